From an optimization exercise on the open Yosys and OpenROAD flow, aimed at small area and a short achievable clock period; shortcuts taken in it are not production practice. Where RTL was checked, it was by simulation tests only, not by an equivalence proof against the original. Runs are listed by start time; runs that overlapped did not see each other's results, and the first one shown may already differ from the original design. Some runs may be left out. An edit can pass the tests and still lose a function that they never use. The RTL of runs 3 and 4 was laid out without a check of its function. Power and IR drop assume default switching activity.

[flow/design.v]
module RouteCompute(
    input       [16+128-1:0]  control_in, 
    input       [1:0]    addrx,
    input       [1:0]    addry,
    input       [1:0]    addrx_max,
    input       [1:0]    addry_max,
    output      [4-1:0]  rmatrix);
    wire                valid;
    wire    [1:0]    destx;
    wire    [1:0]    desty;
    assign valid = control_in[11];
    assign destx = control_in[3:2];
    assign desty = control_in[1:0];
    assign rmatrix = 
        valid ? 
        {destx < addrx, destx > addrx, desty > addry, desty < addry} :
        4'b0000;
endmodule
module ejector
(
    input [4-1:0] addr,
    input [(16+128+0)-1:0] c0,
    input [(16+128+0)-1:0] c1,
    input [(16+128+0)-1:0] c2,
    input [(16+128+0)-1:0] c3,
    output [(16+128+0)-1:0] c0_o,
    output [(16+128+0)-1:0] c1_o,
    output [(16+128+0)-1:0] c2_o,
    output [(16+128+0)-1:0] c3_o,
    output [(16+128+0)-1:0] c_out
);
    wire ej_0 = c0[11] && (c0[3:0] == addr);
    wire ej_1 = c1[11] && (c1[3:0] == addr);
    wire ej_2 = c2[11] && (c2[3:0] == addr);
    wire ej_3 = c3[11] && (c3[3:0] == addr);
    wire ej0 = ej_0;
    wire ej1 = ~ej_0 && ej_1;
    wire ej2 = ~ej_0 && ~ej_1 && ej_2;
    wire ej3 = ~ej_0  && ~ej_1 && ~ej_2 && ej_3;
    assign c0_o = ej0 ? 0 : c0;
    assign c1_o = ej1 ? 0 : c1;
    assign c2_o = ej2 ? 0 : c2;
    assign c3_o = ej3 ? 0 : c3;
    assign c_out =
        ej_0 ? c0 :
        (ej_1 ? c1 :
         (ej_2 ? c2 :
          (ej_3 ? c3 : 0)));
endmodule
module injector
(
    input [(16+128+0)-1:0] c0,
    input [(16+128+0)-1:0] c1,
    input [(16+128+0)-1:0] c2,
    input [(16+128+0)-1:0] c3,
    output [(16+128+0)-1:0] c0_o,
    output [(16+128+0)-1:0] c1_o,
    output [(16+128+0)-1:0] c2_o,
    output [(16+128+0)-1:0] c3_o,
    input [(16+128+0)-1:0] c_in,
    output used,
    output ready
);
    wire
        valid0 = c0[11], valid1 = c1[11],
        valid2 = c2[11], valid3 = c3[11],
        valid_inj = c_in[11];
    wire inj_0 = valid_inj && ~valid0;
    wire inj_1 = valid_inj && valid0 && ~valid1;
    wire inj_2 = valid_inj && valid0 && valid1 && ~valid2;
    wire inj_3 = valid_inj && valid0 && valid1 && valid2 && ~valid3;
    assign ready = ~valid0 || ~valid1 || ~valid2 || ~valid3;
    assign used = valid_inj & ready;
    assign c0_o = inj_0 ? c_in : c0;
    assign c1_o = inj_1 ? c_in : c1;
    assign c2_o = inj_2 ? c_in : c2;
    assign c3_o = inj_3 ? c_in : c3;
endmodule
module sortnet
(
    input clk,
    input rst,
    input [4-1:0] rmatrix0,
    input [4-1:0] rmatrix1,
    input [4-1:0] rmatrix2,
    input [4-1:0] rmatrix3,
    input [(16+128+0)-1:0] control0_in,
    input [(16+128+0)-1:0] control1_in,
    input [(16+128+0)-1:0] control2_in,
    input [(16+128+0)-1:0] control3_in,
    output [(16+128+0)-1:0] control0_out,
    output [(16+128+0)-1:0] control1_out,
    output [(16+128+0)-1:0] control2_out,
    output [(16+128+0)-1:0] control3_out
);
    wire [7:0] gold_sel;
    wire [15:0] prand;
    golden_counter gc(.clk(clk), .rst(rst), .gold_sel(gold_sel));
    pseudorandom ps(.clk(clk), .rst(rst), .pseudorand(prand));
    wire [(16+128+0)-1:0] inter0, inter1, inter2, inter3;
    wire [4-1:0] inter0_rm, inter1_rm, inter2_rm, inter3_rm;
    arbiter_block arb0(
            .gold_sel(gold_sel),
            .pseudorand(prand[3]),
            .in0(control0_in),
            .in1(control2_in),
            .rmatrix0(rmatrix0),
            .rmatrix1(rmatrix2),
            .out0(inter0),
            .out1(inter2),
            .rmout0(inter0_rm),
            .rmout1(inter2_rm),
            .route_0(4'b1100),
            .route_1(4'b0011));
    arbiter_block arb1(
            .gold_sel(gold_sel),
            .pseudorand(prand[3]),
            .in0(control1_in),
            .in1(control3_in),
            .rmatrix0(rmatrix1),
            .rmatrix1(rmatrix3),
            .out0(inter1),
            .out1(inter3),
            .rmout0(inter1_rm),
            .rmout1(inter3_rm),
            .route_0(4'b1100),
            .route_1(4'b0011));
    wire [4-1:0] dummy0_rm, dummy1_rm, dummy2_rm, dummy3_rm;
    arbiter_block arb2(
            .gold_sel(gold_sel),
            .pseudorand(prand[3]),
            .in0(inter0),
            .in1(inter1),
            .rmatrix0(inter0_rm),
            .rmatrix1(inter1_rm),
            .out0(control0_out),
            .out1(control1_out),
            .rmout0(dummy0_rm),
            .rmout1(dummy1_rm),
            .route_0(4'b1000),
            .route_1(4'b0100));
    arbiter_block arb3(
            .gold_sel(gold_sel),
            .pseudorand(prand[3]),
            .in0(inter2),
            .in1(inter3),
            .rmatrix0(inter2_rm),
            .rmatrix1(inter3_rm),
            .out0(control2_out),
            .out1(control3_out),
            .rmout0(dummy2_rm),
            .rmout1(dummy3_rm),
            .route_0(4'b0010),
            .route_1(4'b0001));
endmodule
module arbiter_block
(
    input pseudorand,
    input [7:0] gold_sel,
    input [(16+128+0)-1:0] in0,
    input [(16+128+0)-1:0] in1,
    output [(16+128+0)-1:0] out0,
    output [(16+128+0)-1:0] out1,
    input [4-1:0] rmatrix0,
    input [4-1:0] rmatrix1,
    output [4-1:0] rmout0,
    output [4-1:0] rmout1,
    input [4-1:0] route_0,
    input [4-1:0] route_1
);
    wire desired0 = (rmatrix0 & route_1) != 0 ? 1 : 0;
    wire desired1 = (rmatrix1 & route_1) != 0 ? 1 : 0;
    wire valid0 = in0[11], valid1 = in1[11];
    wire [7:0] goldnum0 = { in0[15:12], in0[7:4] }, goldnum1 = { in1[15:12], in1[7:4] };
    wire gold0 = (goldnum0 == gold_sel), gold1 = (goldnum1 == gold_sel);
    wire [3-1:0] seq0 = in0[10:8], seq1 = in1[10:8];
    wire winner = ( 
            (valid0 && valid1) && (gold0 && gold1) && (seq1 > seq0) ||
            (valid0 && valid1) && (~gold0 && gold1) ||
            (valid0 && valid1) && (~gold0 && ~gold1) && pseudorand ||
            (~valid0 && valid1)
            );
    wire swap =
        winner ? ~desired1 : desired0;
    assign rmout0 = swap ? rmatrix1 : rmatrix0;
    assign rmout1 = swap ? rmatrix0 : rmatrix1;
    assign out0 = swap ? in1 : in0;
    assign out1 = swap ? in0 : in1;
endmodule
module golden_counter
(
    input clk,
    input rst,
    output reg [7:0] gold_sel
);
    always @(posedge clk)
        if (rst) gold_sel <= 0;
        else gold_sel <= gold_sel + 1;
endmodule
module pseudorandom
(
    input clk,
    input rst,
    output reg [15:0] pseudorand
);
    always @(posedge clk)
        if (rst) pseudorand <= 16'h0001;
        else pseudorand <= { pseudorand[14:0], pseudorand[7] ^ pseudorand[3] };
endmodule
module brouter
#(parameter     addr = 4'b0101)
(   
    input       [16+128-1:0]  port0_ci,
    input       [16+128-1:0]  port1_ci,
    input       [16+128-1:0]  port2_ci,
    input       [16+128-1:0]  port3_ci,
    input       [16+128-1:0]  port4_ci,
    output                  port4_ack,
    input                   clk,
    input                   rst,
    output      [16+128-1:0]  port0_co,
    output      [16+128-1:0]  port1_co,
    output      [16+128-1:0]  port2_co,
    output      [16+128-1:0]  port3_co,
    output      [16+128-1:0]  port4_co,
    output                  port4_ready);
    wire    [1:0]    addrx, max_addrx;
    wire    [1:0]    addry, max_addry;
    assign addrx = addr[3:2];    
    assign addry = addr[1:0];    
    assign max_addrx = 2'b11;
    assign max_addry = 2'b11;
    wire [16+128-1:0] port0_c_0, port1_c_0, port2_c_0, port3_c_0, port4_c_0;
    assign port0_c_0 = (rst) ? {16+128{1'b0}} : port0_ci;
    assign port1_c_0 = (rst) ? {16+128{1'b0}} : port1_ci;
    assign port2_c_0 = (rst) ? {16+128{1'b0}} : port2_ci;
    assign port3_c_0 = (rst) ? {16+128{1'b0}} : port3_ci;
    assign port4_c_0 = (rst) ? {16+128{1'b0}} : port4_ci;
    reg [16+128-1:0] port0_c_0_r, port1_c_0_r, port2_c_0_r, port3_c_0_r;
    always @(posedge clk) begin
        port0_c_0_r <= port0_c_0;
        port1_c_0_r <= port1_c_0;
        port2_c_0_r <= port2_c_0;
        port3_c_0_r <= port3_c_0;
    end
    wire [(16+128+0)-1:0] port0_c_1, port1_c_1, port2_c_1, port3_c_1;
    wire [(16+128+0)-1:0] port0_c_2, port1_c_2, port2_c_2, port3_c_2;
    wire [(16+128+0)-1:0] port4_c_2;
    ejector ej(
            .addr(addr),
            .c0(port0_c_0_r),
            .c1(port1_c_0_r),
            .c2(port2_c_0_r),
            .c3(port3_c_0_r),
            .c0_o(port0_c_1),
            .c1_o(port1_c_1),
            .c2_o(port2_c_1),
            .c3_o(port3_c_1),
            .c_out(port4_c_2));
    injector ij(
            .c0(port0_c_1),
            .c1(port1_c_1),
            .c2(port2_c_1),
            .c3(port3_c_1),
            .c0_o(port0_c_2),
            .c1_o(port1_c_2),
            .c2_o(port2_c_2),
            .c3_o(port3_c_2),
            .c_in(port4_c_0),
            .used(port4_ack),
            .ready(port4_ready));
    reg [(16+128+0)-1:0] port0_c_2_r, port1_c_2_r, port2_c_2_r, port3_c_2_r;
    always @(posedge clk) begin
        port0_c_2_r <= port0_c_2;
        port1_c_2_r <= port1_c_2;
        port2_c_2_r <= port2_c_2;
        port3_c_2_r <= port3_c_2;
    end
    wire [(16+128+0)-1:0] port0_c_3, port1_c_3, port2_c_3, port3_c_3;
    wire [4-1:0] rmatrix0, rmatrix1, rmatrix2, rmatrix3;
    RouteCompute rc0(.control_in(port0_c_2_r [16+128-1:0] ),
                     .addrx(addrx),
                     .addry(addry),
                     .addrx_max(max_addrx),
                     .addry_max(max_addry),
                     .rmatrix(rmatrix0));
    RouteCompute rc1(.control_in(port1_c_2_r [16+128-1:0] ),
                     .addrx(addrx),
                     .addry(addry),
                     .addrx_max(max_addrx),
                     .addry_max(max_addry),
                     .rmatrix(rmatrix1));
    RouteCompute rc2(.control_in(port2_c_2_r [16+128-1:0] ),
                     .addrx(addrx),
                     .addry(addry),
                     .addrx_max(max_addrx),
                     .addry_max(max_addry),
                     .rmatrix(rmatrix2));
    RouteCompute rc3(.control_in(port3_c_2_r [16+128-1:0] ),
                     .addrx(addrx),
                     .addry(addry),
                     .addrx_max(max_addrx),
                     .addry_max(max_addry),
                     .rmatrix(rmatrix3));
    sortnet sn(
            .clk(clk),
            .rst(rst),
            .rmatrix0(rmatrix0),
            .rmatrix1(rmatrix1),
            .rmatrix2(rmatrix2),
            .rmatrix3(rmatrix3),
            .control0_in(port0_c_2_r),
            .control1_in(port1_c_2_r),
            .control2_in(port2_c_2_r),
            .control3_in(port3_c_2_r),
            .control0_out(port0_c_3),
            .control1_out(port1_c_3),
            .control2_out(port2_c_3),
            .control3_out(port3_c_3));
    reg [(16+128+0)-1:0] port0_c_3_r, port1_c_3_r, port2_c_3_r, port3_c_3_r;
    always @(posedge clk) begin
        port0_c_3_r <= port0_c_3;
        port1_c_3_r <= port1_c_3;
        port2_c_3_r <= port2_c_3;
        port3_c_3_r <= port3_c_3;
    end
    assign port0_co = port0_c_3_r;
    assign port1_co = port1_c_3_r;
    assign port2_co = port2_c_3_r;
    assign port3_co = port3_c_3_r;
    assign port4_co = port4_c_2;
endmodule
[flow/run.sh]
#!/bin/bash
# synth_recipe.tcl (not shown) runs the flow's synth.tcl, then flattens the netlist and writes it again
# the make line also repeats each setting of config.mk as NAME=value (left out here)
make -C /OpenROAD-flow-scripts/flow DESIGN_CONFIG=/design/flow/config.mk WORK_HOME=/design/flow/orfs CLKGATE_MAP_FILE= SYNTH_SCRIPT=/design/flow/synth_recipe.tcl finish
[flow/config.mk]
export PLATFORM = sky130hd
export DESIGN_NAME = brouter
export DESIGN_NICKNAME = brouter
export VERILOG_FILES = /design/flow/design.v
export SDC_FILE = /design/flow/constraint.sdc
export NUM_CORES = 4
export LEC_CHECK = 0
export CAP_MARGIN = 20
export CORE_AREA = 5 5 515 515
export DIE_AREA = 0 0 520 520
export SLEW_MARGIN = 20
[flow/constraint.sdc]
create_clock -name core_clock -period 6.0 [get_ports {clk}]
set_input_delay 1.2000 -clock core_clock [delete_from_list [all_inputs] [get_ports {clk}]]
set_output_delay 1.2000 -clock core_clock [all_outputs]
set_load 0.01 [all_outputs]
==> results of run 1 <==
==> how the worst max path moves through the flow <==
stage,start,cells after the start,end
after detailed placement,sn.gc.gold_sel[5],19,port3_c_3_r[61]
after global placement,sn.gc.gold_sel[5],19,port2_c_3_r[79]
after global routing,sn.gc.gold_sel[3],19,port1_c_3_r[91]
after floorplan,sn.gc.gold_sel[1],22,port1_c_3_r[115]
final,port0_c_0_r[2],6,port4_co[100]
after CTS,port0_c_0_r[3],6,port4_co[100]
==> layer usage <==
layer | track usage [%] | vias up
li1 | - | 24431
met1 | 30.27 | 26626
met2 | 32.85 | 2918
met3 | 6.789 | 629
met4 | 12.08 | 36
met5 | 0 | -
==> flip-flops by register name, summed over array words and instances (netlist names) <==
name              flops
port0_c_0_r         144
port0_c_2_r         144
port0_c_3_r         144
port1_c_0_r         144
port1_c_2_r         144
port1_c_3_r         144
port2_c_0_r         144
port2_c_2_r         144
port2_c_3_r         144
port3_c_0_r         144
port3_c_2_r         144
port3_c_3_r         144
sn.gc.gold_sel        8
sn.ps.pseudorand      8
==> report_power, final <==
| group | total [uW] | internal, uW | switching, uW | leakage [uW] |
|---|---|---|---|---|
| Combinational | 5510 | 2720 | 2780 | 0.0196 |
| Clock | 11700 | 6630 | 5050 | 0.00301 |
| Sequential | 13600 | 12700 | 844 | 0.0145 |
| Total | 30800 | 22100 | 8670 | 0.0372 |
==> cells in the mapped netlist, drive strengths merged, types with 34 or more instances <==
master and instances:
dfxtp 1744, mux2i 1137, o21ai 727, nor2b 602, nand2 465, nand3 444, clkbuf 384, nor2 189
nand2b 158, a221oi 143, buf 111, inv 39, a21oi 34
==> worst min-delay path: stages (launching register included) <==
cell and delay, ns:
dfxtp_1 0.32, nand3_1 0.06, o21ai_0 0.06
==> kinds of logic after synthesis <==
group / Yosys count
AO/OA/AOI/OAI: 956
XOR/XNOR: 35
multiplexers: 1146
buffers and inverters: 535
other: 1
flip-flops: 1744
AND/OR/NAND/NOR: 1901
adder cells (fa/ha/maj): 13
==> through the flow <==
step / cells / utilization, % / cell area [um^2] / worst slack (ns) / hold slack [ns]
after global routing: 11237 / 34.45 / 89310 / 0.3343 / 0.4592
after detailed placement: 10845 / 31.99 / 82940 / 0.7075 / 0.4269
after CTS: 11174 / 34.39 / 89150 / 0.4189 / 0.4142
after floorplan: 6332 / - / 64660 / 1.534 / 0.4138
after global placement: 10845 / 31.99 / 82930 / 0.6113 / 0.4200
final: 11247 / 34.46 / 89340 / 0.3373 / 0.4193
==> area by class of cell <==
cell class | instances | area, um^2
Sequential cell | 1744 | 34910
Multi-Input combinational cell | 4053 | 27390
Inverter | 40 | 150.1
Timing Repair Buffer | 1606 | 16230
Antenna cell | 73 | 182.7
Tap cell | 3402 | 4257
Fill cell | 25960 | 169900
Clock buffer | 264 | 5290
Clock inverter | 65 | 925.9
==> key figures, run 1 <==
Status
  • Status: complete, no violations

Clocking
  • H-Tree Depth: 4
  • Cts hold-fix bufs: 0
  • CTS tree: built
  • Postcts setup bufs: 0
  • CTS resizes: 0
  • Longest Clk Path Bufs: 3
  • Clock sinks: 1744
  • Clock latency on the worst-skew pair: 0.86 ns
  • Num CTS Buffers: 187
  • Clock-pin slew on the worst setup and hold paths: approximately 0.06 ns
  • Clk root buf: clkbuf_16

Yosys
  • Area leader, netlist: dfxtp_1
  • Share of synthesized cell area in full adder, half adder and majority cells: 0.2516%
  • Mux share of post-synthesis cell area: 17.76%
  • Area share of the largest cell type after synthesis: a little over half
  • Compound-Gate Fraction of Synth Area: approximately 8.5%
  • Xor/xnor cell area share of the yosys netlist: less than 1%
  • Top FF cell, synth: dfxtp_1
  • Mapped Area: roughly 65000 um^2
  • Sequential fraction of the synthesis area: 54.00%
  • Synth Area in Simple Gates: around 15%
  • Synth async-reset ratio: 0%
  • Register bit total from synthesis: about 1700
  • Synth Warn #: 3
  • Cells after Synth: between 6000 and 7000
  • Yosys cell types: 66
  • Syn Area/Cell: about 10 um^2
  • Synth top area cells: dfxtp_1 (54%), mux2i_1 (18%), nor2b_1 (5.8%)
  • Largest family of logic cells by synthesized area: multiplexers
  • Post-synth EDFFs: 0

Cells and area
  • Most frequent cells in the layout: dfxtp_1 (1744), clkdlybuf4s50_1 (1440), mux2i_1 (1133), o21ai_0 (727), nor2b_1 (601)
  • Layout cells sized above 1: 6.215%
  • Area Growth Syn to Fin: 38.17%
  • Commonest non-fill, non-tap cell in the layout: dfxtp_1
  • Nets: between 8000 and 9000

Drt
  • Drt drc: 0
  • Vias: approximately 55000
  • Met3 wire length: roughly 30000 um
  • Average vias per placed instance: 4.858
  • Initial DRC count: 5123
  • Avg WL per Cell: ~29 um
  • Antenna Nets Post-Route: 0
  • Routed WL: 322200 um
  • Initial DRT Pass Iterations: 6
  • Top routing layer in use: met5
  • WL met2: roughly 130000 um
  • M1 WL: roughly 140000 um

STA
  • Endpoints failing setup: 0
  • Rel. slew slack: between 20% and 30%
  • Final hold violations: 0
  • Period Utilization, post-route: about 94%
  • Fin. max-slew vios: 0
  • RSZ-0062 raised after global routing: false
  • Fin crit period: 5.663 ns
  • Final setup TNS: 0 ns
  • Final clock skew: 0.09317 ns
  • Peak Freq: 176.6 MHz
  • Slew @ Worst Pin: about 1.2 ns

Power
  • PD cells: about 340 nW/um^2
  • Pwr Total: slightly above 30000 uW
  • Lkg Pwr: ~0.037 uW
  • Worst VDD drop: ~0.00032 V

Critical path
  • Crit Path Class: flop to output pin
  • Critical R2R Capture: port2_c_3_r[58]
  • FF-to-FF path depth: 19
  • Top Family by Delay on Critical Path: compound AO/OA/AOI/OAI gates
  • Reg-to-reg setup timing slack: between 0.5 and 0.6 ns
  • Startpoint types: flop
  • Crit-path slowest cell: o21ai_0
  • CP Max Fanout: between 40 and 50
  • Worst r2r src: sn.gc.gold_sel[5]
  • Critical path's largest stage delay: between 0.9 and 1 ns
  • Buffers & Inverters on Critical Path: 2
  • Worst EP arrival: between 4 and 5 ns
  • Crit path cell chain: nor4bb_1 -> and2_4 -> buf_12 -> a221oi_1 -> o21ai_0 -> clkdlybuf4s50_1
  • Worst Setup End Kind: output pin
  • Worst endpoint required time: 4.80 ns

GRT
  • Vias in the first global route: 54643
  • Total gr overflow: 0
  • Total global-route track usage: between 20% and 30%
  • Antenna violations before repair: between 100 and 150
  • First-pass GRT wire length: roughly 440000 um
  • Largest net degree at the start of global routing: 132

Placed design
  • Gp weighted congestion: 0.9617
  • Post-DP HPWL: between 200000 and 250000 um
  • IO buf count: approximately 1400

Die
  • Initial Util: 24.94%
  • Height of the die: approximately 520 um
  • Die span in x: about 520 um
  • Core ar.: about 260000 um^2
  • Io pins: between 1000 and 1500
  • Die area: 270400 um^2
  • Row count: about 190

Run
  • Max-Cap Viols: 0

Worst hold path
  • Worst min-delay path class: flop to flop
  • Hold EP: port3_c_2_r[108]
  • Worst Hold Path Cells: 2
  • Beginning of the worst hold path: port3_c_0_r[108]
==> inputs of run 2 (changes only) <==
==> flow/design.v (replaced) <==
module brouter
#(parameter     addr = 4'b0101)
(
    input       [143:0]     port0_ci,
    input       [143:0]     port1_ci,
    input       [143:0]     port2_ci,
    input       [143:0]     port3_ci,
    input       [143:0]     port4_ci,
    output                  port4_ack,
    input                   clk,
    input                   rst,
    output      [143:0]     port0_co,
    output      [143:0]     port1_co,
    output      [143:0]     port2_co,
    output      [143:0]     port3_co,
    output      [143:0]     port4_co,
    output                  port4_ready);
    localparam [1:0] ax = addr[3:2];
    localparam [1:0] ay = addr[1:0];
    reg [7:0]  gold_sel;
    reg [15:0] prand;
    always @(posedge clk) begin
        if (rst) gold_sel <= 8'd0;
        else gold_sel <= gold_sel + 8'd1;
        if (rst) prand <= 16'h0001;
        else prand <= {prand[14:0], prand[7] ^ prand[3]};
    end
    wire [7:0] gold_nxt = rst ? 8'd0 : gold_sel + 8'd1;
    wire [143:0] ci [0:3];
    assign ci[0] = port0_ci;
    assign ci[1] = port1_ci;
    assign ci[2] = port2_ci;
    assign ci[3] = port3_ci;
    wire [3:0] vin, ejin;
    genvar k;
    generate for (k = 0; k < 4; k = k + 1) begin : g_in
        assign vin[k] = ci[k][11] & ~rst;
        assign ejin[k] = vin[k] & (ci[k][3:0] == addr);
    end endgenerate
    wire [3:0] eoh = {ejin[3] & ~|ejin[2:0], ejin[2] & ~|ejin[1:0], ejin[1] & ~ejin[0], ejin[0]};
    wire [3:0] pvin = vin & ~eoh;    
    reg [143:0] d1 [0:3];    
    reg [3:0]   e1;          
    reg         ejv1;        
    reg         rdy1;        
    generate for (k = 0; k < 4; k = k + 1) begin : g_r1
        always @(posedge clk)
            d1[k] <= {ci[k][143:12], pvin[k], ci[k][10:0]};
    end endgenerate
    always @(posedge clk) begin
        e1   <= eoh;
        ejv1 <= |ejin;
        rdy1 <= ~&pvin;
    end
    wire [143:0] ej_data = ({144{e1[0]}} & d1[0]) | ({144{e1[1]}} & d1[1]) |
                           ({144{e1[2]}} & d1[2]) | ({144{e1[3]}} & d1[3]);
    assign port4_co = {ej_data[143:12], ejv1, ej_data[10:0]};
    assign port4_ready = rdy1;
    wire vi = port4_ci[11] & ~rst;
    assign port4_ack = vi & rdy1;
    wire [3:0] pv1 = {d1[3][11], d1[2][11], d1[1][11], d1[0][11]};
    wire [3:0] inj = {vi & &pv1[2:0] & ~pv1[3], vi & &pv1[1:0] & ~pv1[2], vi & pv1[0] & ~pv1[1], vi & ~pv1[0]};
    function [7:0] fields(input [143:0] f, input v, input [7:0] gs);
        reg [3:0] rm;
        begin
            rm = v ? {f[3:2] < ax, f[3:2] > ax, f[1:0] > ay, f[1:0] < ay} : 4'b0000;
            fields = {v, {f[15:12], f[7:4]} == gs, f[10:8], rm[1] | rm[0], rm[2], rm[0]};
        end
    endfunction
    wire [7:0] fi = fields(port4_ci, vi, gold_nxt);
    reg [143:0] d2 [0:3];
    reg [143:0] di2;
    reg [3:0]   is2;
    reg [7:0]   c2 [0:3];
    generate for (k = 0; k < 4; k = k + 1) begin : g_r2
        always @(posedge clk) begin
            d2[k] <= d1[k];
            c2[k] <= inj[k] ? fi : fields(d1[k], pv1[k], gold_nxt);
        end
    end endgenerate
    always @(posedge clk) begin
        di2 <= port4_ci;
        is2 <= inj;
    end
    wire pr = prand[3];
    function win1(input [7:0] a, input [7:0] b, input p);
        reg va, vb, ga, gb;
        begin
            va = a[7]; vb = b[7]; ga = a[6]; gb = b[6];
            win1 = (va & vb & ga & gb & (b[5:3] > a[5:3])) |
                   (va & vb & ~ga & gb) |
                   (va & vb & ~ga & ~gb & p) |
                   (~va & vb);
        end
    endfunction
    wire swA = win1(c2[0], c2[2], pr) ? ~c2[2][2] : c2[0][2];
    wire swB = win1(c2[1], c2[3], pr) ? ~c2[3][2] : c2[1][2];
    wire [7:0] i0 = swA ? c2[2] : c2[0];
    wire [7:0] i2 = swA ? c2[0] : c2[2];
    wire [7:0] i1 = swB ? c2[3] : c2[1];
    wire [7:0] i3 = swB ? c2[1] : c2[3];
    wire swC = win1(i0, i1, pr) ? ~i1[1] : i0[1];
    wire swD = win1(i2, i3, pr) ? ~i3[0] : i2[0];
    wire [3:0] s0 = swC ? (swB ? 4'b1000 : 4'b0010) : (swA ? 4'b0100 : 4'b0001);
    wire [3:0] s1 = swC ? (swA ? 4'b0100 : 4'b0001) : (swB ? 4'b1000 : 4'b0010);
    wire [3:0] s2 = swD ? (swB ? 4'b0010 : 4'b1000) : (swA ? 4'b0001 : 4'b0100);
    wire [3:0] s3 = swD ? (swA ? 4'b0001 : 4'b0100) : (swB ? 4'b0010 : 4'b1000);
    wire [3:0] v2 = {c2[3][7], c2[2][7], c2[1][7], c2[0][7]};
    function [143:0] pick(input [3:0] s);
        reg [3:0] sd;
        begin
            sd = s & ~is2;
            pick = ({144{sd[0]}} & d2[0]) | ({144{sd[1]}} & d2[1]) |
                   ({144{sd[2]}} & d2[2]) | ({144{sd[3]}} & d2[3]) |
                   ({144{|(s & is2)}} & di2);
            pick[11] = |(s & v2);
        end
    endfunction
    reg [143:0] d3 [0:3];
    always @(posedge clk) begin
        d3[0] <= pick(s0);
        d3[1] <= pick(s1);
        d3[2] <= pick(s2);
        d3[3] <= pick(s3);
    end
    assign port0_co = d3[0];
    assign port1_co = d3[1];
    assign port2_co = d3[2];
    assign port3_co = d3[3];
endmodule
==> run 2 against run 1 <==
Effect of this change:
- global-route usage grew 3.6 points
- critical path type is now flop to flop
- flip-flop and latch count grew 181
- clock skew grew 0.0065 ns
- still clean on timing, DRC and antenna
- clock power is 15% higher
- combinational power increased by 46%
- non-clock buffer count shrank 11
- critical endpoint is now d3[1][116]
- synthesized cell count increased by 2.3%
- register-to-register slack improved by 0.03 ns
- hold slack worse by 0.10 ns
==> key figures, run 2 <==
Clocking
  • Num CTS Buffers: 204
  • Postcts setup bufs: 0
  • Clk root buf: clkbuf_16
  • Longest Clk Path Bufs: 3
  • Clock-pin slew on the worst setup and hold paths: 0.07 ns
  • CTS tree: built
  • Clock sinks: ~1900
  • Clock latency on the worst-skew pair: slightly below 0.9 ns
  • H-Tree Depth: 4
  • Cts hold-fix bufs: 0
  • CTS resizes: 0

Cells and area
  • Commonest non-fill, non-tap cell in the layout: dfxtp_1
  • Nets: 8374
  • Most frequent cells in the layout: dfxtp_1 (1919), clkdlybuf4s50_1 (1443), o21ai_0 (601), a21oi_1 (587), nor3_1 (577)
  • Fillers: between 20000 and 30000
  • Area Growth Syn to Fin: 39.49%
  • Layout cells sized above 1: 6.888%
  • Final core occ: a little over a third
  • Fin cells: between 10000 and 15000
  • Largest regs: d1: 576 flops, d3: 576 flops, d2: 572 flops

Yosys
  • Most common cell in the netlist: dfxtp_1
  • Sequential fraction of the synthesis area: between 50% and 60%
  • Mux share of post-synthesis cell area: under 10%
  • Share of synthesized cell area in full adder, half adder and majority cells: 0.2485%
  • Area leader, netlist: dfxtp_1
  • Commonest cells post-synth: dfxtp_1 (1925), o21ai_0 (604), a21oi_1 (587)
  • Synth Area in Simple Gates: a little under a tenth
  • Post-synth EDFFs: 0
  • Xor/xnor cell area share of the yosys netlist: less than 1%
  • Synth async-reset ratio: 0%
  • Top FF cell, synth: dfxtp_1
  • Mapped Area: approximately 65000 um^2
  • Register bit total from synthesis: 1925
  • Syn Area/Cell: between 10 and 15 um^2
  • Largest family of logic cells by synthesized area: compound AO/OA/AOI/OAI gates
  • Compound-Gate Fraction of Synth Area: approximately 22%
  • Yosys cell types: 56
  • Synth top area cells: dfxtp_1 (59%), o22ai_1 (5.5%), o21ai_0 (4.6%)
  • Synth Warn #: 5
  • Cells after Synth: roughly 6500
  • Area share of the largest cell type after synthesis: a little under 60%

GRT
  • Largest net degree at the start of global routing: 113
  • Vias in the first global route: between 50000 and 60000
  • Antenna violations before repair: between 100 and 150
  • First-pass GRT wire length: slightly above 500000 um
  • Total gr overflow: 0
  • Total global-route track usage: a little over a quarter

STA
  • Final setup TNS: 0 ns
  • Slew @ Worst Pin: around 1.1 ns
  • Peak Freq: about 180 MHz
  • Endpoints failing setup: 0
  • Final hold violations: 0
  • Final Hold Slack: between 0.3 and 0.4 ns
  • Setup WS post-layout: 0.5748 ns
  • Fin. max-slew vios: 0
  • RSZ-0062 raised after global routing: false
  • Fin crit period: roughly 5.4 ns
  • Final clock skew: 0.09968 ns
  • Period Utilization, post-route: between 90 and 100%
  • Rel. slew slack: 25.52%

Critical path
  • Startpoint types: flop
  • Worst endpoint required time: 6.72 ns
  • Reg-to-reg setup timing slack: about 0.57 ns
  • Worst r2r src: c2[1][5]
  • Crit Path Class: flop to flop
  • CP Max Fanout: between 90 and 100
  • Worst EP arrival: around 6.2 ns
  • FF-to-FF path depth: 18
  • Worst Setup End Kind: flop
  • Critical R2R Capture: d3[1][116]

Drt
  • Drt drc: 0
  • Initial DRT Pass Iterations: 8
  • Average vias per placed instance: about 5.4
  • M1 WL: 130500 um
  • Antenna Nets Post-Route: 0
  • Top routing layer in use: met5
  • Routed WL: 374500 um
  • Initial DRC count: between 8000 and 9000
  • Avg WL per Cell: approximately 33 um
  • Met3 wire length: 34410 um
  • Vias: ~61000
  • WL met2: 173300 um

Placed design
  • Gp weighted congestion: 0.9483
  • IO buf count: approximately 1400
  • Pre-CTS setup slack: about 0.6 ns
  • Placed Instances: ~11000
  • Post-DP HPWL: roughly 270000 um

Worst hold path
  • Hold EP: d2[0][90]
  • Beginning of the worst hold path: d1[0][90]
  • Worst min-delay path class: flop to flop
  • Worst Hold Path Cells: 0

Power
  • Worst VDD drop: 0.0003901 V
  • Lkg Pwr: roughly 0.035 uW
  • PD cells: about 400 nW/um^2

Die
  • Die area: approximately 270000 um^2
  • Core ar.: roughly 260000 um^2
  • Io pins: 1444
  • Row count: between 150 and 200
  • Height of the die: ~520 um
  • Initial Util: 25.25%
  • Die span in x: approximately 520 um

Status
  • Status: complete, no violations

Run
  • Max-Cap Viols: 0
-- run 2: area by class of cell --
class                           count  area, um^2  share of cell area [%]
Sequential cell                  1925       38560                   42.23
Tap cell                         3402        4257                   4.662
Multi-Input combinational cell   3895       24400                   26.72
Timing Repair Buffer             1595       16580                   18.15
Inverter                           18       67.56                 0.07400
Clock inverter                     92        1364                   1.494
Antenna cell                       75       187.7                  0.2056
Clock buffer                      286        5896                   6.457
-- run 2: cell families (layout without fill, tap and decap cells) --
family / after synthesis / after routing
simple gates: 1156 / 1156
other cells: 0 / 75
buf+inv: 656 / 1991
mux: 305 / 305
fa+ha+maj: 13 / 13
compound gates: 2376 / 2376
xor+xnor: 45 / 45
flops: 1925 / 1925
-- run 2: stage by stage --
stage / instance area [um^2] / power, uW
after global routing: 91240 / 38080
after CTS: 91090 / 37100
after global placement: 83800 / 23560
final: 91300 / 36890
after detailed placement: 83830 / 23590
after floorplan: 65460 / 18240
-- run 2: how the worst max path moves through the flow --
stage	start	to	slack [ns]	depth (start not counted)
3_3_place_gp	c2[1][5]	d3[1][8]	0.56	19
4_1_cts	c2[1][5]	d3[1][8]	0.50	19
5_1_grt	c2[1][5]	d3[1][126]	0.08	18
6_report	c2[1][5]	d3[1][116]	0.57	18
2_1_floorplan	c2[0][5]	d3[0][100]	1.59	21
3_5_place_dp	c2[1][5]	d3[1][8]	0.59	19
-- run 2: worst max-delay path: stages (launching register included) --
cell,delay (ns)
dfxtp_1,0.32
inv_1,0.06
ha_1,0.33
a21oi_1,0.14
o21ai_0,0.21
a32oi_1,0.51
nand2_1,0.44
o21ai_0,0.31
ha_1,0.28
nor2b_1,0.13
o21ai_0,0.14
a32oi_1,0.12
and4_1,0.28
nor3_1,0.47
o21a_4,0.28
buf_12,0.28
buf_4,0.43
o21ai_0,0.17
o22ai_1,0.18
-- run 2: per-layer routing --
metal | up-vias | GRT usage (%)
met5 | - | 0
met2 | 4227 | 43.34
met1 | 30028 | 28.62
li1 | 26130 | -
met4 | 56 | 20.79
met3 | 1005 | 6.981
-- run 2: where the power goes --
group | total [uW] | switching [uW] | leakage (uW) | internal, uW
Combinational | 8030 | 4580 | 0.0154 | 3450
Clock | 13500 | 5710 | 0.00349 | 7760
Sequential | 15400 | 1150 | 0.0162 | 14200
Total | 36900 | 11400 | 0.0352 | 25500
==> inputs of run 3 (changes only) <==
--- a/flow/design.v
+++ b/flow/design.v
@@ -53,6 +53,6 @@
         rdy1 <= ~&pvin;
     end
-    wire [143:0] ej_data = ({144{e1[0]}} & d1[0]) | ({144{e1[1]}} & d1[1]) |
-                           ({144{e1[2]}} & d1[2]) | ({144{e1[3]}} & d1[3]);
+    wire [143:0] ej_data;
+    pick5 pe(.s({1'b0, e1}), .a(d1[0]), .b(d1[1]), .c(d1[2]), .d(d1[3]), .e(144'd0), .y(ej_data));
     assign port4_co = {ej_data[143:12], ejv1, ej_data[10:0]};
     assign port4_ready = rdy1;
@@ -107,20 +107,19 @@
     wire [3:0] s3 = swD ? (swA ? 4'b0001 : 4'b0100) : (swB ? 4'b0010 : 4'b1000);
     wire [3:0] v2 = {c2[3][7], c2[2][7], c2[1][7], c2[0][7]};
-    function [143:0] pick(input [3:0] s);
-        reg [3:0] sd;
-        begin
-            sd = s & ~is2;
-            pick = ({144{sd[0]}} & d2[0]) | ({144{sd[1]}} & d2[1]) |
-                   ({144{sd[2]}} & d2[2]) | ({144{sd[3]}} & d2[3]) |
-                   ({144{|(s & is2)}} & di2);
-            pick[11] = |(s & v2);
-        end
-    endfunction
+    wire [4:0] q0 = {|(s0 & is2), s0 & ~is2};
+    wire [4:0] q1 = {|(s1 & is2), s1 & ~is2};
+    wire [4:0] q2 = {|(s2 & is2), s2 & ~is2};
+    wire [4:0] q3 = {|(s3 & is2), s3 & ~is2};
+    wire [143:0] o0, o1, o2, o3;
+    pick5 p0(.s(q0), .a(d2[0]), .b(d2[1]), .c(d2[2]), .d(d2[3]), .e(di2), .y(o0));
+    pick5 p1(.s(q1), .a(d2[0]), .b(d2[1]), .c(d2[2]), .d(d2[3]), .e(di2), .y(o1));
+    pick5 p2(.s(q2), .a(d2[0]), .b(d2[1]), .c(d2[2]), .d(d2[3]), .e(di2), .y(o2));
+    pick5 p3(.s(q3), .a(d2[0]), .b(d2[1]), .c(d2[2]), .d(d2[3]), .e(di2), .y(o3));
     reg [143:0] d3 [0:3];
     always @(posedge clk) begin
-        d3[0] <= pick(s0);
-        d3[1] <= pick(s1);
-        d3[2] <= pick(s2);
-        d3[3] <= pick(s3);
+        d3[0] <= {o0[143:12], |(s0 & v2), o0[10:0]};
+        d3[1] <= {o1[143:12], |(s1 & v2), o1[10:0]};
+        d3[2] <= {o2[143:12], |(s2 & v2), o2[10:0]};
+        d3[3] <= {o3[143:12], |(s3 & v2), o3[10:0]};
     end
     assign port0_co = d3[0];
@@ -129,2 +128,15 @@
     assign port3_co = d3[3];
 endmodule
+module pick5
+(
+    input  [4:0]   s,
+    input  [143:0] a,
+    input  [143:0] b,
+    input  [143:0] c,
+    input  [143:0] d,
+    input  [143:0] e,
+    output [143:0] y
+);
+    assign y = ({144{s[0]}} & a) | ({144{s[1]}} & b) | ({144{s[2]}} & c) |
+               ({144{s[3]}} & d) | ({144{s[4]}} & e);
+endmodule
--- a/flow/config.mk
+++ b/flow/config.mk
@@ -9,3 +9,5 @@
 export CORE_AREA = 5 5 515 515
 export DIE_AREA = 0 0 520 520
+export SETUP_SLACK_MARGIN = 3.0
 export SLEW_MARGIN = 20
+export SYNTH_HIERARCHICAL = 1
==> run 3 against run 2 <==
Effect of this change:
- still clean on timing, DRC and antenna
- routed wire length is 19% higher
- total power rose by 2.7%
- global-route usage rose by 3.7 points
- clock power about the same
- first-iteration DRC count rose by 69%
- clock skew rose by 0.0017 ns
- synthesized cell count down 26%
- count of clock-buffer cells in the layout down 20
- largest power group unchanged
==> key figures, run 3 <==
Cells and area
  • Largest regs: d1: 576 flops, d3: 576 flops, d2: 572 flops
  • Commonest non-fill, non-tap cell in the layout: dfxtp_1
  • Fillers: around 25000
  • Area Growth Syn to Fin: 65.44%
  • Most frequent cells in the layout: dfxtp_1 (1865), clkdlybuf4s50_1 (830), nand2_1 (729), a222oi_1 (715), a22oi_1 (664)
  • Layout cells sized above 1: between 20 and 25%
  • Nets: 7619
  • Fin cells: between 10000 and 15000

Clocking
  • Clk root buf: clkbuf_16
  • Longest Clk Path Bufs: 3
  • Clock-pin slew on the worst setup and hold paths: about 0.060 ns
  • H-Tree Depth: 4
  • Clock sinks: approximately 1900
  • Num CTS Buffers: about 200
  • Clock latency on the worst-skew pair: approximately 0.90 ns
  • CTS tree: built

STA
  • Final clock skew: 0.1014 ns
  • Period Utilization, post-route: approximately 81%
  • RSZ-0062 raised after global routing: true
  • Rel. slew slack: 45.12%
  • Fin. max-slew vios: 0
  • Setup WS post-layout: 1.166 ns
  • Peak Freq: around 210 MHz
  • Endpoints failing setup: 0
  • Final hold violations: 0
  • Final setup TNS: 0 ns
  • Fin crit period: between 4 and 5 ns
  • Final Hold Slack: 0.3056 ns
  • Slew @ Worst Pin: just over 0.8 ns

Die
  • Initial Util: roughly 22%
  • Die span in x: between 500 and 600 um
  • Die area: roughly 270000 um^2
  • Core ar.: between 200000 and 300000 um^2
  • Io pins: around 1400
  • Height of the die: about 520 um
  • Row count: 187

Power
  • Worst VDD drop: ~0.00032 V
  • Clk network pwr share: 36.2%
  • P_sw: between 10000 and 15000 uW
  • P_int: roughly 26000 uW
  • PD cells: 392.5 nW/um^2
  • Gate power share: 23.4%
  • Lkg Pwr: ~0.04 uW
  • Sequential power share: around two fifths
  • Pwr Total: around 38000 uW
  • Switching Share: 31.55%

Placed design
  • Gp weighted congestion: 0.9391
  • IO buf count: between 1000 and 1500
  • Post-DP HPWL: roughly 260000 um
  • Pre-CTS setup slack: ~0.74 ns
  • Placed Instances: between 9000 and 10000

Critical path
  • Worst EP arrival: between 5 and 6 ns
  • Crit Path Class: flop to flop
  • Top Family by Delay on Critical Path: compound AO/OA/AOI/OAI gates
  • Worst Setup End Kind: flop
  • Startpoint types: flop
  • Critical Path Most Common Cell: buf_4
  • Worst endpoint required time: about 6.7 ns
  • Critical path's largest stage delay: around 0.38 ns
  • Crit-path slowest cell: buf_4
  • Crit path cell chain: inv_2 -> ha_4 -> and3_4 -> a211o_1 -> and3_4 -> nor2_4 -> mux2i_1 -> ha_1 -> nor2b_1 -> o21a_1 -> o211a_1 -> a221oi_4 -> buf_4 -> a2111oi_4 -> buf_4 -> nor2_4 -> buf_4 -> nor3_4 -> buf_12 -> buf_4 -> a22oi_1 -> nand2_1
  • Buffers & Inverters on Critical Path: 6
  • CP Max Fanout: 55

GRT
  • Vias in the first global route: 56540
  • Total gr overflow: 0
  • Total global-route track usage: between 20% and 30%
  • Antenna violations before repair: approximately 140
  • Largest net degree at the start of global routing: 144
  • First-pass GRT wire length: 549100 um

Yosys
  • Cells after Synth: just under 5000
  • Mapped Area: 58320 um^2
  • Synth Warn #: 15
  • Syn Area/Cell: ~12 um^2

Drt
  • Drt drc: 0
  • Routed WL: 445400 um
  • Avg WL per Cell: ~42 um
  • Vias: slightly below 60000
  • Average vias per placed instance: between 5 and 6
  • Initial DRT Pass Iterations: 15
  • Antenna Nets Post-Route: 0
  • Initial DRC count: 13618

Worst hold path
  • Worst min-delay path class: flop to flop

Run
  • Max-Cap Viols: 0

Status
  • Status: complete, no violations
run 3: cell count changes in the layout (fill, tap and decap cells not counted), moves of 374 or more:
cell             previous run  this run
clkdlybuf4s50_1          1443       830
dlygate4sd2_1               0       434
o21ai_0                   601        19
a222oi_1                    0       715
a22oi_1                   290       664
a21oi_1                   587         8
nand2_1                   172       729
nor3_1                    577         3
o22ai_1                   573         2
run 3: worst paths after layout:
| check | depth (start not counted) | slack (ns) | to | start |
|---|---|---|---|---|
| setup / recovery | 22 | 1.17 | d3[3][139] | c2[0][5] |
| hold / removal | 0 | 0.31 | d2[3][25] | d1[3][25] |
| setup reg to reg | 22 | 1.17 | d3[3][139] | c2[0][5] |
| hold reg to reg | 0 | 0.31 | d2[3][25] | d1[3][25] |
run 3: final cells by class:
cell class / instances / area (um^2) / area share [%]
clock buffer: 266 / 5749 / 5.959
clock inverter: 112 / 1564 / 1.621
antenna: 84 / 210.2 / 0.2179
sequential: 1925 / 38640 / 40.05
inverter: 21 / 82.58 / 0.08559
timing repair buffer: 2142 / 27250 / 28.25
multi-input combinational: 2591 / 18720 / 19.40
tap: 3402 / 4257 / 4.412
run 3: power groups by stage:
stage / Clock, uW / Sequential (uW) / Combinational [uW]
6_report: 13700 / 15300 / 8850
5_1_grt: 14300 / 15400 / 8950
3_3_place_gp: 0 / 15600 / 6730
2_1_floorplan: 0 / 15400 / 2060
3_5_place_dp: 0 / 15500 / 6760
4_1_cts: 13800 / 15300 / 8130
run 3: metrics by stage:
step	instance area (um^2)	util, %
after floorplan	59230	-
after global placement	77730	29.98
after detailed placement	77740	29.99
after CTS	93490	36.06
after global routing	96400	37.19
final	96480	37.22
run 3: what timing repair did:
action / CTS / global route
pin swaps: 646 / 498
gates resized for setup: 1819 / 248
hold buffers: 0 / 0
setup endpoints to repair: 1183 / 743
cloned: 173 / 43
setup buffers: 230 / 82
run 3: metal layers:
metal / global-route usage (%) / up-vias / part of all wire [%]
met5: 0 / - / 0.042
met4: 21.74 / 30 / 9.3
met3: 10.92 / 1728 / 13
met2: 46.15 / 5990 / 43
met1: 34.15 / 28542 / 34
li1: - / 23087 / -
==> inputs of run 4 (changes only) <==
--- a/flow/config.mk
+++ b/flow/config.mk
@@ -7,6 +7,6 @@
 export LEC_CHECK = 0
 export CAP_MARGIN = 20
-export CORE_AREA = 5 5 515 515
-export DIE_AREA = 0 0 520 520
+export CORE_AREA = 5 5 335 335
+export DIE_AREA = 0 0 340 340
 export SETUP_SLACK_MARGIN = 3.0
 export SLEW_MARGIN = 20
==> run 4 against run 3 <==
Effect of this change:
- the flow now stops in I/O pin placement (3_2_place_iop)
- synthesized area did not move
- synthesized cell count did not move
==> key figures, run 4 <==
Yosys
  • Mapped Area: 58320 um^2
  • Syn Area/Cell: around 12 um^2
  • Cells after Synth: slightly below 5000
  • Synth Warn #: 15

Die
  • Row count: about 120
  • Height of the die: roughly 340 um
  • Die span in x: roughly 340 um
  • Initial Util: between 50% and 60%

Status
  • Error: [ERROR PPL-0024] Number of IO pins (1444) exceeds maximum number of available positions (1228). Increase the die perimeter from 1360.00um to 1963.84um.
  • Status: aborted with a tool error
  • Halt Stage: I/O pin placement (3_2_place_iop)
==> inputs of run 5 (changes only) <==
--- a/flow/design.v
+++ b/flow/design.v
@@ -54,5 +54,5 @@
     end
     wire [143:0] ej_data;
-    pick5 pe(.s({1'b0, e1}), .a(d1[0]), .b(d1[1]), .c(d1[2]), .d(d1[3]), .e(144'd0), .y(ej_data));
+    pick4 pe(.s(e1), .a(d1[0]), .b(d1[1]), .c(d1[2]), .d(d1[3]), .y(ej_data));
     assign port4_co = {ej_data[143:12], ejv1, ej_data[10:0]};
     assign port4_ready = rdy1;
@@ -61,20 +61,40 @@
     wire [3:0] pv1 = {d1[3][11], d1[2][11], d1[1][11], d1[0][11]};
     wire [3:0] inj = {vi & &pv1[2:0] & ~pv1[3], vi & &pv1[1:0] & ~pv1[2], vi & pv1[0] & ~pv1[1], vi & ~pv1[0]};
-    function [7:0] fields(input [143:0] f, input v, input [7:0] gs);
+    function [4:0] dirs(input [143:0] f, input v);
         reg [3:0] rm;
         begin
             rm = v ? {f[3:2] < ax, f[3:2] > ax, f[1:0] > ay, f[1:0] < ay} : 4'b0000;
-            fields = {v, {f[15:12], f[7:4]} == gs, f[10:8], rm[1] | rm[0], rm[2], rm[0]};
+            dirs = {rm[1] | rm[0], rm[2], rm[0]};
         end
     endfunction
-    wire [7:0] fi = fields(port4_ci, vi, gold_nxt);
+    wire pr_nxt = rst ? 1'b0 : prand[2];
+    wire [3:0] sv;               
+    wire [3:0] sg;               
+    wire [2:0] sq [0:3];         
+    wire [2:0] sd [0:3];         
+    wire gi = {port4_ci[15:12], port4_ci[7:4]} == gold_nxt;
+    wire [2:0] di = dirs(port4_ci, vi);
+    generate for (k = 0; k < 4; k = k + 1) begin : g_slot
+        assign sv[k] = pv1[k] | inj[k];
+        assign sg[k] = inj[k] ? gi : ({d1[k][15:12], d1[k][7:4]} == gold_nxt);
+        assign sq[k] = inj[k] ? port4_ci[10:8] : d1[k][10:8];
+        assign sd[k] = inj[k] ? di : dirs(d1[k], pv1[k]);
+    end endgenerate
+    function beats(input integer a, input integer b);
+        beats = (sv[a] & sv[b] & sg[a] & sg[b] & (sq[b] > sq[a])) |
+                (sv[a] & sv[b] & ~sg[a] & sg[b]) |
+                (sv[a] & sv[b] & ~sg[a] & ~sg[b] & pr_nxt) |
+                (~sv[a] & sv[b]);
+    endfunction
     reg [143:0] d2 [0:3];
     reg [143:0] di2;
     reg [3:0]   is2;
-    reg [7:0]   c2 [0:3];
+    reg [3:0]   v2;
+    reg [2:0]   w2 [0:3];        
+    reg         w02, w13, w01, w03, w21, w23;
     generate for (k = 0; k < 4; k = k + 1) begin : g_r2
         always @(posedge clk) begin
             d2[k] <= d1[k];
-            c2[k] <= inj[k] ? fi : fields(d1[k], pv1[k], gold_nxt);
+            w2[k] <= sd[k];
         end
     end endgenerate
@@ -82,29 +102,22 @@
         di2 <= port4_ci;
         is2 <= inj;
+        v2  <= sv;
+        w02 <= beats(0, 2);
+        w13 <= beats(1, 3);
+        w01 <= beats(0, 1);
+        w03 <= beats(0, 3);
+        w21 <= beats(2, 1);
+        w23 <= beats(2, 3);
     end
-    wire pr = prand[3];
-    function win1(input [7:0] a, input [7:0] b, input p);
-        reg va, vb, ga, gb;
-        begin
-            va = a[7]; vb = b[7]; ga = a[6]; gb = b[6];
-            win1 = (va & vb & ga & gb & (b[5:3] > a[5:3])) |
-                   (va & vb & ~ga & gb) |
-                   (va & vb & ~ga & ~gb & p) |
-                   (~va & vb);
-        end
-    endfunction
-    wire swA = win1(c2[0], c2[2], pr) ? ~c2[2][2] : c2[0][2];
-    wire swB = win1(c2[1], c2[3], pr) ? ~c2[3][2] : c2[1][2];
-    wire [7:0] i0 = swA ? c2[2] : c2[0];
-    wire [7:0] i2 = swA ? c2[0] : c2[2];
-    wire [7:0] i1 = swB ? c2[3] : c2[1];
-    wire [7:0] i3 = swB ? c2[1] : c2[3];
-    wire swC = win1(i0, i1, pr) ? ~i1[1] : i0[1];
-    wire swD = win1(i2, i3, pr) ? ~i3[0] : i2[0];
+    wire swA = w02 ? ~w2[2][2] : w2[0][2];
+    wire swB = w13 ? ~w2[3][2] : w2[1][2];
+    wire winC = swA ? (swB ? w23 : w21) : (swB ? w03 : w01);
+    wire swC = winC ? ~(swB ? w2[3][1] : w2[1][1]) : (swA ? w2[2][1] : w2[0][1]);
+    wire winD = swA ? (swB ? w01 : w03) : (swB ? w21 : w23);
+    wire swD = winD ? ~(swB ? w2[1][0] : w2[3][0]) : (swA ? w2[0][0] : w2[2][0]);
     wire [3:0] s0 = swC ? (swB ? 4'b1000 : 4'b0010) : (swA ? 4'b0100 : 4'b0001);
     wire [3:0] s1 = swC ? (swA ? 4'b0100 : 4'b0001) : (swB ? 4'b1000 : 4'b0010);
     wire [3:0] s2 = swD ? (swB ? 4'b0010 : 4'b1000) : (swA ? 4'b0001 : 4'b0100);
     wire [3:0] s3 = swD ? (swA ? 4'b0001 : 4'b0100) : (swB ? 4'b0010 : 4'b1000);
-    wire [3:0] v2 = {c2[3][7], c2[2][7], c2[1][7], c2[0][7]};
     wire [4:0] q0 = {|(s0 & is2), s0 & ~is2};
     wire [4:0] q1 = {|(s1 & is2), s1 & ~is2};
@@ -141,2 +154,14 @@
                ({144{s[3]}} & d) | ({144{s[4]}} & e);
 endmodule
+module pick4
+(
+    input  [3:0]   s,
+    input  [143:0] a,
+    input  [143:0] b,
+    input  [143:0] c,
+    input  [143:0] d,
+    output [143:0] y
+);
+    assign y = ({144{s[0]}} & a) | ({144{s[1]}} & b) | ({144{s[2]}} & c) |
+               ({144{s[3]}} & d);
+endmodule
==> flow/flow/run.sh (new file) <==
#!/bin/bash
set -euo pipefail
export BUFFER_PORTS_ARGS="-buffer_cell sky130_fd_sc_hd__buf_1"
export CTS_ARGS="-sink_clustering_enable -repair_clock_nets -sink_clustering_size 30 -sink_clustering_max_diameter 120 -dont_use_dummy_load"
bash standard.sh finish > standard_flow.log 2>&1
==> flow/standard.sh (new file) <==
#!/bin/bash
# synth_recipe.tcl (not shown) runs the flow's synth.tcl, then flattens the netlist and writes it again
# the make line also repeats each setting of config.mk as NAME=value (left out here)
make -C /OpenROAD-flow-scripts/flow DESIGN_CONFIG=/design/flow/config.mk WORK_HOME=/design/flow/orfs CLKGATE_MAP_FILE= SYNTH_SCRIPT=/design/flow/synth_recipe.tcl "${@:-finish}"
--- a/flow/config.mk
+++ b/flow/config.mk
@@ -7,7 +7,7 @@
 export LEC_CHECK = 0
 export CAP_MARGIN = 20
-export CORE_AREA = 5 5 335 335
-export DIE_AREA = 0 0 340 340
-export SETUP_SLACK_MARGIN = 3.0
+export CORE_AREA = 5 5 515 515
+export DIE_AREA = 0 0 520 520
+export SETUP_SLACK_MARGIN = 3.2
 export SLEW_MARGIN = 20
 export SYNTH_HIERARCHICAL = 1
removed: flow/run.sh
==> run 5 against run 4 <==
Effect of this change:
- the run now finishes clean
- synthesized area about the same
- synthesized cell count barely moved
==> key figures, run 5 <==
Status
  • Status: complete, no violations

Clocking
  • Clk root buf: clkbuf_16
  • Clock sinks: roughly 1900
  • Longest Clk Path Bufs: 3
  • CTS tree: built
  • H-Tree Depth: 3
  • Clock-pin slew on the worst setup and hold paths: 0.11 ns
  • Clock latency on the worst-skew pair: ~0.8 ns
  • Num CTS Buffers: ~80
  • Cts hold-fix bufs: 0

Critical path
  • CP Max Fanout: 8
  • FF-to-FF path depth: 11
  • Crit Path Class: flop to output pin
  • Worst r2r src: w13
  • Reg-to-reg setup timing slack: 2.86 ns
  • Critical R2R Capture: d3[2][97]
  • Worst Setup End Kind: output pin
  • Worst EP arrival: approximately 2.2 ns
  • Worst endpoint required time: between 4 and 5 ns
  • Startpoint types: flop

GRT
  • Largest net degree at the start of global routing: 54
  • First-pass GRT wire length: between 500000 and 600000 um
  • Total gr overflow: 0
  • Vias in the first global route: 53898
  • Antenna violations before repair: 180
  • Total global-route track usage: 29.72%

STA
  • Period Utilization, post-route: between 50% and 60%
  • RSZ-0062 raised after global routing: true
  • Rel. slew slack: a little over two fifths
  • Final clock skew: between 0.08 and 0.09 ns
  • Fin. max-slew vios: 0
  • Slew @ Worst Pin: approximately 0.87 ns
  • Peak Freq: around 300 MHz
  • Endpoints failing setup: 0
  • Fin crit period: 3.387 ns
  • Final hold violations: 0
  • Setup WS post-layout: ~2.6 ns
  • Final setup TNS: 0 ns

Cells and area
  • Seq. cell area: 38370 um^2
  • Layout cells sized above 1: approximately 19%
  • Final instance area: slightly above 80000 um^2
  • Area Growth Syn to Fin: 41.30%
  • Fin cells: roughly 10000
  • Final core occ: 31.80%
  • Fillers: ~26000
  • Multi-input gate area: 19440 um^2
  • Commonest non-fill, non-tap cell in the layout: dfxtp_1
  • Most frequent cells in the layout: dfxtp_1 (1903), buf_1 (1288), nand2_1 (637), a22oi_1 (598), a222oi_1 (572)
  • Nets: just over 7000
  • Largest regs: d1: 576 flops, d3: 576 flops, d2: 572 flops

Die
  • Io pins: between 1000 and 1500
  • Height of the die: around 520 um
  • Die area: 270400 um^2
  • Core ar.: ~260000 um^2
  • Die span in x: 520 um
  • Initial Util: ~23%
  • Row count: between 150 and 200

Placed design
  • Pre-CTS setup slack: approximately 1.8 ns
  • Gp weighted congestion: 0.9451
  • IO buf count: 1443
  • Placed Instances: between 9000 and 10000
  • Post-DP HPWL: 241200 um
  • Post-placement cell area: 66780 um^2

Worst hold path
  • Hold EP: d2[1][108]
  • Worst Hold Path Cells: 0
  • Worst min-delay path class: flop to flop
  • Beginning of the worst hold path: d1[1][108]

Drt
  • Average vias per placed instance: between 5 and 6
  • Avg WL per Cell: about 50 um
  • Initial DRC count: about 13000
  • Antenna Nets Post-Route: 0
  • Vias: about 60000
  • Initial DRT Pass Iterations: 15
  • Routed WL: 492500 um
  • Drt drc: 0

Yosys
  • Mapped Area: slightly below 60000 um^2
  • Cells after Synth: 4804
  • Syn Area/Cell: 12.15 um^2
  • Synth Warn #: 15

Power
  • Worst VDD drop: 0.0002914 V
  • PD cells: roughly 370 nW/um^2
  • Lkg Pwr: about 0.032 uW

Run
  • Max-Cap Viols: 0
## run 5: report_power, final
part | switching [uW] | leakage, uW | internal, uW | total, uW
clock | 4130 | 0.000999 | 2430 | 6560
sequential | 1210 | 0.0161 | 14200 | 15400
combinational | 5480 | 0.0147 | 2900 | 8380
## run 5: layer usage
layer	wire (um)	vias to the layer above	part of all wire, %	GRT usage (%)
li1	-	22075	-	-
met1	170000	28705	35	34.46
met2	214200	6279	43	46.38
met3	57760	1750	12	8.936
met4	49730	66	10	21.99
met5	783	-	0.16	0
## run 5: area by class of cell
cell class | count | share of cell area (%)
diodes | 129 | 0.3915
well taps | 3402 | 5.163
clock buffers | 81 | 2.458
inverters | 30 | 0.1381
flip-flops and latches | 1915 | 46.54
repair buffers | 2007 | 21.73
multi-input cells | 2461 | 23.58
## run 5: what timing repair did
item / 4_1_cts / 5_1_grt
setup buffers: 127 / 100
gates cloned: 118 / 150
setup endpoints to repair: 748 / 723
gates resized for setup: 784 / 433
pin swaps: 211 / 866
## run 5: how the worst max path moves through the flow
stage           from            end  slack [ns]  depth (start not counted)
2_1_floorplan    rst            w13        2.65                         10
3_3_place_gp     rst            w23        1.77                         14
3_5_place_dp     rst            w23        1.79                         14
4_1_cts        e1[0]   port4_co[23]        2.63                          6
5_1_grt        e1[2]  port4_co[114]        2.62                          5
6_report       e1[2]  port4_co[114]        2.61                          5
## run 5: stage by stage
stage	hold slack, ns	total power (uW)
6_report	0.2869	30320
5_1_grt	0.2973	30820
4_1_cts	0.3067	28430
3_5_place_dp	0.3378	20810
3_3_place_gp	0.3361	20810
2_1_floorplan	0.3311	17600
## run 5: critical path, stage by stage, from the launching register on
cell	delay, ns
dfxtp_4	0.49
buf_12	0.24
buf_16	0.20
a22oi_2	0.09
nand2_2	0.23
buf_6	0.15
==> inputs of run 6 (changes only) <==
--- a/flow/design.v
+++ b/flow/design.v
@@ -41,7 +41,8 @@
     wire [3:0] pvin = vin & ~eoh;    
     reg [143:0] d1 [0:3];    
-    reg [3:0]   e1;          
-    reg         ejv1;        
     reg         rdy1;        
+    reg [143:0] ej1;         
+    wire [143:0] ej_data;
+    pick4 pe(.s(eoh), .a(ci[0]), .b(ci[1]), .c(ci[2]), .d(ci[3]), .y(ej_data));
     generate for (k = 0; k < 4; k = k + 1) begin : g_r1
         always @(posedge clk)
@@ -49,11 +50,8 @@
     end endgenerate
     always @(posedge clk) begin
-        e1   <= eoh;
-        ejv1 <= |ejin;
         rdy1 <= ~&pvin;
+        ej1  <= {ej_data[143:12], |ejin, ej_data[10:0]};
     end
-    wire [143:0] ej_data;
-    pick4 pe(.s(e1), .a(d1[0]), .b(d1[1]), .c(d1[2]), .d(d1[3]), .y(ej_data));
-    assign port4_co = {ej_data[143:12], ejv1, ej_data[10:0]};
+    assign port4_co = ej1;
     assign port4_ready = rdy1;
     wire vi = port4_ci[11] & ~rst;
==> run 6 against run 5 <==
Effect of this change:
- synthesized area is 4.9% higher
- worst setup slack lost 0.019 ns
- fmax down 0.56%
- total power grew 8.1%
- hold slack lost 0.047 ns
- combinational power increased by 15%
- design area up 5.1%
- first-iteration DRC count down 4.9%
- flip-flop and latch count up 139
==> key figures, run 6 <==
Clocking
  • Clk root buf: clkbuf_16
  • Clock sinks: slightly above 2000
  • Clock latency on the worst-skew pair: about 0.8 ns
  • CTS tree: built
  • Longest Clk Path Bufs: 3
  • H-Tree Depth: 3
  • Cts hold-fix bufs: 0
  • Num CTS Buffers: 87
  • Clock-pin slew on the worst setup and hold paths: ~0.12 ns

Power
  • P_int: approximately 21000 uW
  • Clk network pwr share: 21.3%
  • P_sw: ~11000 uW
  • Gate power share: between 20% and 30%
  • PD cells: between 300 and 400 nW/um^2
  • Worst VDD drop: about 0.00027 V
  • Lkg Pwr: 0.03350 uW
  • Sequential power share: 49.4%
  • Switching Share: between 30% and 40%

Die
  • Initial Util: about a quarter
  • Core ar.: around 260000 um^2
  • Die area: approximately 270000 um^2
  • Row count: between 150 and 200
  • Io pins: 1444
  • Height of the die: 520 um
  • Die span in x: roughly 520 um

Cells and area
  • Nets: ~7500
  • Fin cells: about 10000
  • Largest regs: d1: 576 flops, d3: 576 flops, d2: 572 flops
  • Commonest non-fill, non-tap cell in the layout: dfxtp_1
  • Layout cells sized above 1: between 15 and 20%
  • Most frequent cells in the layout: dfxtp_1 (2040), buf_1 (1403), nand2_1 (711), a222oi_1 (572), a22oi_1 (553)
  • Area Growth Syn to Fin: 41.52%

Placed design
  • Post-DP HPWL: ~230000 um
  • Placed Instances: 9467
  • IO buf count: about 1400
  • Gp weighted congestion: just under 1

Drt
  • Initial DRC count: between 10000 and 15000
  • Routed WL: roughly 460000 um
  • Vias: between 50000 and 60000
  • Avg WL per Cell: 44.56 um
  • Antenna Nets Post-Route: 0
  • Drt drc: 0
  • Average vias per placed instance: about 5.8
  • Initial DRT Pass Iterations: 17

Yosys
  • Mapped Area: 61220 um^2
  • Syn Area/Cell: roughly 12 um^2
  • Cells after Synth: between 4000 and 5000
  • Synth Warn #: 15

GRT
  • Vias in the first global route: between 50000 and 60000
  • Total gr overflow: 0
  • Antenna violations before repair: around 140
  • First-pass GRT wire length: roughly 530000 um
  • Total global-route track usage: 29.10%
  • Largest net degree at the start of global routing: 84

STA
  • Final clock skew: about 0.14 ns
  • Fin. max-slew vios: 0
  • Rel. slew slack: roughly a quarter
  • Endpoints failing setup: 0
  • Peak Freq: 293.6 MHz
  • Final setup TNS: 0 ns
  • Period Utilization, post-route: a little under three fifths
  • Final hold violations: 0
  • Fin crit period: roughly 3.4 ns
  • RSZ-0062 raised after global routing: true
  • Slew @ Worst Pin: between 1 and 1.5 ns

Run
  • Max-Cap Viols: 0

Critical path
  • FF-to-FF path depth: 13
  • Worst endpoint required time: roughly 6.5 ns
  • Worst Setup End Kind: flop
  • Startpoint types: flop
  • Worst EP arrival: ~3.9 ns
  • CP Max Fanout: 7
  • Crit Path Class: flop to flop

Worst hold path
  • Worst Hold Path Cells: 0
  • Worst min-delay path class: flop to flop

Status
  • Status: complete, no violations
==> run 6: cell type report <==
class                   count  area, um^2
multi-input cells        2481       19560
clock buffers              87        2177
flip-flops and latches   2054       41140
well taps                3402        4257
repair buffers           2103       19100
fillers                 25599      172600
inverters                  29       117.6
diodes                    113       282.8
==> run 6: worst paths after layout <==
check | start | end | slack [ns]
setup / recovery | w13 | d3[3][80] | 2.59
hold / removal | d1[3][54] | d2[3][54] | 0.24
setup reg to reg | w13 | d3[3][80] | 2.59
hold reg to reg | d1[3][54] | d2[3][54] | 0.24
==> run 6: power groups by stage <==
| stage | registers [uW] | clock network (uW) | logic [uW] |
|---|---|---|---|
| after floorplan | 16400 | 0 | 2090 |
| after global placement | 16400 | 0 | 5220 |
| after detailed placement | 16400 | 0 | 5240 |
| after CTS | 16100 | 7010 | 8230 |
| after global routing | 16300 | 7460 | 9670 |
| final | 16200 | 6980 | 9620 |
==> run 6: repair_timing <==
| action | in CTS | in global routing |
|---|---|---|
| hold endpoints to repair | 0 | 0 |
| resized for setup | 717 | 279 |
| buffers inserted | 219 | 92 |
| gates cloned | 187 | 104 |
| setup endpoints to repair | 746 | 654 |
| pin swaps | 512 | 541 |
==> run 6: per-layer routing <==
metal	share of wire, %	up-vias	GRT usage (%)
met1	34	28868	33.59
li1	-	22773	-
met4	10	60	21.00
met3	13	1861	10.77
met5	0.12	-	0
met2	42	6047	44.36
==> run 6: metrics by stage <==
step / utilization (%) / setup WS [ns] / cell area (um^2) / hold slack (ns) / total power, uW
floorplan: - / 2.833 / 61370 / 0.3096 / 18510
CTS: 31.62 / 2.800 / 81960 / 0.2358 / 31360
detailed placement: 26.89 / 1.758 / 69720 / 0.3121 / 21630
global route: 33.36 / 2.604 / 86480 / 0.2450 / 33390
global placement: 26.89 / 1.857 / 69720 / 0.3097 / 21600
finish: 33.42 / 2.594 / 86630 / 0.2396 / 32790
==> run 6: critical path, cell delays in order, from the launching register on <==
cell and delay (ns):
dfxtp_4 0.40, nor2_4 0.12, a21o_4 0.11, mux4_2 0.55
buf_6 0.16, mux2i_4 0.31, buf_6 0.15, buf_6 0.09
nor3_4 0.04, buf_12 0.18, buf_6 0.12, buf_16 0.16
a222oi_1 0.46, nand2_1 0.24
==> inputs of run 7 (changes only) <==
==> flow/design.v (replaced) <==
module brouter
#(parameter     addr = 4'b0101)
(
    input       [143:0]     port0_ci,
    input       [143:0]     port1_ci,
    input       [143:0]     port2_ci,
    input       [143:0]     port3_ci,
    input       [143:0]     port4_ci,
    output                  port4_ack,
    input                   clk,
    input                   rst,
    output      [143:0]     port0_co,
    output      [143:0]     port1_co,
    output      [143:0]     port2_co,
    output      [143:0]     port3_co,
    output      [143:0]     port4_co,
    output                  port4_ready);
    localparam [1:0] ax = addr[3:2];
    localparam [1:0] ay = addr[1:0];
    reg [7:0]  gold_sel;
    reg [15:0] prand;
    always @(posedge clk) begin
        if (rst) gold_sel <= 8'd0;
        else gold_sel <= gold_sel + 8'd1;
        if (rst) prand <= 16'h0001;
        else prand <= {prand[14:0], prand[7] ^ prand[3]};
    end
    wire [7:0] gold_nxt = rst ? 8'd0 : gold_sel + 8'd1;
    wire       pr_nxt = rst ? 1'b0 : prand[2];
    wire [143:0] ci [0:3];
    assign ci[0] = port0_ci;
    assign ci[1] = port1_ci;
    assign ci[2] = port2_ci;
    assign ci[3] = port3_ci;
    wire [3:0] vin, ejin;
    genvar k;
    generate for (k = 0; k < 4; k = k + 1) begin : g_in
        assign vin[k] = ci[k][11] & ~rst;
        assign ejin[k] = vin[k] & (ci[k][3:0] == addr);
    end endgenerate
    wire [3:0] eoh = {ejin[3] & ~|ejin[2:0], ejin[2] & ~|ejin[1:0], ejin[1] & ~ejin[0], ejin[0]};
    wire [3:0] pvin = vin & ~eoh;    
    reg [143:0] d1 [0:3];    
    reg         rdy1;        
    reg [143:0] ej1;         
    wire [143:0] ej_data;
    pick4 pe(.s(eoh), .a(ci[0]), .b(ci[1]), .c(ci[2]), .d(ci[3]), .y(ej_data));
    generate for (k = 0; k < 4; k = k + 1) begin : g_r1
        always @(posedge clk)
            d1[k] <= {ci[k][143:12], pvin[k], ci[k][10:0]};
    end endgenerate
    always @(posedge clk) begin
        rdy1 <= ~&pvin;
        ej1  <= {ej_data[143:12], |ejin, ej_data[10:0]};
    end
    assign port4_co = ej1;
    assign port4_ready = rdy1;
    wire vi = port4_ci[11] & ~rst;
    ackgate ag(.v(port4_ci[11]), .rst(rst), .ready(rdy1), .ack(port4_ack));
    wire [3:0] pv1 = {d1[3][11], d1[2][11], d1[1][11], d1[0][11]};
    wire [3:0] inj = {vi & &pv1[2:0] & ~pv1[3], vi & &pv1[1:0] & ~pv1[2], vi & pv1[0] & ~pv1[1], vi & ~pv1[0]};
    function [2:0] dirs(input [143:0] f, input v);
        reg [3:0] rm;
        begin
            rm = v ? {f[3:2] < ax, f[3:2] > ax, f[1:0] > ay, f[1:0] < ay} : 4'b0000;
            dirs = {rm[1] | rm[0], rm[2], rm[0]};    
        end
    endfunction
    wire [3:0] sv;               
    wire [3:0] sg;               
    wire [2:0] sq [0:3];         
    wire [2:0] sd [0:3];         
    wire gi = {port4_ci[15:12], port4_ci[7:4]} == gold_nxt;
    wire [2:0] di = dirs(port4_ci, vi);
    generate for (k = 0; k < 4; k = k + 1) begin : g_slot
        assign sv[k] = pv1[k] | inj[k];
        assign sg[k] = inj[k] ? gi : ({d1[k][15:12], d1[k][7:4]} == gold_nxt);
        assign sq[k] = inj[k] ? port4_ci[10:8] : d1[k][10:8];
        assign sd[k] = inj[k] ? di : dirs(d1[k], pv1[k]);
    end endgenerate
    function win(input va, input vb, input ga, input gb, input [2:0] qa, input [2:0] qb, input p);
        win = (va & vb & ga & gb & (qb > qa)) |
              (va & vb & ~ga & gb) |
              (va & vb & ~ga & ~gb & p) |
              (~va & vb);
    endfunction
    wire w02 = win(sv[0], sv[2], sg[0], sg[2], sq[0], sq[2], pr_nxt);
    wire w13 = win(sv[1], sv[3], sg[1], sg[3], sq[1], sq[3], pr_nxt);
    wire w01 = win(sv[0], sv[1], sg[0], sg[1], sq[0], sq[1], pr_nxt);
    wire w03 = win(sv[0], sv[3], sg[0], sg[3], sq[0], sq[3], pr_nxt);
    wire w21 = win(sv[2], sv[1], sg[2], sg[1], sq[2], sq[1], pr_nxt);
    wire w23 = win(sv[2], sv[3], sg[2], sg[3], sq[2], sq[3], pr_nxt);
    wire swA = w02 ? ~sd[2][2] : sd[0][2];
    wire swB = w13 ? ~sd[3][2] : sd[1][2];
    wire winC = swA ? (swB ? w23 : w21) : (swB ? w03 : w01);
    wire swC = winC ? ~(swB ? sd[3][1] : sd[1][1]) : (swA ? sd[2][1] : sd[0][1]);
    wire winD = swA ? (swB ? w01 : w03) : (swB ? w21 : w23);
    wire swD = winD ? ~(swB ? sd[1][0] : sd[3][0]) : (swA ? sd[0][0] : sd[2][0]);
    wire vi0 = swA ? sv[2] : sv[0];
    wire vi2 = swA ? sv[0] : sv[2];
    wire vi1 = swB ? sv[3] : sv[1];
    wire vi3 = swB ? sv[1] : sv[3];
    wire [143:0] n0, n1, n2, n3;
    pick3n p0(.s({~swA & inj[0] | swA & inj[2], swA & ~inj[2], ~swA & ~inj[0]}),
              .a(d1[0]), .b(d1[2]), .c(port4_ci), .y(n0));
    pick3n p2(.s({~swA & inj[2] | swA & inj[0], swA & ~inj[0], ~swA & ~inj[2]}),
              .a(d1[2]), .b(d1[0]), .c(port4_ci), .y(n2));
    pick3n p1(.s({~swB & inj[1] | swB & inj[3], swB & ~inj[3], ~swB & ~inj[1]}),
              .a(d1[1]), .b(d1[3]), .c(port4_ci), .y(n1));
    pick3n p3(.s({~swB & inj[3] | swB & inj[1], swB & ~inj[1], ~swB & ~inj[3]}),
              .a(d1[3]), .b(d1[1]), .c(port4_ci), .y(n3));
    reg [143:0] n2r [0:3];
    reg         swC2, swD2;
    reg [3:0]   ov2;             
    always @(posedge clk) begin
        n2r[0] <= n0;
        n2r[1] <= n1;
        n2r[2] <= n2;
        n2r[3] <= n3;
        swC2 <= swC;
        swD2 <= swD;
        ov2 <= {swD ? vi2 : vi3, swD ? vi3 : vi2, swC ? vi0 : vi1, swC ? vi1 : vi0};
    end
    wire [143:0] o0, o1, o2, o3;
    mux2n m0(.s(swC2), .a(n2r[0]), .b(n2r[1]), .y(o0));
    mux2n m1(.s(swC2), .a(n2r[1]), .b(n2r[0]), .y(o1));
    mux2n m2(.s(swD2), .a(n2r[2]), .b(n2r[3]), .y(o2));
    mux2n m3(.s(swD2), .a(n2r[3]), .b(n2r[2]), .y(o3));
    reg [143:0] d3 [0:3];
    always @(posedge clk) begin
        d3[0] <= {o0[143:12], ov2[0], o0[10:0]};
        d3[1] <= {o1[143:12], ov2[1], o1[10:0]};
        d3[2] <= {o2[143:12], ov2[2], o2[10:0]};
        d3[3] <= {o3[143:12], ov2[3], o3[10:0]};
    end
    assign port0_co = d3[0];
    assign port1_co = d3[1];
    assign port2_co = d3[2];
    assign port3_co = d3[3];
endmodule
module pick4
(
    input  [3:0]   s,
    input  [143:0] a,
    input  [143:0] b,
    input  [143:0] c,
    input  [143:0] d,
    output [143:0] y
);
    assign y = ({144{s[0]}} & a) | ({144{s[1]}} & b) | ({144{s[2]}} & c) |
               ({144{s[3]}} & d);
endmodule
module pick3n
(
    input  [2:0]   s,
    input  [143:0] a,
    input  [143:0] b,
    input  [143:0] c,
    output [143:0] y
);
    assign y = ~(({144{s[0]}} & a) | ({144{s[1]}} & b) | ({144{s[2]}} & c));
endmodule
module mux2n
(
    input          s,
    input  [143:0] a,
    input  [143:0] b,
    output [143:0] y
);
    assign y = ~(s ? b : a);
endmodule
module ackgate
(
    input  v,
    input  rst,
    input  ready,
    output ack
);
    assign ack = v & ~rst & ready;
endmodule
==> run 7 against run 6 <==
Effect of this change:
- synthesized area down 6.2%
- flip-flop and latch count down 163
- largest cell class unchanged
- critical path depth up 6
- still clean
- non-clock buffer count down 301
- largest power group unchanged
- global-route usage down 5.2 points
- synthesized cell count down 16%
- cell count down 11%
- clock power down 6.0%
- clock skew down 0.0087 ns
==> key figures, run 7 <==
GRT
  • Total global-route track usage: a little under a quarter
  • Vias in the first global route: between 40000 and 50000
  • Largest net degree at the start of global routing: between 80 and 90
  • Antenna violations before repair: 178
  • First-pass GRT wire length: 439900 um
  • Total gr overflow: 0

Power
  • Switching Share: 31.39%
  • P_sw: approximately 8700 uW
  • PD cells: roughly 370 nW/um^2
  • Pwr Total: 27720 uW
  • P_int: 19020 uW
  • Clk network pwr share: a little under a quarter
  • Sequential power share: 54.9%
  • Gate power share: 21.4%
  • Worst VDD drop: ~0.00027 V
  • Lkg Pwr: 0.02774 uW

Critical path
  • Worst EP arrival: between 4 and 5 ns
  • Startpoint types: input port
  • Worst r2r src: gold_sel[0]
  • Critical R2R Capture: n2r[1][80]
  • Crit Path Class: input port to flop
  • Reg-to-reg setup timing slack: approximately 1.9 ns
  • Worst Setup End Kind: flop
  • Worst endpoint required time: ~6.6 ns
  • FF-to-FF path depth: 16
  • CP Max Fanout: 7

Cells and area
  • Fillers: approximately 27000
  • Multi-input gate area: ~18000 um^2
  • Commonest non-fill, non-tap cell in the layout: dfxtp_1
  • Final core occ: 28.63%
  • Area Growth Syn to Fin: 29.19%
  • Seq. cell area: between 30000 and 40000 um^2
  • Most frequent cells in the layout: dfxtp_1 (1878), buf_1 (1412), mux2i_1 (583), a222oi_1 (572), a22oi_1 (221)
  • Nets: ~6400
  • Layout cells sized above 1: 11.69%
  • Largest regs: d1: 576 flops, d3: 576 flops, n2r: 572 flops

Drt
  • Average vias per placed instance: between 5 and 6
  • Initial DRT Pass Iterations: 13
  • Initial DRC count: around 8300
  • Antenna Nets Post-Route: 0
  • Drt drc: 0
  • Avg WL per Cell: 38.00 um
  • Routed WL: around 350000 um
  • Vias: ~48000

Die
  • Height of the die: between 500 and 600 um
  • Die area: roughly 270000 um^2
  • Initial Util: between 20% and 30%
  • Core ar.: around 260000 um^2
  • Row count: ~190
  • Die span in x: 520 um
  • Io pins: approximately 1400

Clocking
  • Clock sinks: about 1900
  • CTS tree: built
  • Longest Clk Path Bufs: 3
  • Clk root buf: clkbuf_16
  • Num CTS Buffers: 83
  • Clock-pin slew on the worst setup and hold paths: 0.11 ns
  • Cts hold-fix bufs: 0
  • Clock latency on the worst-skew pair: around 0.80 ns
  • H-Tree Depth: 3

STA
  • Peak Freq: around 240 MHz
  • Fin. max-slew vios: 0
  • Final setup TNS: 0 ns
  • Rel. slew slack: a little over two fifths
  • Final hold violations: 0
  • Fin crit period: approximately 4.2 ns
  • Slew @ Worst Pin: approximately 0.84 ns
  • Endpoints failing setup: 0
  • RSZ-0062 raised after global routing: true
  • Final clock skew: 0.1332 ns
  • Period Utilization, post-route: a little over two thirds

Yosys
  • Mapped Area: 57450 um^2
  • Synth Warn #: 13
  • Syn Area/Cell: about 14 um^2
  • Cells after Synth: just over 4000

Run
  • Max-Cap Viols: 0

Worst hold path
  • Worst Hold Path Cells: 0
  • Beginning of the worst hold path: ov2[0]
  • Worst min-delay path class: flop to flop
  • Hold EP: d3[0][11]

Placed design
  • Gp weighted congestion: just over 0.9
  • Post-DP HPWL: ~230000 um
  • IO buf count: roughly 1400

Status
  • Status: complete, no violations
-- run 7: worst max-delay path by stage --
stage / from / end / slack [ns] / cells past startpoint
after floorplan: rst / n2r[1][100] / 1.42 / 20
after global placement: rst / n2r[0][42] / 0.45 / 17
after detailed placement: rst / n2r[0][35] / 0.54 / 17
after CTS: rst / n2r[3][33] / 1.98 / 19
after global routing: rst / n2r[2][35] / 1.81 / 22
final: rst / n2r[1][80] / 1.84 / 19
-- run 7: power groups by stage --
stage / logic [uW] / registers, uW / clock network (uW)
detailed placement: 4720 / 15500 / 0
global placement: 4700 / 15500 / 0
CTS: 5790 / 15200 / 6710
finish: 5920 / 15200 / 6560
floorplan: 2040 / 15500 / 0
global route: 6140 / 15400 / 7100
-- run 7: area by class of cell --
class / instances / share of cell area (%)
antenna: 68 / 0.2293
clock buffer: 83 / 2.798
timing repair buffer: 1802 / 16.35
multi-input combinational: 1911 / 23.74
inverter: 19 / 0.09609
tap: 3402 / 5.735
sequential: 1891 / 51.05
-- run 7: critical path: stages --
cell       delay [ns]
clkbuf_16        0.14
and4b_2          0.31
nand2_2          0.08
nor2_4           0.20
mux2_4           0.34
ha_4             0.27
a21o_1           0.10
a21oi_1          0.06
a31oi_1          0.24
a221oi_2         0.06
a311o_1          0.34
mux2i_4          0.23
buf_6            0.13
a21oi_4          0.17
nor2_4           0.09
buf_12           0.15
buf_16           0.16
clkbuf_16        0.21
a222oi_1         0.26
-- run 7: through the flow --
stage          area [um^2]  setup slack, ns  std cells  hold WS [ns]
6_report             74220            1.839       9176        0.3438
3_3_place_gp         66010           0.4502       8763        0.3220
4_1_cts              73190            1.976       9073        0.3452
5_1_grt              74140            1.810       9143        0.3603
3_5_place_dp         66010           0.5371       8763        0.3193
2_1_floorplan        57900            1.422       4156        0.3096
-- run 7: metal layers --
layer / track usage [%] / share of wire, % / up-vias
met5: 0 / 0.17 / -
met4: 13.56 / 7.1 / 92
met3: 6.427 / 9.5 / 829
met2: 40.53 / 47 / 3608
met1: 27.21 / 36 / 23876
li1: - / - / 19223
-- run 7: repair_timing --
action | 4_1_cts | 5_1_grt
setup buffers | 137 | 18
pin swaps | 350 | 127
setup endpoints to repair | 751 | 696
cloned | 90 | 17
resized for setup | 381 | 77
hold endpoints to repair | 0 | 0
==> inputs of run 8 (changes only) <==
==> flow/design.v (replaced) <==
module brouter
#(parameter     addr = 4'b0101)
(
    input       [143:0]     port0_ci,
    input       [143:0]     port1_ci,
    input       [143:0]     port2_ci,
    input       [143:0]     port3_ci,
    input       [143:0]     port4_ci,
    output                  port4_ack,
    input                   clk,
    input                   rst,
    output      [143:0]     port0_co,
    output      [143:0]     port1_co,
    output      [143:0]     port2_co,
    output      [143:0]     port3_co,
    output      [143:0]     port4_co,
    output                  port4_ready);
    localparam [1:0] ax = addr[3:2];
    localparam [1:0] ay = addr[1:0];
    reg [7:0]  gold_sel;
    reg [15:0] prand;
    always @(posedge clk) begin
        if (rst) gold_sel <= 8'd0;
        else gold_sel <= gold_sel + 8'd1;
        if (rst) prand <= 16'h0001;
        else prand <= {prand[14:0], prand[7] ^ prand[3]};
    end
    wire [7:0] gold_nxt = gold_sel + 8'd1;
    wire       pr_nxt = prand[2];
    wire [143:0] ci [0:3];
    assign ci[0] = port0_ci;
    assign ci[1] = port1_ci;
    assign ci[2] = port2_ci;
    assign ci[3] = port3_ci;
    wire [3:0] vin, ejin;
    genvar k;
    generate for (k = 0; k < 4; k = k + 1) begin : g_in
        assign vin[k] = ci[k][11] & ~rst;
        assign ejin[k] = vin[k] & (ci[k][3:0] == addr);
    end endgenerate
    wire [3:0] eoh = {ejin[3] & ~|ejin[2:0], ejin[2] & ~|ejin[1:0], ejin[1] & ~ejin[0], ejin[0]};
    wire [3:0] pvin = vin & ~eoh;    
    reg [143:0] d1 [0:3];    
    reg         rdy1;        
    reg [143:0] ej1;         
    wire [143:0] ej_data;
    pick4 pe(.s(eoh), .a(ci[0]), .b(ci[1]), .c(ci[2]), .d(ci[3]), .y(ej_data));
    generate for (k = 0; k < 4; k = k + 1) begin : g_r1
        always @(posedge clk)
            d1[k] <= {ci[k][143:12], pvin[k], ci[k][10:0]};
    end endgenerate
    always @(posedge clk) begin
        rdy1 <= ~&pvin;
        ej1  <= {ej_data[143:12], |ejin, ej_data[10:0]};
    end
    assign port4_co = ej1;
    assign port4_ready = rdy1;
    wire vi = port4_ci[11] & ~rst;
    ackgate ag(.v(port4_ci[11]), .rst(rst), .ready(rdy1), .ack(port4_ack));
    wire [3:0] pv1 = {d1[3][11], d1[2][11], d1[1][11], d1[0][11]};
    wire [3:0] fr = {&pv1[2:0] & ~pv1[3], &pv1[1:0] & ~pv1[2], pv1[0] & ~pv1[1], ~pv1[0]};
    wire [3:0] inj = {4{vi}} & fr;
    function [2:0] dirs(input [143:0] f, input v);
        reg [3:0] rm;
        begin
            rm = v ? {f[3:2] < ax, f[3:2] > ax, f[1:0] > ay, f[1:0] < ay} : 4'b0000;
            dirs = {rm[1] | rm[0], rm[2], rm[0]};    
        end
    endfunction
    wire [3:0]  ng;
    wire [11:0] nq, nd;
    wire [3:0]  ig;
    wire [11:0] iq, id;
    wire gi = {port4_ci[15:12], port4_ci[7:4]} == gold_nxt;
    wire [2:0] di = dirs(port4_ci, 1'b1);
    generate for (k = 0; k < 4; k = k + 1) begin : g_slot
        assign ng[k] = {d1[k][15:12], d1[k][7:4]} == gold_nxt;
        assign nq[3*k+2:3*k] = d1[k][10:8];
        assign nd[3*k+2:3*k] = dirs(d1[k], pv1[k]);
        assign ig[k] = fr[k] ? gi : ng[k];
        assign iq[3*k+2:3*k] = fr[k] ? port4_ci[10:8] : nq[3*k+2:3*k];
        assign id[3*k+2:3*k] = fr[k] ? di : nd[3*k+2:3*k];
    end endgenerate
    wire [7:0] an, ai;
    arbiter arn(.sv(pv1), .sg(ng), .sq(nq), .sd(nd), .pr(pr_nxt), .dec(an));
    arbiter ari(.sv(pv1 | fr), .sg(ig), .sq(iq), .sd(id), .pr(pr_nxt), .dec(ai));
    wire [11:0] seln = {1'b0, an[1], ~an[1],  1'b0, an[0], ~an[0],
                        1'b0, an[1], ~an[1],  1'b0, an[0], ~an[0]};
    wire [11:0] seli = {~ai[1] & fr[3] | ai[1] & fr[1], ai[1] & ~fr[1], ~ai[1] & ~fr[3],
                        ~ai[0] & fr[2] | ai[0] & fr[0], ai[0] & ~fr[0], ~ai[0] & ~fr[2],
                        ~ai[1] & fr[1] | ai[1] & fr[3], ai[1] & ~fr[3], ~ai[1] & ~fr[1],
                        ~ai[0] & fr[0] | ai[0] & fr[2], ai[0] & ~fr[2], ~ai[0] & ~fr[0]};
    wire [17:0] dec;
    pick2 pd(.s(vi), .a({an[7:2], seln}), .b({ai[7:2], seli}), .y(dec));
    wire [3:0] ov = dec[17:14];
    wire swC = dec[12], swD = dec[13];
    wire [143:0] n0, n1, n2, n3;
    pick3n p0(.s(dec[2:0]),  .a(d1[0]), .b(d1[2]), .c(port4_ci), .y(n0));
    pick3n p1(.s(dec[5:3]),  .a(d1[1]), .b(d1[3]), .c(port4_ci), .y(n1));
    pick3n p2(.s(dec[8:6]),  .a(d1[2]), .b(d1[0]), .c(port4_ci), .y(n2));
    pick3n p3(.s(dec[11:9]), .a(d1[3]), .b(d1[1]), .c(port4_ci), .y(n3));
    reg [143:0] n2r [0:3];
    reg         swC2, swD2;
    reg [3:0]   ov2;             
    always @(posedge clk) begin
        n2r[0] <= n0;
        n2r[1] <= n1;
        n2r[2] <= n2;
        n2r[3] <= n3;
        swC2 <= swC;
        swD2 <= swD;
        ov2 <= ov;
    end
    wire [143:0] o0, o1, o2, o3;
    mux2n m0(.s(swC2), .a(n2r[0]), .b(n2r[1]), .y(o0));
    mux2n m1(.s(swC2), .a(n2r[1]), .b(n2r[0]), .y(o1));
    mux2n m2(.s(swD2), .a(n2r[2]), .b(n2r[3]), .y(o2));
    mux2n m3(.s(swD2), .a(n2r[3]), .b(n2r[2]), .y(o3));
    reg [143:0] d3 [0:3];
    always @(posedge clk) begin
        d3[0] <= {o0[143:12], ov2[0], o0[10:0]};
        d3[1] <= {o1[143:12], ov2[1], o1[10:0]};
        d3[2] <= {o2[143:12], ov2[2], o2[10:0]};
        d3[3] <= {o3[143:12], ov2[3], o3[10:0]};
    end
    assign port0_co = d3[0];
    assign port1_co = d3[1];
    assign port2_co = d3[2];
    assign port3_co = d3[3];
endmodule
module pick4
(
    input  [3:0]   s,
    input  [143:0] a,
    input  [143:0] b,
    input  [143:0] c,
    input  [143:0] d,
    output [143:0] y
);
    assign y = ({144{s[0]}} & a) | ({144{s[1]}} & b) | ({144{s[2]}} & c) |
               ({144{s[3]}} & d);
endmodule
module pick3n
(
    input  [2:0]   s,
    input  [143:0] a,
    input  [143:0] b,
    input  [143:0] c,
    output [143:0] y
);
    assign y = ~(({144{s[0]}} & a) | ({144{s[1]}} & b) | ({144{s[2]}} & c));
endmodule
module mux2n
(
    input          s,
    input  [143:0] a,
    input  [143:0] b,
    output [143:0] y
);
    assign y = ~(s ? b : a);
endmodule
module ackgate
(
    input  v,
    input  rst,
    input  ready,
    output ack
);
    assign ack = v & ~rst & ready;
endmodule
module arbiter
(
    input  [3:0]  sv,            
    input  [3:0]  sg,            
    input  [11:0] sq,            
    input  [11:0] sd,            
    input         pr,            
    output [7:0]  dec
);
    function win(input va, input vb, input ga, input gb, input [2:0] qa, input [2:0] qb, input p);
        win = (va & vb & ga & gb & (qb > qa)) |
              (va & vb & ~ga & gb) |
              (va & vb & ~ga & ~gb & p) |
              (~va & vb);
    endfunction
    wire w02 = win(sv[0], sv[2], sg[0], sg[2], sq[2:0], sq[8:6], pr);
    wire w13 = win(sv[1], sv[3], sg[1], sg[3], sq[5:3], sq[11:9], pr);
    wire w01 = win(sv[0], sv[1], sg[0], sg[1], sq[2:0], sq[5:3], pr);
    wire w03 = win(sv[0], sv[3], sg[0], sg[3], sq[2:0], sq[11:9], pr);
    wire w21 = win(sv[2], sv[1], sg[2], sg[1], sq[8:6], sq[5:3], pr);
    wire w23 = win(sv[2], sv[3], sg[2], sg[3], sq[8:6], sq[11:9], pr);
    wire swA = w02 ? ~sd[8] : sd[2];
    wire swB = w13 ? ~sd[11] : sd[5];
    wire winC = swA ? (swB ? w23 : w21) : (swB ? w03 : w01);
    wire swC = winC ? ~(swB ? sd[10] : sd[4]) : (swA ? sd[7] : sd[1]);
    wire winD = swA ? (swB ? w01 : w03) : (swB ? w21 : w23);
    wire swD = winD ? ~(swB ? sd[3] : sd[9]) : (swA ? sd[0] : sd[6]);
    wire vi0 = swA ? sv[2] : sv[0];
    wire vi2 = swA ? sv[0] : sv[2];
    wire vi1 = swB ? sv[3] : sv[1];
    wire vi3 = swB ? sv[1] : sv[3];
    assign dec = {swD ? vi2 : vi3, swD ? vi3 : vi2, swC ? vi0 : vi1, swC ? vi1 : vi0,
                  swD, swC, swB, swA};
endmodule
module pick2
(
    input         s,
    input  [17:0] a,
    input  [17:0] b,
    output [17:0] y
);
    assign y = s ? b : a;
endmodule
==> flow/flow/run.sh (replaced) <==
#!/bin/bash
set -euo pipefail
export BUFFER_PORTS_ARGS="-buffer_cell sky130_fd_sc_hd__buf_1"
export CTS_ARGS="-sink_clustering_enable -repair_clock_nets -sink_clustering_size 24 -sink_clustering_max_diameter 100 -dont_use_dummy_load"
bash standard.sh finish > standard_flow.log 2>&1
==> run 8 against run 7 <==
Effect of this change:
- via count increased by 3.6%
- clock power increased by 11%
- sequential power about the same
- routed wire length increased by 2.9%
- critical endpoint is now n2r[0][81]
- largest power group unchanged
- highest routed layer unchanged
==> key figures, run 8 <==
Die
  • Die area: roughly 270000 um^2
  • Initial Util: 22.56%
  • Core ar.: approximately 260000 um^2
  • Die span in x: 520 um
  • Row count: approximately 190
  • Height of the die: ~520 um
  • Io pins: approximately 1400

Drt
  • Drt drc: 0
  • Initial DRC count: ~9000
  • Vias: between 40000 and 50000
  • Average vias per placed instance: between 5 and 6
  • Routed WL: ~360000 um
  • Initial DRT Pass Iterations: 14
  • Antenna Nets Post-Route: 0
  • Avg WL per Cell: approximately 38 um

Critical path
  • Worst EP arrival: 5.20 ns
  • Crit path cell chain: buf_1 -> xor2_4 -> or4_4 -> o21ai_2 -> a31oi_1 -> a2111o_1 -> buf_4 -> o21ai_2 -> o21ai_2 -> o21ai_4 -> mux2i_4 -> inv_4 -> nor2b_4 -> nor2_4 -> mux2_8 -> buf_16 -> a222oi_1
  • Startpoint types: input port
  • Critical R2R Capture: n2r[0][81]
  • CP Max Fanout: 5
  • Reg-to-reg setup timing slack: 1.40 ns
  • Worst Setup SP: port4_ci[6]
  • Worst Setup End Kind: flop
  • Crit-path slowest cell: a2111o_1
  • Worst r2r src: gold_sel[0]
  • Crit Path Class: input port to flop
  • Critical path's largest stage delay: between 0.5 and 0.6 ns
  • Critical Path Most Common Cell: o21ai_2
  • Worst endpoint required time: approximately 6.5 ns
  • FF-to-FF path depth: 18

STA
  • Period Utilization, post-route: 78.18%
  • Endpoints failing setup: 0
  • Final clock skew: roughly 0.12 ns
  • Fin crit period: 4.691 ns
  • Rel. slew slack: 32.67%
  • RSZ-0062 raised after global routing: true
  • Setup WS post-layout: between 1 and 1.5 ns
  • Fin. max-slew vios: 0
  • Final setup TNS: 0 ns
  • Final hold violations: 0
  • Peak Freq: 213.2 MHz
  • Slew @ Worst Pin: approximately 1 ns

Cells and area
  • Area Growth Syn to Fin: 30.08%
  • Seq. cell area: 37890 um^2
  • Nets: about 6700
  • Commonest non-fill, non-tap cell in the layout: dfxtp_1
  • Multi-input gate area: 18810 um^2
  • Layout cells sized above 1: 12.52%
  • Most frequent cells in the layout: dfxtp_1 (1876), buf_1 (1399), mux2i_1 (597), a222oi_1 (572), a22oi_1 (225)
  • Largest regs: d1: 576 flops, d3: 576 flops, n2r: 572 flops
  • Fillers: 26636

GRT
  • Largest net degree at the start of global routing: 88
  • Antenna violations before repair: about 170
  • Total gr overflow: 0
  • First-pass GRT wire length: 437900 um
  • Vias in the first global route: 47051
  • Total global-route track usage: between 20% and 30%

Yosys
  • Syn Area/Cell: about 14 um^2
  • Mapped Area: approximately 60000 um^2
  • Synth Warn #: 14
  • Cells after Synth: ~4300

Worst hold path
  • Worst Hold Path Cells: 0
  • Worst min-delay path class: flop to flop
  • Beginning of the worst hold path: ov2[1]
  • Hold EP: d3[1][11]

Power
  • Sequential power share: 52.6%
  • Switching Share: 31.80%
  • Lkg Pwr: approximately 0.029 uW
  • P_int: just under 20000 uW
  • Worst VDD drop: 0.0002891 V
  • PD cells: around 380 nW/um^2
  • Gate power share: around 22%
  • P_sw: a little over 9000 uW
  • Clk network pwr share: 25.1%

Run
  • Max-Cap Viols: 0

Clocking
  • Clk root buf: clkbuf_16
  • Clock latency on the worst-skew pair: roughly 0.8 ns
  • Clock-pin slew on the worst setup and hold paths: ~0.060 ns
  • CTS tree: built
  • Longest Clk Path Bufs: 3
  • Clock sinks: approximately 1900
  • H-Tree Depth: 3
  • Num CTS Buffers: 107

Status
  • Status: complete, no violations

Placed design
  • IO buf count: around 1400
  • Pre-CTS setup slack: about 0.43 ns
  • Gp weighted congestion: roughly 0.98
  • Post-DP HPWL: ~230000 um
## run 8: metrics by stage
step / util, % / hold slack, ns / area (um^2) / power [uW] / cells
global placement: 25.90 / 0.3500 / 67160 / 20630 / 8906
finish: 29.34 / 0.3424 / 76070 / 29160 / 9399
global route: 29.32 / 0.3518 / 76000 / 30050 / 9371
floorplan: - / 0.3096 / 58660 / 17810 / 4302
CTS: 28.46 / 0.3394 / 73790 / 28780 / 9218
detailed placement: 25.90 / 0.3342 / 67160 / 20670 / 8906
## run 8: cell type report
type	instances	share of cell area (%)
well taps	3402	5.596
multi-input cells	2048	24.73
diodes	80	0.2632
repair buffers	1827	15.86
inverters	44	0.2303
clock buffers	107	3.520
flip-flops and latches	1891	49.80
## run 8: worst max-delay path by stage
stage	endpoint	slack, ns	cells after the start
5_1_grt	n2r[0][81]	1.28	18
2_1_floorplan	n2r[3][100]	1.57	17
3_3_place_gp	n2r[0][36]	0.47	16
6_report	n2r[0][81]	1.31	17
4_1_cts	n2r[0][81]	1.61	17
3_5_place_dp	n2r[0][36]	0.43	16
## run 8: layer usage
| metal | wire length, um | vias to the layer above | track usage [%] |
|---|---|---|---|
| met1 | 128400 | 24562 | 27.13 |
| met2 | 164400 | 3970 | 38.74 |
| met5 | 465 | - | 0 |
| li1 | - | 19825 | - |
| met3 | 38820 | 925 | 7.282 |
| met4 | 26700 | 72 | 13.87 |
## run 8: power groups by stage
stage | registers [uW] | logic (uW) | clock network (uW)
after global placement | 15600 | 5050 | 0
after floorplan | 15600 | 2200 | 0
after CTS | 15300 | 6000 | 7460
final | 15300 | 6510 | 7310
after global routing | 15500 | 6710 | 7880
after detailed placement | 15600 | 5080 | 0
## run 8: critical path, delay by kind of cell
family | cells | cell delay [ns]
AND/OR/NAND/NOR | 3 | 0.67
buffers and inverters | 4 | 0.84
AO/OA/AOI/OAI | 7 | 1.64
XOR/XNOR | 1 | 0.13
multiplexers | 2 | 0.70
## run 8: timing repair
item | in CTS | in global routing
pin swaps | 255 | 278
hold buffers | 0 | 0
setup endpoints to repair | 735 | 637
gates resized for setup | 290 | 112
endpoints found under the hold margin | 0 | 0
gates cloned | 77 | 55
setup buffers | 128 | 46
==> inputs of run 9 (changes only) <==
==> flow/design.v (replaced) <==
module brouter
#(parameter     addr = 4'b0101)
(
    input       [143:0]     port0_ci,
    input       [143:0]     port1_ci,
    input       [143:0]     port2_ci,
    input       [143:0]     port3_ci,
    input       [143:0]     port4_ci,
    output                  port4_ack,
    input                   clk,
    input                   rst,
    output      [143:0]     port0_co,
    output      [143:0]     port1_co,
    output      [143:0]     port2_co,
    output      [143:0]     port3_co,
    output      [143:0]     port4_co,
    output                  port4_ready);
    localparam [1:0] ax = addr[3:2];
    localparam [1:0] ay = addr[1:0];
    reg [7:0]  gold_sel, gold_p1;
    reg [15:0] prand;
    always @(posedge clk) begin
        if (rst) begin
            gold_sel <= 8'd0;
            gold_p1  <= 8'd1;
        end else begin
            gold_sel <= gold_sel + 8'd1;
            gold_p1  <= gold_p1 + 8'd1;
        end
        if (rst) prand <= 16'h0001;
        else prand <= {prand[14:0], prand[7] ^ prand[3]};
    end
    wire [7:0] gold_nxt = gold_p1;
    wire       pr_nxt = prand[2];
    wire [143:0] ci [0:3];
    assign ci[0] = port0_ci;
    assign ci[1] = port1_ci;
    assign ci[2] = port2_ci;
    assign ci[3] = port3_ci;
    wire [3:0] vin, ejin;
    genvar k;
    generate for (k = 0; k < 4; k = k + 1) begin : g_in
        assign vin[k] = ci[k][11] & ~rst;
        assign ejin[k] = vin[k] & (ci[k][3:0] == addr);
    end endgenerate
    wire [3:0] eoh = {ejin[3] & ~|ejin[2:0], ejin[2] & ~|ejin[1:0], ejin[1] & ~ejin[0], ejin[0]};
    wire [3:0] pvin = vin & ~eoh;    
    reg [143:0] d1 [0:3];    
    reg         rdy1;        
    reg [143:0] ej1;         
    wire [143:0] ej_data;
    pick4 pe(.s(eoh), .a(ci[0]), .b(ci[1]), .c(ci[2]), .d(ci[3]), .y(ej_data));
    generate for (k = 0; k < 4; k = k + 1) begin : g_r1
        always @(posedge clk)
            d1[k] <= {ci[k][143:12], pvin[k], ci[k][10:0]};
    end endgenerate
    always @(posedge clk) begin
        rdy1 <= ~&pvin;
        ej1  <= {ej_data[143:12], |ejin, ej_data[10:0]};
    end
    assign port4_co = ej1;
    assign port4_ready = rdy1;
    wire vi = port4_ci[11] & ~rst;
    ackgate ag(.v(port4_ci[11]), .rst(rst), .ready(rdy1), .ack(port4_ack));
    wire [3:0] pv1 = {d1[3][11], d1[2][11], d1[1][11], d1[0][11]};
    wire [3:0] inj = {vi & &pv1[2:0] & ~pv1[3], vi & &pv1[1:0] & ~pv1[2], vi & pv1[0] & ~pv1[1], vi & ~pv1[0]};
    function [4:0] dirs(input [143:0] f, input v);
        reg [3:0] rm;
        begin
            rm = v ? {f[3:2] < ax, f[3:2] > ax, f[1:0] > ay, f[1:0] < ay} : 4'b0000;
            dirs = {rm[1] | rm[0], rm[2], rm[0]};
        end
    endfunction
    wire [3:0] sv;               
    wire [3:0] sg;               
    wire [2:0] sq [0:3];         
    wire [2:0] sd [0:3];         
    wire gi = {port4_ci[15:12], port4_ci[7:4]} == gold_nxt;
    wire [2:0] di = dirs(port4_ci, vi);
    generate for (k = 0; k < 4; k = k + 1) begin : g_slot
        assign sv[k] = pv1[k] | inj[k];
        assign sg[k] = inj[k] ? gi : ({d1[k][15:12], d1[k][7:4]} == gold_nxt);
        assign sq[k] = inj[k] ? port4_ci[10:8] : d1[k][10:8];
        assign sd[k] = inj[k] ? di : dirs(d1[k], pv1[k]);
    end endgenerate
    function beats(input integer a, input integer b);
        beats = (sv[a] & sv[b] & sg[a] & sg[b] & (sq[b] > sq[a])) |
                (sv[a] & sv[b] & ~sg[a] & sg[b]) |
                (sv[a] & sv[b] & ~sg[a] & ~sg[b] & pr_nxt) |
                (~sv[a] & sv[b]);
    endfunction
    reg [143:0] d2 [0:3];
    reg [143:0] di2;
    reg [3:0]   is2;
    reg [3:0]   v2;
    reg [1:0]   w2 [0:3];        
    reg         w01, w03, w21, w23;
    reg         swA, swB;
    generate for (k = 0; k < 4; k = k + 1) begin : g_r2
        always @(posedge clk) begin
            d2[k] <= d1[k];
            w2[k] <= sd[k][1:0];
        end
    end endgenerate
    always @(posedge clk) begin
        di2 <= port4_ci;
        is2 <= inj;
        v2  <= sv;
        w01 <= beats(0, 1);
        w03 <= beats(0, 3);
        w21 <= beats(2, 1);
        w23 <= beats(2, 3);
        swA <= beats(0, 2) ? ~sd[2][2] : sd[0][2];
        swB <= beats(1, 3) ? ~sd[3][2] : sd[1][2];
    end
    wire winC = swA ? (swB ? w23 : w21) : (swB ? w03 : w01);
    wire swC = winC ? ~(swB ? w2[3][1] : w2[1][1]) : (swA ? w2[2][1] : w2[0][1]);
    wire winD = swA ? (swB ? w01 : w03) : (swB ? w21 : w23);
    wire swD = winD ? ~(swB ? w2[1][0] : w2[3][0]) : (swA ? w2[0][0] : w2[2][0]);
    wire [3:0] s0 = swC ? (swB ? 4'b1000 : 4'b0010) : (swA ? 4'b0100 : 4'b0001);
    wire [3:0] s1 = swC ? (swA ? 4'b0100 : 4'b0001) : (swB ? 4'b1000 : 4'b0010);
    wire [3:0] s2 = swD ? (swB ? 4'b0010 : 4'b1000) : (swA ? 4'b0001 : 4'b0100);
    wire [3:0] s3 = swD ? (swA ? 4'b0001 : 4'b0100) : (swB ? 4'b0010 : 4'b1000);
    wire [4:0] q0 = {|(s0 & is2), s0 & ~is2};
    wire [4:0] q1 = {|(s1 & is2), s1 & ~is2};
    wire [4:0] q2 = {|(s2 & is2), s2 & ~is2};
    wire [4:0] q3 = {|(s3 & is2), s3 & ~is2};
    wire [143:0] o0, o1, o2, o3;
    pick5 p0(.s(q0), .a(d2[0]), .b(d2[1]), .c(d2[2]), .d(d2[3]), .e(di2), .y(o0));
    pick5 p1(.s(q1), .a(d2[0]), .b(d2[1]), .c(d2[2]), .d(d2[3]), .e(di2), .y(o1));
    pick5 p2(.s(q2), .a(d2[0]), .b(d2[1]), .c(d2[2]), .d(d2[3]), .e(di2), .y(o2));
    pick5 p3(.s(q3), .a(d2[0]), .b(d2[1]), .c(d2[2]), .d(d2[3]), .e(di2), .y(o3));
    reg [143:0] d3 [0:3];
    always @(posedge clk) begin
        d3[0] <= {o0[143:12], |(s0 & v2), o0[10:0]};
        d3[1] <= {o1[143:12], |(s1 & v2), o1[10:0]};
        d3[2] <= {o2[143:12], |(s2 & v2), o2[10:0]};
        d3[3] <= {o3[143:12], |(s3 & v2), o3[10:0]};
    end
    assign port0_co = d3[0];
    assign port1_co = d3[1];
    assign port2_co = d3[2];
    assign port3_co = d3[3];
endmodule
module pick5
(
    input  [4:0]   s,
    input  [143:0] a,
    input  [143:0] b,
    input  [143:0] c,
    input  [143:0] d,
    input  [143:0] e,
    output [143:0] y
);
    assign y = ({144{s[0]}} & a) | ({144{s[1]}} & b) | ({144{s[2]}} & c) |
               ({144{s[3]}} & d) | ({144{s[4]}} & e);
endmodule
module pick4
(
    input  [3:0]   s,
    input  [143:0] a,
    input  [143:0] b,
    input  [143:0] c,
    input  [143:0] d,
    output [143:0] y
);
    assign y = ({144{s[0]}} & a) | ({144{s[1]}} & b) | ({144{s[2]}} & c) |
               ({144{s[3]}} & d);
endmodule
module ackgate
(
    input  v,
    input  rst,
    input  ready,
    output ack
);
    assign ack = v & ~rst & ready;
endmodule
--- a/flow/config.mk
+++ b/flow/config.mk
@@ -9,5 +9,5 @@
 export CORE_AREA = 5 5 515 515
 export DIE_AREA = 0 0 520 520
-export SETUP_SLACK_MARGIN = 3.2
+export SETUP_SLACK_MARGIN = 3.0
 export SLEW_MARGIN = 20
 export SYNTH_HIERARCHICAL = 1
==> run 9 against run 8 <==
Effect of this change:
- utilization decreased by 1.1 points
- synthesized area increased by 4.2%
- design area decreased by 3.8%
- first-iteration DRC count increased by 19%
- flip-flop and latch count increased by 159
- count of clock-buffer cells in the layout increased by 4
- synthesized cell count increased by 14%
- non-clock buffer count decreased by 286
- global-route usage about the same
- worst setup slack improved by 1.6 ns
- critical endpoint is now ej1[64]
- cell count increased by 2.6%
- still clean on timing, DRC and antenna
==> key figures, run 9 <==
Die
  • Initial Util: between 20% and 30%
  • Die span in x: 520 um
  • Core ar.: about 260000 um^2
  • Row count: ~190
  • Die area: 270400 um^2
  • Io pins: ~1400
  • Height of the die: ~520 um

GRT
  • Vias in the first global route: 49591
  • Antenna violations before repair: 143
  • First-pass GRT wire length: between 400000 and 500000 um
  • Total gr overflow: 0
  • Total global-route track usage: between 20% and 30%
  • Largest net degree at the start of global routing: 86

Power
  • Worst VDD drop: approximately 0.00028 V
  • Pwr Total: roughly 30000 uW
  • PD cells: ~400 nW/um^2
  • Lkg Pwr: about 0.028 uW

Drt
  • Initial DRC count: ~11000
  • Routed WL: roughly 340000 um
  • Avg WL per Cell: 35.59 um
  • Average vias per placed instance: ~5.5
  • Vias: about 53000
  • Initial DRT Pass Iterations: 14
  • Drt drc: 0
  • Antenna Nets Post-Route: 0

STA
  • RSZ-0062 raised after global routing: false
  • Endpoints failing setup: 0
  • Slew @ Worst Pin: approximately 1.3 ns
  • Period Utilization, post-route: between 50 and 60%
  • Fin. max-slew vios: 0
  • Fin crit period: 3.072 ns
  • Setup WS post-layout: slightly below 3 ns
  • Final clock skew: roughly 0.15 ns
  • Final setup TNS: 0 ns
  • Rel. slew slack: ~12%
  • Final hold violations: 0
  • Peak Freq: 325.5 MHz

Worst hold path
  • Worst Hold Path Cells: 0
  • Beginning of the worst hold path: d1[0][87]
  • Hold EP: d2[0][87]
  • Worst min-delay path class: flop to flop

Placed design
  • IO buf count: 1443
  • Gp weighted congestion: 0.9777
  • Pre-CTS setup slack: roughly 1.9 ns
  • Post-DP HPWL: between 200000 and 250000 um

Run
  • Max-Cap Viols: 0

Critical path
  • Startpoint types: input port
  • Worst EP arrival: 3.70 ns
  • Worst Setup End Kind: flop
  • Crit Path Class: input port to flop
  • Reg-to-reg setup timing slack: around 3.0 ns
  • FF-to-FF path depth: 6
  • CP Max Fanout: 70
  • Worst r2r src: swB
  • Critical R2R Capture: d3[0][98]
  • Worst endpoint required time: 6.62 ns

Cells and area
  • Largest regs: d1: 576 flops, d3: 576 flops, d2: 572 flops
  • Final core occ: about 28%
  • Fillers: 26878
  • Nets: 6889
  • Layout cells sized above 1: 6.134%
  • Most frequent cells in the layout: dfxtp_1 (2046), buf_1 (1426), a22oi_1 (797), nand2_1 (729), a222oi_1 (572)
  • Commonest non-fill, non-tap cell in the layout: dfxtp_1
  • Area Growth Syn to Fin: 20.15%

Clocking
  • H-Tree Depth: 3
  • Clock sinks: just over 2000
  • Clk root buf: clkbuf_16
  • Clock-pin slew on the worst setup and hold paths: 0.09 ns
  • CTS tree: built
  • Cts hold-fix bufs: 0
  • Longest Clk Path Bufs: 3
  • Clock latency on the worst-skew pair: between 0.8 and 0.9 ns
  • Num CTS Buffers: between 100 and 150

Yosys
  • Mapped Area: ~60000 um^2
  • Synth Warn #: 15
  • Cells after Synth: roughly 4900
  • Syn Area/Cell: 12.44 um^2

Status
  • Status: complete, no violations
[run 9: layout make-up]
| type | instances | area [um^2] | share of cell area (%) |
|---|---|---|---|
| diodes | 99 | 247.7 | 0.3385 |
| inverters | 23 | 86.33 | 0.1180 |
| well taps | 3402 | 4257 | 5.816 |
| clock buffers | 111 | 2778 | 3.795 |
| multi-input cells | 2421 | 17780 | 24.30 |
| repair buffers | 1541 | 6985 | 9.545 |
| flip-flops and latches | 2050 | 41050 | 56.09 |
[run 9: timing repair]
| item | 4_1_cts | 5_1_grt |
|---|---|---|
| endpoints found under the setup margin | 724 | 125 |
| pin swaps | 5 | 8 |
| gates cloned | 4 | 2 |
| resized for setup | 69 | 22 |
| buffers inserted | 20 | 7 |
[run 9: where the power goes]
| group | total [uW] | switching, uW | internal, uW | leakage, uW |
|---|---|---|---|---|
| registers | 16000 | 935 | 15100 | 0.0172 |
| logic | 5830 | 4180 | 1650 | 0.00933 |
| clock network | 7690 | 4430 | 3260 | 0.00137 |
| total | 29500 | 9550 | 20000 | 0.0279 |
[run 9: how the worst max path moves through the flow]
stage | start | to | slack (ns) | cells after the start
finish | port0_ci[2] | ej1[64] | 2.93 | 8
global route | rst | swA | 3.00 | 12
CTS | swB | d3[3][82] | 3.00 | 7
detailed placement | rst | ej1[63] | 1.87 | 8
global placement | rst | ej1[80] | 1.94 | 8
floorplan | rst | swB | 2.83 | 12
[run 9: through the flow]
stage                     hold slack (ns)  cell area (um^2)  instances
after CTS                          0.2586             72760       9538
after global routing               0.2508             73080       9603
after detailed placement           0.3121             69450       9403
after global placement             0.3097             69430       9402
after floorplan                    0.3096             61070       4895
final                              0.2406             73190       9647
[run 9: routing by layer]
| metal | share of wire, % | up-vias | GRT usage (%) |
|---|---|---|---|
| li1 | - | 21203 | - |
| met1 | 35 | 25705 | 27.35 |
| met2 | 44 | 5044 | 36.72 |
| met3 | 13 | 1121 | 8.481 |
| met4 | 8.2 | 68 | 15.57 |
| met5 | 0.15 | - | 0 |
[run 9: worst max-delay path: stages]
cell,delay [ns]
buf_1,0.13
nor4bb_4,0.60
and3b_4,0.36
buf_12,0.26
nor2_4,0.11
buf_12,0.19
a22oi_1,0.39
nand2_1,0.10
==> inputs of run 10 (changes only) <==
--- a/flow/config.mk
+++ b/flow/config.mk
@@ -9,5 +9,5 @@
 export CORE_AREA = 5 5 515 515
 export DIE_AREA = 0 0 520 520
-export SETUP_SLACK_MARGIN = 3.0
+export SETUP_SLACK_MARGIN = 3.3
 export SLEW_MARGIN = 20
 export SYNTH_HIERARCHICAL = 1
==> run 10 against run 9 <==
Effect of this change:
- sequential share of layout area down 1.7 points
- total power increased by 1.3%
- utilization increased by 0.92 points
- still clean
- synthesized cell count unchanged
- clock power is 3% lower
- die area stayed put
- critical path type is now input port to output pin
- cell count rose by 1.1%
- clock skew decreased by 0.044 ns
==> key figures, run 10 <==
STA
  • Final clock skew: between 0.1 and 0.15 ns
  • Rel. slew slack: between 30 and 40%
  • Final hold violations: 0
  • Final setup TNS: 0 ns
  • Slew @ Worst Pin: slightly below 1 ns
  • Period Utilization, post-route: around 50%
  • Peak Freq: 333.9 MHz
  • Endpoints failing setup: 0
  • Fin. max-slew vios: 0
  • Fin crit period: around 3.0 ns
  • RSZ-0062 raised after global routing: true
  • Final Hold Slack: roughly 0.25 ns

Power
  • Switching Share: about 33%
  • P_int: between 20000 and 25000 uW
  • Worst VDD drop: between 0.0003 and 0.0004 V
  • Lkg Pwr: around 0.03 uW
  • Sequential power share: 53.6%
  • Gate power share: a little over a fifth
  • Clk network pwr share: approximately a quarter
  • PD cells: about 400 nW/um^2
  • P_sw: 9794 uW

Clocking
  • Num CTS Buffers: about 110
  • Clock-pin slew on the worst setup and hold paths: about 0.10 ns
  • CTS tree: built
  • Clock latency on the worst-skew pair: 0.82 ns
  • H-Tree Depth: 3
  • Cts hold-fix bufs: 0
  • Clock sinks: about 2100
  • Clk root buf: clkbuf_16
  • Longest Clk Path Bufs: 3

Placed design
  • IO buf count: approximately 1400
  • Gp weighted congestion: approximately 0.96
  • Post-DP HPWL: roughly 240000 um

Die
  • Row count: approximately 190
  • Height of the die: 520 um
  • Die span in x: 520 um
  • Initial Util: between 20% and 30%
  • Core ar.: 259200 um^2
  • Io pins: 1444
  • Die area: about 270000 um^2

Cells and area
  • Layout cells sized above 1: between 10% and 20%
  • Most frequent cells in the layout: dfxtp_1 (2006), buf_1 (1292), a22oi_1 (779), nand2_1 (725), a222oi_1 (572)
  • Area Growth Syn to Fin: 24.05%
  • Nets: 6995
  • Commonest non-fill, non-tap cell in the layout: dfxtp_1
  • Fillers: between 20000 and 30000
  • Largest regs: d1: 576 flops, d3: 576 flops, d2: 572 flops

Status
  • Status: complete, no violations

GRT
  • Antenna violations before repair: roughly 170
  • Total global-route track usage: 24.27%
  • Vias in the first global route: roughly 50000
  • Total gr overflow: 0
  • First-pass GRT wire length: between 400000 and 500000 um
  • Largest net degree at the start of global routing: between 80 and 90

Critical path
  • Cell count along the critical path: 4
  • Worst Setup End Kind: output pin
  • CP Max Fanout: 2
  • Worst EP arrival: 1.79 ns
  • Startpoint types: input port
  • Crit Path Class: input port to output pin
  • Critical Path Most Common Cell: buf_12
  • Buffers & Inverters on Critical Path: 3
  • Crit path cell chain: buf_12 -> buf_12 -> and3b_1 -> buf_6
  • Top Family by Delay on Critical Path: buffers and inverters
  • Reg-to-reg setup timing slack: roughly 3.2 ns
  • Critical path's largest stage delay: 0.22 ns
  • FF-to-FF path depth: 8
  • Worst endpoint required time: approximately 4.8 ns
  • Crit-path slowest cell: and3b_1

Drt
  • Initial DRT Pass Iterations: 15
  • Routed WL: approximately 380000 um
  • Avg WL per Cell: roughly 39 um
  • Vias: about 54000
  • Drt drc: 0
  • Antenna Nets Post-Route: 0
  • Initial DRC count: approximately 12000
  • Average vias per placed instance: 5.569

Yosys
  • Mapped Area: 60910 um^2
  • Syn Area/Cell: 12.44 um^2
  • Cells after Synth: around 4900
  • Synth Warn #: 15

Worst hold path
  • Worst min-delay path class: flop to flop
  • Worst Hold Path Cells: 0

Run
  • Max-Cap Viols: 0
-- run 10: cell types whose count changed in the layout (fill, tap and decap cells not counted), sizes merged --
| cell | before | now |
|---|---|---|
| buf | 1528 | 1605 |
| clkbuf | 116 | 146 |
| bufbuf | 3 | 8 |
| clkdlybuf4s15 | 5 | 0 |
| and3b | 3 | 2 |
| diode | 99 | 98 |
-- run 10: path summary, 6_finish.rpt --
check                                start         end
worst min-delay path            d1[2][128]  d2[2][128]
worst min register to register  d1[2][128]  d2[2][128]
worst max register to register         swB   d3[1][82]
worst max-delay path                   rst   port4_ack
-- run 10: area by class of cell --
type / instances / area [um^2] / area share, %
inverters: 23 / 93.84 / 0.1242
diodes: 98 / 245.2 / 0.3246
well taps: 3402 / 4257 / 5.633
flip-flops and latches: 2050 / 41110 / 54.40
repair buffers: 1654 / 9228 / 12.21
clock buffers: 105 / 2628 / 3.477
multi-input cells: 2420 / 18000 / 23.83
-- run 10: power by group through the flow --
stage / sequential, uW / clock (uW) / combinational [uW]
5_1_grt: 16100 / 8060 / 6580
4_1_cts: 16000 / 7580 / 5900
2_1_floorplan: 16400 / 0 / 2120
3_5_place_dp: 16300 / 0 / 5530
6_report: 16000 / 7490 / 6400
3_3_place_gp: 16300 / 0 / 5530
-- run 10: metrics by stage --
| step | setup slack [ns] | instances | total power, uW | instance area [um^2] | util, % |
|---|---|---|---|---|---|
| 5_1_grt | 2.997 | 9705 | 30780 | 75440 | 29.10 |
| 2_1_floorplan | 2.833 | 4895 | 18520 | 61080 | - |
| 4_1_cts | 3.006 | 9574 | 29490 | 73800 | 28.47 |
| 6_report | 3.005 | 9752 | 29930 | 75560 | 29.15 |
| 3_3_place_gp | 1.991 | 9404 | 21830 | 69510 | 26.81 |
| 3_5_place_dp | 2.045 | 9404 | 21840 | 69510 | 26.81 |
-- run 10: what timing repair did --
item	CTS	global route
pin swaps	25	85
buffers inserted	48	44
resized for setup	328	111
gates cloned	17	36
setup endpoints to repair	891	340
-- run 10: metal layers --
metal	global-route usage, %	vias to the layer above	routed length (um)
li1	-	21450	-
met1	28.47	26169	131800
met2	37.27	5363	161800
met3	8.692	1251	50250
met4	16.19	80	31580
met5	0	-	556
==> inputs of run 11 (changes only) <==
--- a/flow/config.mk
+++ b/flow/config.mk
@@ -9,5 +9,5 @@
 export CORE_AREA = 5 5 515 515
 export DIE_AREA = 0 0 520 520
-export SETUP_SLACK_MARGIN = 3.3
+export SETUP_SLACK_MARGIN = 3.15
 export SLEW_MARGIN = 20
 export SYNTH_HIERARCHICAL = 1
==> run 11 against run 10 <==
Effect of this change:
- still clean on timing, DRC and antenna
- synthesized area is the same
- utilization decreased by 0.64 points
- critical path depth grew 3
- non-clock buffer count fell by 66
- fmax is 0.67% higher
- die area unchanged
- hold slack better by 0.0090 ns
- largest cell class unchanged
- largest power group unchanged
==> key figures, run 11 <==
Clocking
  • Cts hold-fix bufs: 0
  • Longest Clk Path Bufs: 3
  • CTS tree: built
  • Clock sinks: around 2000
  • Clock-pin slew on the worst setup and hold paths: 0.10 ns
  • Num CTS Buffers: 110
  • H-Tree Depth: 3
  • Clock latency on the worst-skew pair: a little over 0.8 ns
  • Clk root buf: clkbuf_16

Worst hold path
  • Worst min-delay path class: flop to flop
  • Beginning of the worst hold path: d1[3][83]
  • Worst Hold Path Cells: 0
  • Hold EP: d2[3][83]

Yosys
  • Syn Area/Cell: approximately 12 um^2
  • Synth Warn #: 15
  • Mapped Area: 60910 um^2
  • Cells after Synth: about 5000

Critical path
  • Reg-to-reg setup timing slack: around 3.0 ns
  • Crit Path Class: flop to flop
  • Critical path's largest stage delay: approximately 0.58 ns
  • Crit-path slowest cell: mux4_2
  • FF-to-FF path depth: 7
  • Worst endpoint required time: 6.61 ns
  • CP Max Fanout: between 70 and 80
  • Startpoint types: flop
  • Worst r2r src: swB
  • Crit path cell chain: mux4_2 -> mux2_4 -> buf_4 -> nor2_4 -> buf_12 -> a222oi_1 -> nand2_1
  • Worst Setup End Kind: flop
  • Worst EP arrival: 3.59 ns
  • Critical R2R Capture: d3[3][50]

Cells and area
  • Nets: 6935
  • Fin cells: between 9000 and 10000
  • Largest regs: d1: 576 flops, d3: 576 flops, d2: 572 flops
  • Fillers: ~27000
  • Final core occ: between 20% and 30%
  • Commonest non-fill, non-tap cell in the layout: dfxtp_1
  • Most frequent cells in the layout: dfxtp_1 (2044), buf_1 (1380), a22oi_1 (797), nand2_1 (729), a222oi_1 (572)
  • Area Growth Syn to Fin: 21.31%
  • Layout cells sized above 1: 7.671%

Drt
  • M1 WL: 123100 um
  • Antenna Nets Post-Route: 0
  • Avg WL per Cell: about 36 um
  • Met3 wire length: ~45000 um
  • Routed WL: between 300000 and 400000 um
  • WL met2: 154300 um
  • Top routing layer in use: met5
  • Vias: between 50000 and 60000
  • Drt drc: 0
  • Initial DRT Pass Iterations: 11
  • Initial DRC count: around 10000
  • Average vias per placed instance: 5.471

Die
  • Io pins: between 1000 and 1500
  • Height of the die: ~520 um
  • Die area: ~270000 um^2
  • Core ar.: around 260000 um^2
  • Initial Util: between 20% and 30%
  • Die span in x: about 520 um
  • Row count: approximately 190

GRT
  • First-pass GRT wire length: between 400000 and 500000 um
  • Vias in the first global route: between 40000 and 50000
  • Largest net degree at the start of global routing: 85
  • Antenna violations before repair: 142
  • Total global-route track usage: 24.01%
  • Total gr overflow: 0

Power
  • Worst VDD drop: 0.0003117 V
  • Lkg Pwr: between 0.02 and 0.03 uW
  • PD cells: just over 400 nW/um^2

Placed design
  • Placed Instances: around 9400
  • Gp weighted congestion: ~0.96
  • Pre-CTS setup slack: approximately 1.9 ns
  • IO buf count: between 1000 and 1500
  • Post-DP HPWL: 247400 um

STA
  • Final setup TNS: 0 ns
  • Endpoints failing setup: 0
  • Fin. max-slew vios: 0
  • Slew @ Worst Pin: approximately 0.93 ns
  • RSZ-0062 raised after global routing: true
  • Period Utilization, post-route: 49.58%
  • Final hold violations: 0
  • Rel. slew slack: about 38%
  • Peak Freq: around 340 MHz
  • Setup WS post-layout: 3.025 ns
  • Fin crit period: between 2 and 3 ns
  • Final clock skew: 0.1306 ns

Status
  • Status: complete, no violations

Run
  • Max-Cap Viols: 0
## run 11: worst max path at each step
stage / startpoint / to / depth (start not counted)
2_1_floorplan: rst / swB / 12
3_3_place_gp: rst / ej1[96] / 8
3_5_place_dp: rst / ej1[85] / 8
4_1_cts: rst / port4_ack / 4
5_1_grt: rst / port4_ack / 4
6_report: swB / d3[3][50] / 7
## run 11: metal layers
layer  vias to the layer above  GRT usage (%)
met5                         -              0
met4                        78          15.49
met3                      1037          8.503
met2                      4647          37.74
met1                     25912          27.71
li1                      21314              -
## run 11: area by class of cell
class | instances | area (um^2) | area share, %
inverters | 23 | 88.84 | 0.1202
diodes | 91 | 227.7 | 0.3082
repair buffers | 1588 | 7699 | 10.42
well taps | 3402 | 4257 | 5.760
flip-flops and latches | 2050 | 41050 | 55.55
clock buffers | 110 | 2753 | 3.725
multi-input cells | 2421 | 17820 | 24.11
## run 11: worst max-delay path, delay by kind of cell (launching register included)
family | cells | cell delay, ns
compound gates | 1 | 0.25
flops | 1 | 0.39
simple gates | 2 | 0.39
buf+inv | 2 | 0.46
mux | 2 | 0.98
## run 11: report_power, final
group          internal (uW)  leakage [uW]  switching, uW
clock                   3240       0.00136           4440
sequential             15100        0.0172            967
combinational           1740       0.00984           4260
total                  20100        0.0284           9670
## run 11: repair_timing
item                       CTS  global route
setup endpoints to repair  765           189
pin swaps                   14            25
gates resized for setup    120            47
setup buffers               27            18
gates cloned                 6             6
## run 11: stage by stage
step / area [um^2] / hold WS [ns] / total power [uW]
floorplan: 61080 / 0.3096 / 18520
global placement: 69620 / 0.3101 / 21980
detailed placement: 69690 / 0.3121 / 22010
CTS: 73210 / 0.2613 / 29720
global route: 73800 / 0.2650 / 30630
finish: 73890 / 0.2605 / 29740

[what the ideal ports hide]
No port has a modelled driver above. Below, the same layouts with a new extraction and two added sets of constraints. Step 1 sets driving cells, clkbuf_16 on the clock port and buf_2 on the other inputs (assumed; they add their load-dependent delay and slew). Step 2 moves the port delays by t, midway between the first and last clock arrival at a register: inputs arrive t later, outputs are due t later. That takes back most of the time a late clock gives input paths. Slacks: no drivers / after step 1 / after step 2; pairs: no drivers / after step 1.
| run | shift t [ns] | setup WS [ns] | clock arrival spread, ns |
|---|---|---|---|
| run 1 | 0.895 | 0.337 / 0.255 / 0.539 | 0.099 / 0.099 |
| run 2 | 0.913 | 0.575 / 0.575 / 0.575 | 0.110 / 0.109 |
| run 3 | 0.952 | 1.166 / 1.166 / 1.166 | 0.102 / 0.101 |
| run 5 | 0.831 | 2.613 / 2.505 / 2.244 | 0.129 / 0.128 |
| run 6 | 0.834 | 2.594 / 2.566 / 2.034 | 0.145 / 0.144 |
| run 7 | 0.823 | 1.839 / 1.850 / 1.027 | 0.141 / 0.141 |
| run 8 | 0.834 | 1.309 / 1.271 / 0.437 | 0.145 / 0.145 |
| run 9 | 0.850 | 2.928 / 2.963 / 2.117 | 0.192 / 0.192 |
| run 10 | 0.857 | 3.005 / 2.957 / 2.276 | 0.158 / 0.158 |
| run 11 | 0.863 | 3.025 / 2.980 / 2.355 | 0.149 / 0.149 |
After both steps setup and hold are still met in every run listed. The setup slack of run 8, which loses most, moves by -0.038 ns with the drivers and by -0.872 ns with both steps.
